What follows belongs to an exercise in optimizing a design on an open flow for small area; a production flow would make more cautious choices.
At most, simulation tests tie the RTL to the original design; equivalence was not proved.
Runs are listed by start time; runs that overlapped did not see each other's results, and the first one shown may already differ from the original design.
Some runs may be left out. An edit can pass the tests and still lose a function that they never use.
The RTL of runs 2 to 6 was laid out without a check of its function.

<file path="flow/constraint.sdc">
create_clock -name core_clock -period 25.0 [get_ports {clk}]
set_input_delay 5.0000 -clock core_clock [delete_from_list [all_inputs] [get_ports {clk}]]
set_output_delay 5.0000 -clock core_clock [all_outputs]
set_load 0.01 [all_outputs]
</file>
<file path="flow/config.mk">
export PLATFORM = sky130hd
export DESIGN_NAME = dlf_core
export DESIGN_NICKNAME = dlf_core
export VERILOG_FILES = /design/flow/design.v
export SDC_FILE = /design/flow/constraint.sdc
export NUM_CORES = 4
export LEC_CHECK = 0
export CAP_MARGIN = 20
export CORE_MARGIN = 2
export CORE_UTILIZATION = 40
export SLEW_MARGIN = 20
</file>
<file path="flow/run.sh">
#!/bin/bash
# synth_recipe.tcl (not shown) runs the flow's synth.tcl, then flattens the netlist and writes it again
# the make line also repeats each setting of config.mk as NAME=value (left out here)
make -C /OpenROAD-flow-scripts/flow DESIGN_CONFIG=/design/flow/config.mk WORK_HOME=/design/flow/orfs CLKGATE_MAP_FILE= SYNTH_SCRIPT=/design/flow/synth_recipe.tcl finish
</file>
<file path="flow/design.v">
module decimator
               (
                clk,
                enable,
                rstn,
                filter_in,
                filter_out,
                ce_out
                );
  input   clk; 
  input   enable; 
  input   rstn; 
  input   [5:0] filter_in;  
  output  [20:0] filter_out;  
  output  ce_out; 
  reg  [3:0] cur_count;  
  wire phase_1;  
  reg  ce_out_reg;  
  reg  signed [5:0] input_register;  
  wire signed [5:0] section_in1;  
  wire signed [20:0] section_cast1;  
  wire signed [20:0] sum1;  
  reg  signed [20:0] section_out1;  
  wire signed [20:0] add_cast;  
  wire signed [20:0] add_cast_1;  
  wire signed [21:0] add_temp;  
  wire signed [20:0] section_in2;  
  wire signed [20:0] sum2;  
  reg  signed [20:0] section_out2;  
  wire signed [20:0] add_cast_2;  
  wire signed [20:0] add_cast_3;  
  wire signed [21:0] add_temp_1;  
  wire signed [20:0] section_in3;  
  wire signed [20:0] sum3;  
  reg  signed [20:0] section_out3;  
  wire signed [20:0] add_cast_4;  
  wire signed [20:0] add_cast_5;  
  wire signed [21:0] add_temp_2;  
  wire signed [20:0] section_in4;  
  wire signed [20:0] diff1;  
  wire signed [20:0] section_out4;  
  wire signed [20:0] sub_cast;  
  wire signed [20:0] sub_cast_1;  
  wire signed [21:0] sub_temp;  
  reg  signed [20:0] int_delay_pipe [0:1] ;  
  wire signed [20:0] section_in5;  
  wire signed [20:0] diff2;  
  wire signed [20:0] section_out5;  
  wire signed [20:0] sub_cast_2;  
  wire signed [20:0] sub_cast_3;  
  wire signed [21:0] sub_temp_1;  
  reg  signed [20:0] int_delay_pipe_1 [0:1] ;  
  wire signed [20:0] section_in6;  
  wire signed [20:0] diff3;  
  wire signed [20:0] section_out6;  
  wire signed [20:0] sub_cast_4;  
  wire signed [20:0] sub_cast_5;  
  wire signed [21:0] sub_temp_2;  
  reg  signed [20:0] int_delay_pipe_2 [0:1] ;  
  reg  signed [20:0] output_register;  
  always @ (posedge clk or negedge rstn)
    begin: ce_output
      if (rstn == 1'b0) begin
        cur_count <= 4'b0000;
      end
      else begin
        if (enable == 1'b1) begin
          if (cur_count == 4'b1111) begin
            cur_count <= 4'b0000;
          end
          else begin
            cur_count <= cur_count + 1'b1;
          end
        end
      end
    end  
  assign  phase_1 = (cur_count == 4'b0001 && enable == 1'b1)? 1'b1 : 1'b0;
  always @ (posedge clk or negedge rstn)
    begin: ce_output_register
      if (rstn == 1'b0) begin
        ce_out_reg <= 1'b0;
      end
      else begin
          ce_out_reg <= phase_1;
      end
    end  
  always @ (posedge clk or negedge rstn)
    begin: input_reg_process
      if (rstn == 1'b0) begin
        input_register <= 0;
      end
      else begin
        if (enable == 1'b1) begin
          input_register <= filter_in;
        end
      end
    end  
  assign section_in1 = input_register;
  assign section_cast1 = $signed({{15{section_in1[5]}}, section_in1});
  assign add_cast = section_cast1;
  assign add_cast_1 = section_out1;
  assign add_temp = add_cast + add_cast_1;
  assign sum1 = add_temp[20:0];
  always @ (posedge clk or negedge rstn)
    begin: integrator_delay_section1
      if (rstn == 1'b0) begin
        section_out1 <= 0;
      end
      else begin
        if (enable == 1'b1) begin
          section_out1 <= sum1;
        end
      end
    end  
  assign section_in2 = section_out1;
  assign add_cast_2 = section_in2;
  assign add_cast_3 = section_out2;
  assign add_temp_1 = add_cast_2 + add_cast_3;
  assign sum2 = add_temp_1[20:0];
  always @ (posedge clk or negedge rstn)
    begin: integrator_delay_section2
      if (rstn == 1'b0) begin
        section_out2 <= 0;
      end
      else begin
        if (enable == 1'b1) begin
          section_out2 <= sum2;
        end
      end
    end  
  assign section_in3 = section_out2;
  assign add_cast_4 = section_in3;
  assign add_cast_5 = section_out3;
  assign add_temp_2 = add_cast_4 + add_cast_5;
  assign sum3 = add_temp_2[20:0];
  always @ (posedge clk or negedge rstn)
    begin: integrator_delay_section3
      if (rstn == 1'b0) begin
        section_out3 <= 0;
      end
      else begin
        if (enable == 1'b1) begin
          section_out3 <= sum3;
        end
      end
    end  
  assign section_in4 = section_out3;
  assign sub_cast = section_in4;
  assign sub_cast_1 = diff1;
  assign sub_temp = sub_cast - sub_cast_1;
  assign section_out4 = sub_temp[20:0];
  always @ (posedge clk or negedge rstn)
    begin: comb_delay_section4
      if (rstn == 1'b0) begin
        int_delay_pipe[0] <= 21'b000000000000000000000;
        int_delay_pipe[1] <= 21'b000000000000000000000;
      end
      else begin
        if (phase_1 == 1'b1) begin
          int_delay_pipe[1] <= int_delay_pipe[0];
          int_delay_pipe[0] <= section_in4;
        end
      end
    end  
  assign diff1 = int_delay_pipe[1];
  assign section_in5 = section_out4;
  assign sub_cast_2 = section_in5;
  assign sub_cast_3 = diff2;
  assign sub_temp_1 = sub_cast_2 - sub_cast_3;
  assign section_out5 = sub_temp_1[20:0];
  always @ (posedge clk or negedge rstn)
    begin: comb_delay_section5
      if (rstn == 1'b0) begin
        int_delay_pipe_1[0] <= 21'b000000000000000000000;
        int_delay_pipe_1[1] <= 21'b000000000000000000000;
      end
      else begin
        if (phase_1 == 1'b1) begin
          int_delay_pipe_1[1] <= int_delay_pipe_1[0];
          int_delay_pipe_1[0] <= section_in5;
        end
      end
    end  
  assign diff2 = int_delay_pipe_1[1];
  assign section_in6 = section_out5;
  assign sub_cast_4 = section_in6;
  assign sub_cast_5 = diff3;
  assign sub_temp_2 = sub_cast_4 - sub_cast_5;
  assign section_out6 = sub_temp_2[20:0];
  always @ (posedge clk or negedge rstn)
    begin: comb_delay_section6
      if (rstn == 1'b0) begin
        int_delay_pipe_2[0] <= 21'b000000000000000000000;
        int_delay_pipe_2[1] <= 21'b000000000000000000000;
      end
      else begin
        if (phase_1 == 1'b1) begin
          int_delay_pipe_2[1] <= int_delay_pipe_2[0];
          int_delay_pipe_2[0] <= section_in6;
        end
      end
    end  
  assign diff3 = int_delay_pipe_2[1];
  always @ (posedge clk or negedge rstn)
    begin: output_reg_process
      if (rstn == 1'b0) begin
        output_register <= 0;
      end
      else begin
        if (phase_1 == 1'b1) begin
          output_register <= section_out6;
        end
      end
    end  
  assign ce_out = ce_out_reg;
  assign filter_out = output_register;
endmodule   
`timescale 1 ns / 1 ns
module loop_filter
          (
           clk,
           rstn,
           enable,
           filter_in,
           ceout,
           filter_out,
           a2,a3,b1,b2
          );
  input   clk;
  input   rstn;
  input   enable;
  input   signed [15:0] filter_in;   
  output  ceout;
  output  signed [15:0] filter_out;   
  input signed [17:0] a2,a3,b1,b2;
  wire enb_1_16_0;
  wire signed [33:0] b_1_out1;   
  wire signed [33:0] b_2_out1;   
  wire signed [15:0] CastCAS_out1;   
  wire signed [33:0] a_2_out1;   
  wire signed [33:0] a_3_out1;   
  wire signed [15:0] CastStates3_out1;   
  reg signed [15:0] BodyDelay3_out1;   
  wire signed [36:0] BodyLSum2_sub_cast;   
  wire signed [37:0] BodyLSum2_sub_cast_1;   
  wire signed [36:0] BodyLSum2_sub_cast_2;   
  wire signed [37:0] BodyLSum2_sub_cast_3;   
  wire signed [37:0] BodyLSum2_sub_temp;   
  wire signed [36:0] BodyLSum2_out1;   
  wire signed [37:0] BodyRSum2_sub_cast;   
  wire signed [36:0] BodyRSum2_sub_cast_1;   
  wire signed [37:0] BodyRSum2_sub_cast_2;   
  wire signed [37:0] BodyRSum2_sub_temp;   
  wire signed [36:0] BodyRSum2_out1;   
  wire signed [15:0] CastStates2_out1;   
  reg signed [15:0] BodyDelay2_out1;   
  wire signed [36:0] HeadSum1_add_cast;   
  wire signed [37:0] HeadSum1_add_cast_1;   
  wire signed [36:0] HeadSum1_add_cast_2;   
  wire signed [37:0] HeadSum1_add_cast_3;   
  wire signed [37:0] HeadSum1_add_temp;   
  wire signed [36:0] HeadSum1_out1;   
  assign b_1_out1 = b1 * filter_in;
  assign b_2_out1 = b2 * filter_in;
  assign enb_1_16_0 = enable;
  assign a_2_out1 = a2 * CastCAS_out1;
  assign a_3_out1 = a3 * CastCAS_out1;
  assign CastStates3_out1 = {{3{a_3_out1[33]}}, a_3_out1[33:21]};
  always @(posedge clk or negedge rstn)
    begin : BodyDelay3_process
      if (rstn == 1'b0) begin
        BodyDelay3_out1 <= 16'sb0000000000000000;
      end
      else begin
        if (enb_1_16_0) begin
          BodyDelay3_out1 <= CastStates3_out1;
        end
      end
    end
  assign BodyLSum2_sub_cast = {{2{b_2_out1[33]}}, {b_2_out1, 1'b0}};
  assign BodyLSum2_sub_cast_1 = BodyLSum2_sub_cast;
  assign BodyLSum2_sub_cast_2 = {BodyDelay3_out1, 21'b000000000000000000000};
  assign BodyLSum2_sub_cast_3 = BodyLSum2_sub_cast_2;
  assign BodyLSum2_sub_temp = BodyLSum2_sub_cast_1 - BodyLSum2_sub_cast_3;
  assign BodyLSum2_out1 = ((BodyLSum2_sub_temp[37] == 1'b0) && (BodyLSum2_sub_temp[36] != 1'b0) ? 37'sh0FFFFFFFFF :
              ((BodyLSum2_sub_temp[37] == 1'b1) && (BodyLSum2_sub_temp[36] != 1'b1) ? 37'sh1000000000 :
              $signed(BodyLSum2_sub_temp[36:0])));
  assign BodyRSum2_sub_cast = BodyLSum2_out1;
  assign BodyRSum2_sub_cast_1 = a_2_out1;
  assign BodyRSum2_sub_cast_2 = BodyRSum2_sub_cast_1;
  assign BodyRSum2_sub_temp = BodyRSum2_sub_cast - BodyRSum2_sub_cast_2;
  assign BodyRSum2_out1 = ((BodyRSum2_sub_temp[37] == 1'b0) && (BodyRSum2_sub_temp[36] != 1'b0) ? 37'sh0FFFFFFFFF :
              ((BodyRSum2_sub_temp[37] == 1'b1) && (BodyRSum2_sub_temp[36] != 1'b1) ? 37'sh1000000000 :
              $signed(BodyRSum2_sub_temp[36:0])));
  assign CastStates2_out1 = ((BodyRSum2_out1[36] == 1'b0) && (BodyRSum2_out1[35:21] == 15'b111111111111111) ? 16'sb0111111111111111 :
              $signed(BodyRSum2_out1[36:21]));
  always @(posedge clk or negedge rstn)
    begin : BodyDelay2_process
      if (rstn == 1'b0) begin
        BodyDelay2_out1 <= 16'sb0000000000000000;
      end
      else begin
        if (enb_1_16_0) begin
          BodyDelay2_out1 <= CastStates2_out1;
        end
      end
    end
  assign HeadSum1_add_cast = {{2{b_1_out1[33]}}, {b_1_out1, 1'b0}};
  assign HeadSum1_add_cast_1 = HeadSum1_add_cast;
  assign HeadSum1_add_cast_2 = {BodyDelay2_out1, 21'b000000000000000000000};
  assign HeadSum1_add_cast_3 = HeadSum1_add_cast_2;
  assign HeadSum1_add_temp = HeadSum1_add_cast_1 + HeadSum1_add_cast_3;
  assign HeadSum1_out1 = ((HeadSum1_add_temp[37] == 1'b0) && (HeadSum1_add_temp[36] != 1'b0) ? 37'sh0FFFFFFFFF :
              ((HeadSum1_add_temp[37] == 1'b1) && (HeadSum1_add_temp[36] != 1'b1) ? 37'sh1000000000 :
              $signed(HeadSum1_add_temp[36:0])));
  assign CastCAS_out1 = ((HeadSum1_out1[36] == 1'b0) && (HeadSum1_out1[35:31] != 5'b00000) ? 16'sb0111111111111111 :
              ((HeadSum1_out1[36] == 1'b1) && (HeadSum1_out1[35:31] != 5'b11111) ? 16'sb1000000000000000 :
              $signed(HeadSum1_out1[31:16])));
  assign filter_out = CastCAS_out1;
  assign ceout = enable;
endmodule   
module dlf_core (
   input             clk,
   input             rstn,
   input             dlf_en,
   input  [4:0]      tdc_dout,
   input  [17:0]     dlf_a2,
   input  [17:0]     dlf_a3,
   input  [17:0]     dlf_b1,
   input  [17:0]     dlf_b2,
   input  [14:0]     dlf_sdm_nc_in,
   output [15:0]     dlf_out,
   output            dlf_valid
   );
   wire signed [5:0]  dec_in;
   wire signed [20:0] dec_out;
   wire signed [15:0] dec_out_slc;
   wire signed [15:0] dlf_sdm_nc_in_ext;
   wire signed [15:0] dlf_in;
   wire signed [15:0] lf_out;
   wire               dec_ce;
   reg  [15:0]        dlf_out_r;
   reg                dlf_valid_r;
   assign dec_in = tdc_dout - 6'sd16;
   assign dlf_sdm_nc_in_ext = {1'b0,dlf_sdm_nc_in};
   assign dec_out_slc = dec_out[20:5];
   assign dlf_in = dec_out_slc - dlf_sdm_nc_in_ext;
   decimator decimator_1(
			 .clk(clk),
			 .enable(dlf_en),
			 .rstn(rstn),
			 .filter_in(dec_in),
			 .filter_out(dec_out),
			 .ce_out(dec_ce)
			 );
   loop_filter loop_filter_1(
			     .clk(clk),
			     .rstn(rstn),
			     .enable(dec_ce),
			     .filter_in(dlf_in),
			     .ceout(),
			     .filter_out(lf_out),
			     .a2(dlf_a2),
			     .a3(dlf_a3),
			     .b1(dlf_b1),
			     .b2(dlf_b2)
			     );
   always @(posedge clk or negedge rstn) begin
      if (rstn == 1'b0) begin
	 dlf_out_r <= 16'd0;
	 dlf_valid_r <= 1'b0;
      end
      else begin
	 dlf_valid_r <= dec_ce;
	 if (dec_ce)
	   dlf_out_r <= lf_out;
      end
   end
   assign dlf_out = dlf_out_r;
   assign dlf_valid = dlf_valid_r;
endmodule
</file>
==> results of run 1 <==
metrics by stage:
stage               cells  utilization [%]
floorplan            6756                -
global placement     8715             42.4
detailed placement   8716             42.4
CTS                  8776             43.1
global route         8782             43.2
finish               8782             43.2
layout make-up:
cell class / instances / area share [%]
multi-input combinational: 4768 / 73.4
sequential: 261 / 9.96
inverter: 1479 / 8.47
tap: 2030 / 3.87
timing repair buffer: 179 / 2.50
clock buffer: 50 / 1.50
clock inverter: 10 / 0.233
antenna: 5 / 0.0191
cells by family (layout without fill, tap and decap cells):
logic type | Yosys count | after routing
muxes | 77 | 77
adders and majority gates | 1747 | 1747
xor gates and xnor gates | 204 | 204
AOI/OAI and AO/OA | 723 | 723
DFF | 261 | 261
other | 0 | 5
and+or+nand+nor | 2017 | 2017
buffers and inverters | 1727 | 1718
how the worst max path moves through the flow:
| stage | start | endpoint | slack [ps] | depth (start not counted) |
|---|---|---|---|---|
| final | dlf_sdm_nc_in[0] | loop_filter_1.BodyDelay2_out1[10] | 1330 | 72 |
| after global routing | dlf_sdm_nc_in[0] | loop_filter_1.BodyDelay2_out1[14] | 70 | 72 |
| after CTS | dlf_sdm_nc_in[0] | loop_filter_1.BodyDelay2_out1[14] | 1070 | 72 |
| after detailed placement | dlf_sdm_nc_in[0] | loop_filter_1.BodyDelay2_out1[14] | 520 | 72 |
| after global placement | dlf_sdm_nc_in[0] | loop_filter_1.BodyDelay3_out1[10] | 800 | 72 |
| after floorplan | dlf_sdm_nc_in[0] | loop_filter_1.BodyDelay2_out1[14] | 3570 | 78 |
synth_stat cells, drive strengths merged (40+ instances only):
master,count,area [um2]
inv,1479,5550
xnor2,144,1290
nor2b,82,513
xor2,59,517
o21ai,222,1120
ha,518,6480
nand2,972,3650
nand2b,97,614
nor3,50,250
fa,1228,24600
a21oi,162,822
mux2,58,653
clkbuf,239,897
and2,372,2330
nor2,238,893
a21boi,40,300
dfrtp,261,6530
nand3,69,345
a21o,96,721
and3,62,388
cell usage in the layout (no fill, tap or decap), types with 9 or more instances in the layout:
master and instances:
a21boi_0 34, o41ai_1 10, o21bai_1 17, a21oi_1 159
nand4_1 10, a21o_1 95, nor2_1 230, clkbuf_16 34
nand2b_1 94, ha_1 518, clkdlybuf4s50_1 109, dfrtp_1 260
nor3_1 50, nor2b_1 82, o21a_1 23, and3_1 62
xor2_1 56, and2_1 372, o211ai_1 12, xnor2_1 141
or2_2 10, mux2_2 58, a31oi_1 9, inv_1 1477
o2bb2ai_2 10, o31ai_1 15, buf_4 66, mux2i_1 19
nand2_1 972, o21ai_0 215, fa_1 1228, or3_1 20
a211oi_1 21, nand3_1 69, clkbuf_1 9
metal layers:
layer,global-route usage (%),wire length [um]
met5,0,9
met4,4.65,3590
met3,1.96,7050
met2,34.0,72800
met1,27.2,65400
worst register-to-register path: cells and delay by family (launching register included):
kind / cells / cell delay, ps
simple gates: 10 / 2890
compound gates: 28 / 6450
buf+inv: 13 / 1350
fa+ha+maj: 17 / 7070
xor+xnor: 4 / 1110
flops: 1 / 430
==> impl_metrics.json, run 1 <==
{
  "ctsHoldBuffers": 0,
  "root_buffer": "clkbuf_16",
  "vias": 44100,
  "multi_input_area_mm2": 0.0482,
  "postRouteAntennaNets": 0,
  "remaining_drc_errors": 0,
  "dr.pass1.iters": 5,
  "worst_hold_slack_ps": 462,
  "placed_cell_area_mm2": 0.0644,
  "core_area_mm2": 0.152,
  "run_status": "finished clean",
  "grt_max_degree": 119,
  "regArea_mm2": 0.00653,
  "syn_avg_cell_area_um2": 9.05,
  "synthAdderAreaFrac_pct": 50.8,
  "grt-ovfl-total": 0,
  "crit_type": "input pin to flip-flop",
  "syn_area_mm2": 0.0611,
  "yosysWarnings": 6,
  "period_minus_slack_ps": 23670,
  "fillCellCount": 15000,
  "fin_skew_ps": 22.6,
  "drt_wl_total_um": 149000,
  "synth_cells": 6756,
  "grt_pass1_wl_um": 251000,
  "fmax_ghz": 0.0422,
  "r2r_start": "decimator_1.output_register[5]",
  "clk_path_buf_depth": 3,
  "first_iter_violations": 2360,
  "drv_slew": 0,
  "path_buf_inv": 13,
  "async_flop_share_pct": 100,
  "finalSetupViolations": 0,
  "ys_seq_area_share_pct": 10.7,
  "maxSlewHeadroom_pct": 24.3,
  "place_ws_ps": 517,
  "hp-start": "decimator_1.int_delay_pipe_1[0][0]",
  "initial_utilization_pct": 40.3,
  "rows": 143,
  "synth-edff-count": 0,
  "slowest_delay_ps": 820,
  "synth_xor_area_share_pct": 2.99,
  "ys_ff_latch": 261,
  "worstRegToRegCells": 72,
  "synth_compound_area_share_pct": 7.93,
  "synth.area.mux_share_pct": 1.38,
  "vias_per_cell": 5.02,
  "gp_congestion": 0.911,
  "critPathMaxFanout": 16,
  "critPathMostFrequentCell": "fa_1",
  "clock_latency_ps": 570,
  "ctsResizeCount": 0,
  "slowest_stage": "a21o_1",
  "arrival_ps": 24170,
  "design_area_mm2": 0.0656,
  "timing.final.crit_share_pct": 94.7,
  "largestRegisters": "decimator_1.int_delay_pipe (42), decimator_1.int_delay_pipe_1 (42), decimator_1.int_delay_pipe_2 (42)",
  "worstMarginPinSlew_ps": 1130,
  "path_delay_family": "adder cells",
  "hold_class": "flip-flop to flip-flop",
  "cts_inserted_buffers": 34,
  "min_to": "decimator_1.int_delay_pipe_1[1][0]",
  "grt_pass1_vias": 47100,
  "synth-simple-area-share_pct": 15.6,
  "num-nets-final": 8564,
  "fin_ws_ps": 1330,
  "area_growth_syn_to_layout_pct": 7.27,
  "die_w_um": 395,
  "fin_tns_setup_ps": 0,
  "hold_viol_final": 0,
  "boundaryPins": 112,
  "cts_tree": "built",
  "path_clk_slew_ps": 60,
  "postCtsSetupBuffers": 0,
  "cp_data_required_time_ps": 25500,
  "design.die.area_mm2": 0.156,
  "synth_cell_types": 100,
  "rsz0062_at_grt": "no",
  "io_buffers": 111,
  "synth_top_family_by_area": "adder cells",
  "r2r_setup_slack_ps": 5640,
  "synth_flop_cell": "dfrtp_1",
  "cp-end-kind": "flip-flop",
  "cp-start-kind": "input pin",
  "r2r_end": "loop_filter_1.BodyDelay2_out1[10]",
  "h-tree-depth": 2,
  "hold-path-cell-count": 2,
  "final_layout_size_suffix_gt1_share_pct": 3.84,
  "syn_nets": 8597,
  "grt_use_total_pct": 19.9,
  "drt-wirelength-per-cell_um": 16.9,
  "cts_num_sinks": 261,
  "dp_hpwl_um": 119000,
  "maxCapViolations": 0,
  "die-height_um": 395,
  "antenna_found_initial": 10
}
Power of run 1 is left out: the tool's default activity adds up to more than one toggle a clock period on the data nets, which glitch-free logic cannot reach.
==> run 2, diff against run 1 <==
==> flow/design.v (replaced) <==
module decimator (
   input             clk,
   input             rstn,
   input             enable,
   input      [4:0]  tdc,         
   output reg        sflag,       
   output     [15:0] dec_hi       
   );
   reg [3:0]  cnt;
   reg [4:0]  in1, in2;
   reg [19:0] i1, i2, i3;
   reg [19:0] d11, d12, d21, d22, d31, d32;
   wire [19:0] e1 = i3 - d12;
   wire [19:0] e2 = e1 - d22;
   wire [19:0] e3 = e2 - d32;
   wire [19:0] a1 = enable ? {{15{in2[4]}}, in2} : 20'd0;
   wire [19:0] a2 = enable ? i1 : 20'd0;
   wire [19:0] a3 = enable ? i2 : 20'd0;
   always @(posedge clk or negedge rstn) begin
      if (!rstn) begin
         cnt <= 4'd0;
         sflag <= 1'b0;
         in1 <= 5'd0;
         in2 <= 5'd0;
         i1 <= 20'd0;
         i2 <= 20'd0;
         i3 <= 20'd0;
         d11 <= 20'd0;
         d12 <= 20'd0;
         d21 <= 20'd0;
         d22 <= 20'd0;
         d31 <= 20'd0;
         d32 <= 20'd0;
      end
      else begin
         sflag <= enable & (cnt == 4'd1);
         if (enable) begin
            cnt <= cnt + 4'd1;
            in1 <= tdc ^ 5'h10;
            in2 <= in1;
         end
         i1 <= i1 + a1;
         i2 <= i2 + a2;
         i3 <= i3 + a3;
         if (sflag) begin
            d11 <= i3;
            d12 <= d11;
            d21 <= e1;
            d22 <= d21;
            d31 <= e2;
            d32 <= d31;
         end
      end
   end
   assign dec_hi = {e3[19], e3[19:5]};
endmodule
module loop_filter (
   input                    clk,
   input                    rstn,
   input                    start,
   input             [15:0] x_in,
   input  signed     [17:0] a2,
   input  signed     [17:0] a3,
   input  signed     [17:0] b1,
   input  signed     [17:0] b2,
   output reg        [15:0] y,
   output reg               valid
   );
   reg               run;
   reg        [3:0]  t;
   reg        [15:0] x;
   reg signed [18:0] acc;
   reg signed [13:0] s2;
   reg signed [12:0] s3;
   wire p1 = (t[3:2] == 2'b00);
   wire p3 = (t[3:2] == 2'b11);
   wire p2 = ~p1 & ~p3;
   wire first = (t == 4'd0) | (t == 4'd4) | (t == 4'd12);
   wire [2:0]  j  = t[2:0] - 3'd4;
   wire [2:0]  mA = p2 ? j : {t[1:0], 1'b0};
   wire [2:0]  mB = p2 ? j : {t[1:0], 1'b1};
   wire [16:0] xe = {x, 1'b0};
   wire [16:0] ye = {y, 1'b0};
   wire [16:0] srcA = p3 ? ye : xe;
   wire [16:0] srcB = p1 ? xe : ye;
   wire [2:0]  trA = srcA[{mA, 1'b0} +: 3];
   wire [2:0]  trB = srcB[{mB, 1'b0} +: 3];
   wire signed [18:0] mulA = p1 ? {b1, 1'b0} : p2 ? {b2, 1'b0} : {a3[17], a3};
   wire signed [20:0] mulB = p1 ? {b1, 3'b000} : p2 ? {{3{a2[17]}}, a2} : {a3[17], a3, 2'b00};
   wire negA = trA[2];
   wire oneA = trA[1] ^ trA[0];
   wire twoA = trA[2] ? ~(trA[1] | trA[0]) : (trA[1] & trA[0]);
   wire negB = trB[2] ^ p2;
   wire oneB = trB[1] ^ trB[0];
   wire twoB = trB[2] ? ~(trB[1] | trB[0]) : (trB[1] & trB[0]);
   wire [22:0] mA23 = {{4{mulA[18]}}, mulA};
   wire [22:0] mB23 = {{2{mulB[20]}}, mulB};
   wire [22:0] ppA = oneA ? mA23 : twoA ? {mA23[21:0], 1'b0} : 23'd0;
   wire [22:0] ppB = oneB ? mB23 : twoB ? {mB23[21:0], 1'b0} : 23'd0;
   wire [22:0] rowA = ppA ^ {23{negA}};
   wire [22:0] rowB = ppB ^ {23{negB}};
   wire [22:0] acc_in = first ? 23'd0 : {{4{acc[18]}}, acc};
   wire [22:0] sum = acc_in + rowA + rowB + {22'd0, negA} + {22'd0, negB};
   wire signed [19:0] z = $signed(sum[22:4]) + $signed({s2, 5'b00000});
   wire [15:0] ynew = (z[19:15] == 5'b00000 || z[19:15] == 5'b11111) ? z[15:0] :
                      (z[19] ? 16'h8000 : 16'h7fff);
   wire [13:0] s2new = sum[20:7] - {s3[12], s3};
   wire [12:0] s3new = sum[21:9];
   always @(posedge clk)
      if (run)
         acc <= p2 ? sum[20:2] : sum[22:4];
   always @(posedge clk)
      if (start)
         x <= x_in;
   always @(posedge clk or negedge rstn) begin
      if (!rstn) begin
         run <= 1'b0;
         t <= 4'd0;
         y <= 16'd0;
         valid <= 1'b0;
         s2 <= 14'sd0;
         s3 <= 13'sd0;
      end
      else begin
         valid <= run & (t == 4'd3);
         if (start) begin
            run <= 1'b1;
            t <= 4'd0;
         end
         else if (run) begin
            t <= t + 4'd1;
            if (t == 4'd15)
               run <= 1'b0;
         end
         if (run & (t == 4'd3))
            y <= ynew;
         if (run & (t == 4'd11))
            s2 <= s2new;
         if (run & (t == 4'd15))
            s3 <= s3new;
      end
   end
endmodule
module dlf_core (
   input             clk,
   input             rstn,
   input             dlf_en,
   input  [4:0]      tdc_dout,
   input  [17:0]     dlf_a2,
   input  [17:0]     dlf_a3,
   input  [17:0]     dlf_b1,
   input  [17:0]     dlf_b2,
   input  [14:0]     dlf_sdm_nc_in,
   output [15:0]     dlf_out,
   output            dlf_valid
   );
   wire        sflag;
   wire [15:0] dec_hi;
   wire [15:0] dlf_in = dec_hi - {1'b0, dlf_sdm_nc_in};
   decimator decimator_1 (
      .clk(clk),
      .rstn(rstn),
      .enable(dlf_en),
      .tdc(tdc_dout),
      .sflag(sflag),
      .dec_hi(dec_hi)
      );
   loop_filter loop_filter_1 (
      .clk(clk),
      .rstn(rstn),
      .start(sflag),
      .x_in(dlf_in),
      .a2(dlf_a2),
      .a3(dlf_a3),
      .b1(dlf_b1),
      .b2(dlf_b2),
      .y(dlf_out),
      .valid(dlf_valid)
      );
endmodule
--- a/flow/config.mk
+++ b/flow/config.mk
@@ -7,2 +7,3 @@
 export LEC_CHECK = 0
+export ABC_AREA = 1
 export CAP_MARGIN = 20
==> impl_metrics.json, run 2 <==
{
  "cts_num_sinks": 279,
  "cp-end-kind": "flip-flop",
  "area_growth_syn_to_layout_pct": 13.4,
  "drv_slew": 0,
  "ctsResizeCount": 0,
  "worst_hold_slack_ps": 471,
  "die-height_um": 236,
  "yosysTopAreaCellShare_pct": 28.3,
  "clk_path_buf_depth": 3,
  "ys_top_cells_by_count": "795 x nand2_1, 343 x inv_1, 244 x dfrtp_1",
  "r2r_end": "loop_filter_1.y[12]",
  "design.die.area_mm2": 0.0559,
  "synth-edff-count": 35,
  "num-nets-final": 3283,
  "critPathMaxFanout": 15,
  "grt_pass1_wl_um": 92800,
  "ys_ff_latch": 279,
  "cts_inserted_buffers": 34,
  "crit_type": "input pin to flip-flop",
  "fin_tns_setup_ps": 0,
  "design_area_mm2": 0.0245,
  "ys_seq_area_share_pct": 33.1,
  "synth_cells": 2888,
  "remaining_drc_errors": 0,
  "ctsHoldBuffers": 0,
  "maxCapViolations": 0,
  "cp-start-kind": "input pin",
  "vias_per_cell": 5.10,
  "antenna_found_initial": 0,
  "timing.final.crit_share_pct": 43.1,
  "die_w_um": 236,
  "gp_congestion": 0.900,
  "hold-path-cell-count": 2,
  "dp_hpwl_um": 43800,
  "regArea_mm2": 0.00716,
  "r2r_setup_slack_ps": 14860,
  "final_layout_size_suffix_gt1_share_pct": 4.07,
  "clock_latency_ps": 550,
  "initial_utilization_pct": 40.3,
  "core_area_mm2": 0.0536,
  "run_status": "finished clean",
  "layout_common_cells": "795 x nand2_1, 342 x inv_1, 243 x dfrtp_1",
  "grt-ovfl-total": 0,
  "synthTopCellsByArea": "dfrtp_1 28%, nand2_1 14%, ha_1 11%, inv_1 6.0%, xor2_1 5.5%",
  "slowest_stage": "a21oi_1",
  "maxSlewHeadroom_pct": 31.0,
  "drt_wl_total_um": 55900,
  "hold_viol_final": 0,
  "multi_input_area_mm2": 0.0128,
  "rows": 85,
  "arrival_ps": 11140,
  "io_buffers": 111,
  "hp-start": "decimator_1.d11[3]",
  "grt_max_degree": 91,
  "postCtsSetupBuffers": 0,
  "grt_pass1_vias": 18500,
  "path_clk_slew_ps": 50,
  "diodes": 0,
  "mostFrequentLayoutCell": "nand2_1",
  "grt_use_total_pct": 20.0,
  "synth_cell_types": 60,
  "h-tree-depth": 2,
  "worstMarginPinSlew_ps": 1040,
  "postRouteAntennaNets": 0,
  "syn_area_mm2": 0.0216,
  "fin_skew_ps": 20.0,
  "yosysTopAreaCell": "dfrtp_1",
  "first_iter_violations": 1009,
  "root_buffer": "clkbuf_16",
  "finalSetupViolations": 0,
  "drt-wirelength-per-cell_um": 15.2,
  "yosysWarnings": 2,
  "fillCellCount": 5401,
  "yosysMostFrequentCell": "nand2_1",
  "slowest_delay_ps": 810,
  "hold_class": "flip-flop to flip-flop",
  "fmax_ghz": 0.0927,
  "dr.pass1.iters": 5,
  "vias": 18800,
  "syn_avg_cell_area_um2": 7.48,
  "cts_tree": "built",
  "min_to": "decimator_1.d11[3]",
  "cp_data_required_time_ps": 25360,
  "period_minus_slack_ps": 10780,
  "syn_nets": 3201,
  "worstRegToRegCells": 33,
  "r2r_start": "loop_filter_1.t[2]",
  "async_flop_share_pct": 87.5,
  "synth_flop_cell": "dfrtp_1",
  "boundaryPins": 112,
  "rsz0062_at_grt": "no",
  "placed_cell_area_mm2": 0.0233
}
run 2: through the flow:
stage | util [%] | setup slack, ps | cells
final | 45.7 | 14220 | 3690
after global routing | 45.7 | 13680 | 3690
after CTS | 45.7 | 14220 | 3690
after detailed placement | 43.5 | 13680 | 3630
after global placement | 43.5 | 13800 | 3630
after floorplan | - | 15440 | 2888
run 2: area by class of cell:
class,count,area share [%]
clock inverter,8,0.281
clock buffer,52,4.47
inverter,352,5.42
sequential,279,29.2
timing repair buffer,121,4.84
multi-input combinational,2182,52.2
tap,696,3.56
run 2: worst max-delay path: cells and delay by family:
kind	cells	cell delay, ps
compound gates	8	2380
xor+xnor	3	780
fa+ha+maj	4	1590
buf+inv	3	570
simple gates	7	820
run 2: how the worst max path moves through the flow:
stage | start | end | slack, ps | cells past startpoint
after floorplan | dlf_a3[1] | loop_filter_1.y[10] | 15440 | 25
after global placement | dlf_a3[8] | loop_filter_1.y[12] | 13800 | 28
after detailed placement | dlf_a3[1] | loop_filter_1.y[1] | 13680 | 25
after CTS | dlf_a3[1] | loop_filter_1.y[1] | 14220 | 25
after global routing | dlf_b1[5] | loop_filter_1.y[8] | 13680 | 28
final | dlf_a3[1] | loop_filter_1.y[12] | 14220 | 25
run 2: kinds of logic (layout without fill, tap and decap cells):
kind of cell    count (synthesis)  after routing  synth area share [%]
compound gates                568            568                  14.5
xor+xnor                      198            198                  8.29
fa+ha+maj                     218            218                  13.6
buf+inv                       427            533                  7.70
flops                         279            279                  33.1
mux                             1              1                0.0463
simple gates                 1197           1197                  22.7
run 2: per-layer routing:
| metal | track usage, % | wire (um) | share of wire, % |
|---|---|---|---|
| met1 | 27.2 | 26600 | 48 |
| met2 | 33.7 | 25700 | 46 |
| met3 | 2.87 | 2480 | 4.4 |
| met4 | 4.64 | 1140 | 2.0 |
| met5 | 0 | 0 | 0 |
Power of run 2 is left out for the same reason.
==> run 3, diff against run 2 <==
--- a/flow/design.v
+++ b/flow/design.v
@@ -12,5 +12,6 @@
    reg [19:0] d11, d12, d21, d22, d31, d32;
-   wire [19:0] e1 = i3 - d12;
-   wire [19:0] e2 = e1 - d22;
-   wire [19:0] e3 = e2 - d32;
+   wire [19:0] e1, e2, e3, n1, n2, n3;
+   rca #(20) u_c1 (.a(i3), .b(~d12), .ci(1'b1), .s(e1));
+   rca #(20) u_c2 (.a(e1), .b(~d22), .ci(1'b1), .s(e2));
+   rca #(20) u_c3 (.a(e2), .b(~d32), .ci(1'b1), .s(e3));
    wire [19:0] a1 = enable ? {{15{in2[4]}}, in2} : 20'd0;
@@ -18,2 +19,5 @@
    wire [19:0] a3 = enable ? i2 : 20'd0;
+   rca #(20) u_i1 (.a(i1), .b(a1), .ci(1'b0), .s(n1));
+   rca #(20) u_i2 (.a(i2), .b(a2), .ci(1'b0), .s(n2));
+   rca #(20) u_i3 (.a(i3), .b(a3), .ci(1'b0), .s(n3));
    always @(posedge clk or negedge rstn) begin
@@ -41,5 +45,5 @@
          end
-         i1 <= i1 + a1;
-         i2 <= i2 + a2;
-         i3 <= i3 + a3;
+         i1 <= n1;
+         i2 <= n2;
+         i3 <= n3;
          if (sflag) begin
@@ -102,7 +106,13 @@
    wire [22:0] acc_in = first ? 23'd0 : {{4{acc[18]}}, acc};
-   wire [22:0] sum = acc_in + rowA + rowB + {22'd0, negA} + {22'd0, negB};
-   wire signed [19:0] z = $signed(sum[22:4]) + $signed({s2, 5'b00000});
+   wire [22:0] cs_s = acc_in ^ rowA ^ rowB;
+   wire [22:0] cs_c = (acc_in & rowA) | (acc_in & rowB) | (rowA & rowB);
+   wire [22:0] sum;
+   rca #(23) u_sum (.a(cs_s), .b({cs_c[21:0], negA}), .ci(negB), .s(sum));
+   wire [14:0] zh;
+   rca #(15) u_z (.a({sum[22], sum[22:9]}), .b({s2[13], s2}), .ci(1'b0), .s(zh));
+   wire [19:0] z = {zh, sum[8:4]};
    wire [15:0] ynew = (z[19:15] == 5'b00000 || z[19:15] == 5'b11111) ? z[15:0] :
                       (z[19] ? 16'h8000 : 16'h7fff);
-   wire [13:0] s2new = sum[20:7] - {s3[12], s3};
+   wire [13:0] s2new;
+   rca #(14) u_s2 (.a(sum[20:7]), .b(~{s3[12], s3}), .ci(1'b1), .s(s2new));
    wire [12:0] s3new = sum[21:9];
@@ -158,3 +168,4 @@
    wire [15:0] dec_hi;
-   wire [15:0] dlf_in = dec_hi - {1'b0, dlf_sdm_nc_in};
+   wire [15:0] dlf_in;
+   rca #(16) u_x (.a(dec_hi), .b(~{1'b0, dlf_sdm_nc_in}), .ci(1'b1), .s(dlf_in));
    decimator decimator_1 (
@@ -180 +191,17 @@
 endmodule
+module rca #(parameter W = 8) (
+   input  [W-1:0] a,
+   input  [W-1:0] b,
+   input          ci,
+   output [W-1:0] s
+   );
+   wire [W:0] c;
+   assign c[0] = ci;
+   genvar i;
+   generate
+      for (i = 0; i < W; i = i + 1) begin : bit_
+         assign s[i] = a[i] ^ b[i] ^ c[i];
+         assign c[i+1] = (a[i] & b[i]) | (c[i] & (a[i] ^ b[i]));
+      end
+   endgenerate
+endmodule
--- a/flow/config.mk
+++ b/flow/config.mk
@@ -7,3 +7,2 @@
 export LEC_CHECK = 0
-export ABC_AREA = 1
 export CAP_MARGIN = 20
==> impl_metrics.json, run 3 <==
{
  "r2r_start": "loop_filter_1.t[2]",
  "cp_data_required_time_ps": 25420,
  "fin_cells": 2211,
  "worstRegToRegCells": 50,
  "dp_hpwl_um": 27800,
  "postRouteAntennaNets": 0,
  "syn_area_mm2": 0.0179,
  "yosysTopAreaCellShare_pct": 34.2,
  "period_minus_slack_ps": 17000,
  "timing.final.crit_share_pct": 68.0,
  "initial_utilization_pct": 40.5,
  "cp-start-kind": "input pin",
  "dpl.cell_count": 2155,
  "async_flop_share_pct": 87.5,
  "arrival_ps": 17430,
  "yosysMostFrequentCell": "dfrtp_1",
  "placed_cell_area_mm2": 0.0195,
  "cts_num_sinks": 279,
  "diodes": 0,
  "die-height_um": 215,
  "ctsHoldBuffers": 0,
  "grt_pass1_vias": 11800,
  "syn_avg_cell_area_um2": 11.8,
  "clock_latency_ps": 590,
  "maxSlewHeadroom_pct": 31.1,
  "root_buffer": "clkbuf_16",
  "yosysWarnings": 2,
  "gp_congestion": 0.900,
  "hold_class": "flip-flop to flip-flop",
  "place_ws_ps": 7340,
  "fmax_ghz": 0.0588,
  "fillCellCount": 4048,
  "fin_tns_setup_ps": 0,
  "area_growth_syn_to_layout_pct": 15.2,
  "num-nets-final": 1901,
  "synthTopCellsByArea": "dfrtp_1 34%, fa_1 21%, mux2_2 7.1%, edfxtp_1 5.9%, inv_1 4.2%",
  "clk_path_buf_depth": 3,
  "grt_use_total_pct": 17.0,
  "dr.pass1.iters": 5,
  "ctsResizeCount": 0,
  "synth_cells": 1520,
  "synth_cell_types": 55,
  "worstMarginPinSlew_ps": 1030,
  "boundaryPins": 112,
  "vias_per_cell": 5.04,
  "fin_skew_ps": 33.9,
  "crit_type": "input pin to flip-flop",
  "critPathMostFrequentCell": "fa_1",
  "design_area_mm2": 0.0206,
  "cts_inserted_buffers": 30,
  "slowest_delay_ps": 740,
  "cts_tree": "built",
  "h-tree-depth": 1,
  "core_area_mm2": 0.0441,
  "ys_ff_latch": 279,
  "maxCapViolations": 0,
  "drt-wirelength-per-cell_um": 17.1,
  "slowest_stage": "o21ai_0",
  "synth_flop_cell": "dfrtp_1",
  "hp-start": "decimator_1.cnt[3]",
  "ys_top_cells_by_count": "244 x dfrtp_1, 198 x inv_1, 185 x fa_1",
  "drv_slew": 0,
  "min_to": "decimator_1.sflag",
  "hold_viol_final": 0,
  "vias": 11100,
  "rsz0062_at_grt": "no",
  "timing.critical_path.from": "dlf_a3[1]",
  "path_clk_slew_ps": 60,
  "ys_seq_area_share_pct": 40.0,
  "hold-path-cell-count": 1,
  "grt-ovfl-total": 0,
  "layout_common_cells": "243 x dfrtp_1, 198 x inv_1, 185 x fa_1",
  "rows": 77,
  "r2r_setup_slack_ps": 9450,
  "yosysTopAreaCell": "dfrtp_1",
  "remaining_drc_errors": 0,
  "syn_nets": 1826,
  "grt_pass1_wl_um": 63700,
  "postCtsSetupBuffers": 0,
  "synth-edff-count": 35,
  "io_buffers": 111,
  "cp-end-kind": "flip-flop",
  "drt_wl_total_um": 37800,
  "grt_max_degree": 103,
  "final_layout_size_suffix_gt1_share_pct": 13.1,
  "r2r_end": "loop_filter_1.y[6]",
  "critPathMaxFanout": 11,
  "antenna_found_initial": 0,
  "first_iter_violations": 758,
  "fin_ws_ps": 8000,
  "regArea_mm2": 0.00716,
  "mostFrequentLayoutCell": "dfrtp_1",
  "multi_input_area_mm2": 0.00963,
  "run_status": "finished clean",
  "design.die.area_mm2": 0.0464,
  "finalSetupViolations": 0,
  "die_w_um": 215
}
run 3: changes by cell type in the layout (fill, tap and decap cells not counted), moves of 144 or more:
cell	change
a21oi_1	-144
ha_1	-165
inv_1	-144
fa_1	+156
o21ai_0	-166
nand2_1	-687
run 3: routing by layer:
layer  vias to the layer above  track usage (%)  wire length [um]
met5                         -                0                 0
met4                         0             5.22               898
met3                        58             2.89              2080
met2                       262             27.1             17600
met1                      5618             23.9             17200
li1                       5200                -                 -
run 3: area by class of cell:
| cell class | instances | area share [%] |
|---|---|---|
| timing repair buffer | 129 | 6.05 |
| clock buffer | 42 | 4.51 |
| clock inverter | 14 | 0.614 |
| multi-input combinational | 954 | 46.8 |
| tap | 592 | 3.60 |
| sequential | 279 | 34.8 |
| inverter | 201 | 3.66 |
run 3: cells by family after synthesis:
group | after synthesis | synth area share, %
AO/OA/AOI/OAI | 247 | 8.80
multiplexers | 185 | 12.3
XOR/XNOR | 62 | 3.04
AND/OR/NAND/NOR | 249 | 6.96
adder cells (fa/ha/maj) | 211 | 22.5
buffers and inverters | 287 | 6.29
flip-flops | 279 | 40.0
run 3: critical path: cells and delay by family:
family	cells	cell delay, ps
fa+ha+maj	24	8950
compound gates	6	2010
simple gates	2	300
buf+inv	8	950
mux	1	90
xor+xnor	1	110
run 3: worst max path at each step:
stage               slack, ps             endpoint
global route             7370   loop_filter_1.y[6]
global placement         7620   loop_filter_1.y[9]
finish                   8000   loop_filter_1.y[6]
CTS                      8010   loop_filter_1.y[6]
detailed placement       7340   loop_filter_1.y[6]
floorplan                8900  loop_filter_1.y[10]
run 3: per-stage QoR:
step | utilization (%) | hold slack [ps]
5_1_grt | 46.7 | 473
4_1_cts | 46.7 | 460
6_report | 46.7 | 455
3_5_place_dp | 44.3 | 452
3_3_place_gp | 44.3 | 440
2_1_floorplan | - | 426
Power of run 3 is left out for the same reason.
==> run 4, diff against run 3 <==
--- a/flow/design.v
+++ b/flow/design.v
@@ -10,14 +10,23 @@
    reg [4:0]  in1, in2;
-   reg [19:0] i1, i2, i3;
-   reg [19:0] d11, d12, d21, d22, d31, d32;
-   wire [19:0] e1, e2, e3, n1, n2, n3;
-   rca #(20) u_c1 (.a(i3), .b(~d12), .ci(1'b1), .s(e1));
-   rca #(20) u_c2 (.a(e1), .b(~d22), .ci(1'b1), .s(e2));
-   rca #(20) u_c3 (.a(e2), .b(~d32), .ci(1'b1), .s(e3));
-   wire [19:0] a1 = enable ? {{15{in2[4]}}, in2} : 20'd0;
-   wire [19:0] a2 = enable ? i1 : 20'd0;
-   wire [19:0] a3 = enable ? i2 : 20'd0;
-   rca #(20) u_i1 (.a(i1), .b(a1), .ci(1'b0), .s(n1));
-   rca #(20) u_i2 (.a(i2), .b(a2), .ci(1'b0), .s(n2));
-   rca #(20) u_i3 (.a(i3), .b(a3), .ci(1'b0), .s(n3));
+   reg [16:0] i1, i2, j3;
+   reg [16:0] r1, r2, c1;
+   reg [17:0] c2;
+   reg [18:0] c3;
+   wire [16:0] g1 = enable ? {{12{in2[4]}}, in2} : 17'd0;
+   wire [16:0] g2 = enable ? i1 : 17'd0;
+   wire [16:0] g3 = enable ? i2 : 17'd0;
+   wire [16:0] j3f = sflag ? 17'd0 : j3;
+   wire [16:0] n1, n2, n3;
+   rca #(17) u_i1 (.a(i1), .b(g1), .ci(1'b0), .s(n1));
+   rca #(17) u_i2 (.a(i2), .b(g2), .ci(1'b0), .s(n2));
+   rca #(17) u_i3 (.a(j3f), .b(g3), .ci(1'b0), .s(n3));
+   wire [16:0] f1, f2;
+   wire [17:0] v1;
+   wire [18:0] v2;
+   wire [19:0] dec;
+   rca #(17) u_f1 (.a(j3), .b(~r1), .ci(1'b1), .s(f1));
+   rca #(17) u_f2 (.a(f1), .b(~r2), .ci(1'b1), .s(f2));
+   rca #(18) u_v1 (.a({f2[16], f2}), .b({c1[16], c1}), .ci(1'b0), .s(v1));
+   rca #(19) u_v2 (.a({v1[17], v1}), .b({c2[17], c2}), .ci(1'b0), .s(v2));
+   rca #(20) u_v3 (.a({v2[18], v2}), .b({c3[18], c3}), .ci(1'b0), .s(dec));
    always @(posedge clk or negedge rstn) begin
@@ -28,11 +37,10 @@
          in2 <= 5'd0;
-         i1 <= 20'd0;
-         i2 <= 20'd0;
-         i3 <= 20'd0;
-         d11 <= 20'd0;
-         d12 <= 20'd0;
-         d21 <= 20'd0;
-         d22 <= 20'd0;
-         d31 <= 20'd0;
-         d32 <= 20'd0;
+         i1 <= 17'd0;
+         i2 <= 17'd0;
+         j3 <= 17'd0;
+         r1 <= 17'd0;
+         r2 <= 17'd0;
+         c1 <= 17'd0;
+         c2 <= 18'd0;
+         c3 <= 19'd0;
       end
@@ -47,10 +55,9 @@
          i2 <= n2;
-         i3 <= n3;
+         j3 <= n3;
          if (sflag) begin
-            d11 <= i3;
-            d12 <= d11;
-            d21 <= e1;
-            d22 <= d21;
-            d31 <= e2;
-            d32 <= d31;
+            r1 <= j3;
+            r2 <= f1;
+            c1 <= f2;
+            c2 <= v1;
+            c3 <= v2;
          end
@@ -58,3 +65,3 @@
    end
-   assign dec_hi = {e3[19], e3[19:5]};
+   assign dec_hi = {dec[19], dec[19:5]};
 endmodule
@@ -119,4 +126,3 @@
    always @(posedge clk)
-      if (run)
-         acc <= p2 ? sum[20:2] : sum[22:4];
+      acc <= p2 ? sum[20:2] : sum[22:4];
    always @(posedge clk)
--- a/flow/config.mk
+++ b/flow/config.mk
@@ -9,3 +9,6 @@
 export CORE_MARGIN = 2
-export CORE_UTILIZATION = 40
+export CORE_UTILIZATION = 60
+export CTS_BUF_LIST = sky130_fd_sc_hd__clkbuf_8
+export CTS_CLUSTER_DIAMETER = 50
+export CTS_CLUSTER_SIZE = 20
 export SLEW_MARGIN = 20
==> impl_metrics.json, run 4 <==
{
  "period_minus_slack_ps": 16470,
  "ys_seq_area_share_pct": 35.3,
  "critPathMostFrequentCell": "fa_1",
  "timing.critical_path.from": "dlf_a3[1]",
  "ctsHoldBuffers": 0,
  "boundaryPins": 112,
  "crit_type": "input pin to flip-flop",
  "rsz0062_at_grt": "no",
  "ctsResizeCount": 0,
  "grt_pass1_wl_um": 60000,
  "design_area_mm2": 0.0188,
  "synth_cell_types": 65,
  "r2r_setup_slack_ps": 9630,
  "rows": 61,
  "dp_hpwl_um": 27600,
  "drt_wl_total_um": 36500,
  "cts_tree": "built",
  "synth.area.mux_share_pct": 10.7,
  "grt-ovfl-total": 0,
  "synthTopCellsByArea": "dfrtp_1 30%, fa_1 24%, mux2_2 7.1%, inv_1 4.3%, edfxtp_1 2.9%",
  "cp-start-kind": "input pin",
  "clock_latency_ps": 560,
  "placed_cell_area_mm2": 0.0182,
  "root_buffer": "clkbuf_8",
  "syn_avg_cell_area_um2": 11.2,
  "synth-edff-count": 16,
  "syn_nets": 1822,
  "area_growth_syn_to_layout_pct": 11.8,
  "vias": 11000,
  "die-height_um": 171,
  "synth_compound_area_share_pct": 10.0,
  "r2r_end": "loop_filter_1.y[13]",
  "remaining_drc_errors": 0,
  "fillCellCount": 2196,
  "grt_pass1_vias": 11500,
  "worstRegToRegCells": 49,
  "worstMarginPinSlew_ps": 1050,
  "yosysTopAreaCellShare_pct": 30.2,
  "run_status": "finished clean",
  "synth_top_family_by_area": "adder cells",
  "first_iter_violations": 889,
  "grt_use_total_pct": 26.1,
  "cts_num_sinks": 238,
  "h-tree-depth": 1,
  "yosysWarnings": 2,
  "postCtsSetupBuffers": 0,
  "cp-end-kind": "flip-flop",
  "async_flop_share_pct": 85.3,
  "arrival_ps": 16910,
  "timing.final.crit_share_pct": 65.9,
  "dr.pass1.iters": 9,
  "largestRegisters": "decimator_1.c3 (19), loop_filter_1.acc (19), decimator_1.c2 (18)",
  "synth_cells": 1496,
  "endpoint": "loop_filter_1.y[13]",
  "finalSetupViolations": 0,
  "antenna_found_initial": 1,
  "ys_ff_latch": 238,
  "syn_area_mm2": 0.0168,
  "fin_skew_ps": 19.0,
  "worst_hold_slack_ps": 461,
  "yosysTopAreaCell": "dfrtp_1",
  "fin_tns_setup_ps": 0,
  "synth_flop_cell": "dfrtp_1",
  "clk_path_buf_depth": 3,
  "core_area_mm2": 0.0277,
  "gp_congestion": 0.917,
  "final_layout_size_suffix_gt1_share_pct": 11.9,
  "die_w_um": 171,
  "synthAdderAreaFrac_pct": 26.3,
  "cts_inserted_buffers": 28,
  "vias_per_cell": 5.61,
  "ys_top_cells_by_count": "203 x dfrtp_1, 203 x fa_1, 193 x inv_1",
  "hold_viol_final": 0,
  "critPathMaxFanout": 10,
  "fmax_ghz": 0.0607,
  "synth-simple-area-share_pct": 7.94,
  "initial_utilization_pct": 60.7,
  "layout_common_cells": "203 x fa_1, 202 x dfrtp_1, 197 x inv_1",
  "maxCapViolations": 0,
  "postRouteAntennaNets": 0,
  "io_buffers": 111,
  "mostFrequentLayoutCell": "fa_1",
  "slowest_delay_ps": 730,
  "drt-wirelength-per-cell_um": 18.5,
  "path_clk_slew_ps": 80,
  "drv_slew": 0,
  "r2r_start": "loop_filter_1.t[2]",
  "cp_data_required_time_ps": 25440,
  "hold_class": "flip-flop to flip-flop",
  "slowest_stage": "a41oi_1",
  "design.die.area_mm2": 0.0294,
  "maxSlewHeadroom_pct": 30.0,
  "num-nets-final": 1894,
  "grt_max_degree": 96,
  "synth_xor_area_share_pct": 3.07
}
-- run 4: area by class of cell --
cell class	instances	area (um2)	area share, %
Antenna cell	1	2.50	0.0133
Clock buffer	31	427	2.27
Clock inverter	21	193	1.03
Inverter	195	732	3.90
Multi-Input combinational cell	978	9790	52.1
Sequential cell	238	5940	31.6
Tap cell	378	473	2.52
Timing Repair Buffer	127	1230	6.55
-- run 4: cell families after synthesis --
logic type	after synthesis
mux	152
fa+ha+maj	231
buf+inv	280
compound gates	258
xor+xnor	59
flops	238
simple gates	278
-- run 4: critical path, delay by kind of cell --
family / cells / cell delay (ps)
compound gates: 6 / 1690
mux: 1 / 200
simple gates: 1 / 90
fa+ha+maj: 24 / 8850
xor+xnor: 1 / 100
buf+inv: 8 / 940
-- run 4: how the worst min path moves through the flow --
stage	from	endpoint	cells past startpoint
after floorplan	decimator_1.cnt[3]	decimator_1.sflag	1
after global placement	decimator_1.cnt[3]	decimator_1.sflag	1
after detailed placement	decimator_1.cnt[3]	decimator_1.sflag	1
after CTS	decimator_1.cnt[3]	decimator_1.sflag	1
after global routing	decimator_1.cnt[3]	decimator_1.sflag	1
final	decimator_1.cnt[3]	decimator_1.sflag	1
-- run 4: through the flow --
step           util (%)  worst slack, ps  cells
4_1_cts            67.8             8550   1968
3_5_place_dp       65.6             7910   1916
3_3_place_gp       65.6             8170   1916
6_report           67.8             8530   1969
5_1_grt            67.8             7940   1969
2_1_floorplan         -             9090   1496
-- run 4: per-layer routing --
layer | vias up | routed length, um | share of wire [%] | global-route usage, %
li1 | 5094 | - | - | -
met1 | 5631 | 15900 | 44 | 35.9
met2 | 257 | 17800 | 49 | 43.6
met3 | 65 | 1620 | 4.4 | 3.27
met4 | 0 | 1180 | 3.2 | 8.81
met5 | - | 0 | 0 | 0
Power of run 4 is left out for the same reason.
==> run 5, diff against run 4 <==
--- a/flow/config.mk
+++ b/flow/config.mk
@@ -10,5 +10,5 @@
 export CORE_UTILIZATION = 60
-export CTS_BUF_LIST = sky130_fd_sc_hd__clkbuf_8
-export CTS_CLUSTER_DIAMETER = 50
-export CTS_CLUSTER_SIZE = 20
+export CTS_BUF_LIST = sky130_fd_sc_hd__clkbuf_4
+export CTS_CLUSTER_DIAMETER = 40
+export CTS_CLUSTER_SIZE = 12
 export SLEW_MARGIN = 20
==> impl_metrics.json, run 5 <==
{
  "critPathMaxFanout": 10,
  "rsz0062_at_grt": "no",
  "ys_top_cells_by_count": "203 x dfrtp_1, 203 x fa_1, 193 x inv_1",
  "worstMarginPinSlew_ps": 1050,
  "design_area_mm2": 0.0188,
  "gp_congestion": 0.917,
  "period_minus_slack_ps": 16440,
  "synth.area.mux_share_pct": 10.7,
  "syn_nets": 1822,
  "cp-start-kind": "input pin",
  "utilization_pct": 67.8,
  "remaining_drc_errors": 0,
  "run_status": "finished clean",
  "dr.pass1.iters": 8,
  "worstRegToRegCells": 49,
  "placed_cell_area_mm2": 0.0182,
  "maxSlewHeadroom_pct": 30.3,
  "yosysTopAreaCellShare_pct": 30.2,
  "cp_data_required_time_ps": 25470,
  "hold_class": "flip-flop to flip-flop",
  "async_flop_share_pct": 85.3,
  "die_w_um": 171,
  "multi_input_area_mm2": 0.00979,
  "path_delay_family": "adder cells",
  "synth_flop_cell": "dfrtp_1",
  "arrival_ps": 16910,
  "synth_cells": 1496,
  "h-tree-depth": 2,
  "met2_usage_pct": 43.4,
  "top_usage_layer": "met2",
  "area_growth_syn_to_layout_pct": 11.8,
  "layout_common_cells": "203 x fa_1, 202 x dfrtp_1, 193 x inv_1",
  "drt-wirelength-per-cell_um": 18.4,
  "grtUsageMet3_pct": 3.96,
  "grt_pass1_wl_um": 60100,
  "fillCellCount": 2206,
  "cp-end-kind": "flip-flop",
  "path_buf_inv": 8,
  "postCtsSetupBuffers": 0,
  "synth-simple-area-share_pct": 7.94,
  "boundaryPins": 112,
  "first_iter_violations": 907,
  "ctsHoldBuffers": 0,
  "vias_per_cell": 5.60,
  "initial_utilization_pct": 60.7,
  "synth_cell_types": 65,
  "fmax_ghz": 0.0608,
  "largestRegisters": "decimator_1.c3 (19), loop_filter_1.acc (19), decimator_1.c2 (18)",
  "slowest_delay_ps": 740,
  "mostFrequentLayoutCell": "fa_1",
  "final_layout_size_suffix_gt1_share_pct": 12.9,
  "vias": 11100,
  "cts_inserted_buffers": 38,
  "rows": 61,
  "die-height_um": 171,
  "syn_avg_cell_area_um2": 11.2,
  "design.die.area_mm2": 0.0294,
  "timing.final.crit_share_pct": 65.8,
  "grt_use_total_pct": 26.3,
  "crit_type": "input pin to flip-flop",
  "grt_max_degree": 96,
  "finalSetupViolations": 0,
  "fin_tns_setup_ps": 0,
  "synth-edff-count": 16,
  "slowest_stage": "a41oi_1",
  "yosysTopAreaCell": "dfrtp_1",
  "grt-ovfl-total": 0,
  "clock_latency_ps": 660,
  "hold_viol_final": 0,
  "cp.depth": 41,
  "synth_compound_area_share_pct": 10.0,
  "yosysWarnings": 2,
  "synth_top_family_by_area": "adder cells",
  "num-nets-final": 1904,
  "postRouteAntennaNets": 0,
  "drv_slew": 0,
  "critPathMostFrequentCell": "fa_1",
  "root_buffer": "clkbuf_4",
  "drt_wl_total_um": 36600,
  "ctsResizeCount": 0,
  "synth_xor_area_share_pct": 3.07,
  "ys_ff_latch": 238,
  "met1_usage_pct": 35.8,
  "grt_pass1_vias": 11600,
  "clk_path_buf_depth": 3,
  "hold-path-cell-count": 1,
  "synthTopCellsByArea": "dfrtp_1 30%, fa_1 24%, mux2_2 7.1%, inv_1 4.3%, edfxtp_1 2.9%",
  "ys_seq_area_share_pct": 35.3,
  "path_clk_slew_ps": 110,
  "fin_skew_ps": 74.3,
  "io_buffers": 111,
  "cts_tree": "built",
  "antenna_found_initial": 2,
  "synthAdderAreaFrac_pct": 26.3,
  "cts_num_sinks": 238,
  "regArea_mm2": 0.00594,
  "dp_hpwl_um": 27600,
  "core_area_mm2": 0.0277,
  "syn_area_mm2": 0.0168,
  "maxCapViolations": 0
}
[run 5: cell count changes in the layout (fill, tap and decap cells not counted), sizes merged]
| cell | previous run | this run |
|---|---|---|
| clkinv | 8 | 14 |
| clkbuf | 31 | 46 |
| bufinv | 2 | 6 |
| inv | 204 | 196 |
| diode | 1 | 2 |
[run 5: cells by family after synthesis]
| family | count (synthesis) |
|---|---|
| xor+xnor | 59 |
| compound gates | 258 |
| buf+inv | 280 |
| flops | 238 |
| simple gates | 278 |
| fa+ha+maj | 231 |
| mux | 152 |
[run 5: path summary, 6_finish.rpt]
path	startpoint	slack, ps	endpoint
max	dlf_a3[1]	8560	loop_filter_1.y[14]
min	decimator_1.cnt[3]	460	decimator_1.sflag
max reg2reg	loop_filter_1.t[2]	9530	loop_filter_1.y[14]
min reg2reg	decimator_1.cnt[3]	460	decimator_1.sflag
max in group asynchronous	rstn	19300	decimator_1.c2[1]
min in group asynchronous	rstn	4380	loop_filter_1.t[1]
[run 5: metal layers]
metal | vias up | wire [um]
li1 | 5135 | -
met3 | 78 | 1900
met1 | 5616 | 15600
met4 | 0 | 1270
met5 | - | 0
met2 | 304 | 17800
[run 5: worst reg2reg max path, delay by kind of cell, from the launching register on]
kind / cells / cell delay, ps
adders and majority gates: 26 / 9840
AOI/OAI and AO/OA: 7 / 1910
buffers and inverters: 10 / 1290
and+or+nand+nor: 3 / 900
muxes: 3 / 870
DFF: 1 / 500
[run 5: layout make-up]
type | instances | share of cell area, %
clock buffers | 46 | 1.84
multi-input cells | 978 | 52.1
well taps | 378 | 2.52
repair buffers | 127 | 6.55
flip-flops and latches | 238 | 31.6
inverters | 195 | 3.89
diodes | 2 | 0.0266
clock inverters | 23 | 1.50
[run 5: through the flow]
stage / instances / hold slack [ps] / setup slack [ps]
floorplan: 1496 / 426 / 9090
global placement: 1916 / 439 / 8170
detailed placement: 1916 / 452 / 7910
CTS: 1985 / 468 / 8580
global route: 1987 / 503 / 7990
finish: 1987 / 462 / 8560
Power of run 5 is left out for the same reason.
==> run 6, diff against run 5 <==
==> flow/flow/run.sh (new file) <==
#!/bin/bash
# Own flow: the standard layout (standard.sh), with the buffers that the
# placement step puts on the input and output ports made of
# sky130_fd_sc_hd__buf_1 instead of the placer's default buffer cell.
set -euo pipefail
export BUFFER_PORTS_ARGS="-buffer_cell sky130_fd_sc_hd__buf_1"
bash standard.sh > standard.log 2>&1
==> flow/standard.sh (new file) <==
#!/bin/bash
# synth_recipe.tcl (not shown) runs the flow's synth.tcl, then flattens the netlist and writes it again
# the make line also repeats each setting of config.mk as NAME=value (left out here)
make -C /OpenROAD-flow-scripts/flow DESIGN_CONFIG=/design/flow/config.mk WORK_HOME=/design/flow/orfs CLKGATE_MAP_FILE= SYNTH_SCRIPT=/design/flow/synth_recipe.tcl "${@:-finish}"
--- a/flow/config.mk
+++ b/flow/config.mk
@@ -10,5 +10,5 @@
 export CORE_UTILIZATION = 60
-export CTS_BUF_LIST = sky130_fd_sc_hd__clkbuf_4
-export CTS_CLUSTER_DIAMETER = 40
-export CTS_CLUSTER_SIZE = 12
+export CTS_BUF_LIST = sky130_fd_sc_hd__clkbuf_16
+export CTS_CLUSTER_DIAMETER = 100
+export CTS_CLUSTER_SIZE = 25
 export SLEW_MARGIN = 20
removed: flow/run.sh
==> impl_metrics.json, run 6 <==
{
  "postCtsSetupBuffers": 0,
  "largestRegisters": "decimator_1.c3 (19), loop_filter_1.acc (19), decimator_1.c2 (18)",
  "synth_cells": 1496,
  "crit_type": "input pin to flip-flop",
  "period_minus_slack_ps": 16160,
  "gp_congestion": 0.895,
  "cts_tree": "built",
  "timing.final.crit_share_pct": 64.6,
  "cp-start-kind": "input pin",
  "slowest_stage": "a41oi_1",
  "postRouteAntennaNets": 0,
  "first_iter_violations": 786,
  "cts_num_sinks": 238,
  "syn_area_mm2": 0.0168,
  "final_layout_size_suffix_gt1_share_pct": 10.3,
  "num-nets-final": 1883,
  "root_buffer": "clkbuf_16",
  "die_w_um": 171,
  "syn_avg_cell_area_um2": 11.2,
  "area_growth_syn_to_layout_pct": 6.44,
  "drv_slew": 0,
  "synth-edff-count": 16,
  "dr.pass1.iters": 8,
  "design.die.area_mm2": 0.0294,
  "antenna_found_initial": 0,
  "path_clk_slew_ps": 110,
  "ctsHoldBuffers": 0,
  "maxSlewHeadroom_pct": 33.2,
  "maxCapViolations": 0,
  "grt_pass1_wl_um": 57700,
  "grt_pass1_vias": 11100,
  "rows": 61,
  "ctsResizeCount": 0,
  "boundaryPins": 112,
  "drt-wirelength-per-cell_um": 18.3,
  "clk_path_buf_depth": 3,
  "worstMarginPinSlew_ps": 992,
  "die-height_um": 171,
  "ys_seq_area_share_pct": 35.3,
  "diodes": 0,
  "design_area_mm2": 0.0179,
  "mostFrequentLayoutCell": "fa_1",
  "fin_tns_setup_ps": 0,
  "yosysTopAreaCellShare_pct": 30.2,
  "place_ws_ps": 8320,
  "yosysTopAreaCell": "dfrtp_1",
  "finalSetupViolations": 0,
  "placed_cell_area_mm2": 0.0175,
  "initial_utilization_pct": 60.7,
  "dp_hpwl_um": 26900,
  "path_buf_inv": 8,
  "vias_per_cell": 5.63,
  "core_area_mm2": 0.0277,
  "ys_ff_latch": 238,
  "cp_data_required_time_ps": 25370,
  "run_status": "finished clean",
  "arrival_ps": 16530,
  "io_buffers": 111,
  "remaining_drc_errors": 0,
  "grt_max_degree": 79,
  "synth_cell_types": 65,
  "cp-end-kind": "flip-flop",
  "worst_hold_slack_ps": 459,
  "h-tree-depth": 1,
  "ys_top_cells_by_count": "203 x dfrtp_1, 203 x fa_1, 193 x inv_1",
  "critPathMaxFanout": 10,
  "hold_viol_final": 0,
  "layout_common_cells": "203 x fa_1, 202 x dfrtp_1, 199 x inv_1",
  "fin_ws_ps": 8840,
  "rsz0062_at_grt": "no",
  "path_delay_family": "adder cells",
  "cts_inserted_buffers": 13,
  "vias": 10900,
  "grt-ovfl-total": 0,
  "synth_flop_cell": "dfrtp_1",
  "fin_skew_ps": 21.9,
  "hold_class": "flip-flop to flip-flop",
  "critPathMostFrequentCell": "fa_1",
  "fmax_ghz": 0.0619,
  "drt_wl_total_um": 35500,
  "synthTopCellsByArea": "dfrtp_1 30%, fa_1 24%, mux2_2 7.1%, inv_1 4.3%, edfxtp_1 2.9%",
  "async_flop_share_pct": 85.3,
  "yosysWarnings": 2,
  "syn_nets": 1822,
  "grt_use_total_pct": 25.3,
  "slowest_delay_ps": 780,
  "clock_latency_ps": 480
}
run 6: cell counts after synthesis:
Identical to the previous run, type by type.
run 6: worst paths after layout:
| check | from | cells past startpoint | end | slack (ps) |
|---|---|---|---|---|
| setup / recovery | dlf_a3[1] | 41 | loop_filter_1.y[13] | 8840 |
| hold / removal | decimator_1.cnt[3] | 1 | decimator_1.sflag | 460 |
| setup reg to reg | loop_filter_1.t[2] | 49 | loop_filter_1.y[13] | 9570 |
| hold reg to reg | decimator_1.cnt[3] | 1 | decimator_1.sflag | 460 |
| max in group asynchronous | rstn | 4 | decimator_1.i1[16] | 18580 |
| min in group asynchronous | rstn | 2 | loop_filter_1.valid | 4710 |
run 6: cell families (layout without fill, tap and decap cells):
logic type | after synthesis | count (layout) | synth area share, %
adders and majority gates | 231 | 231 | 26.3
xor gates and xnor gates | 59 | 59 | 3.07
DFF | 238 | 238 | 35.3
muxes | 152 | 152 | 10.7
AOI/OAI and AO/OA | 258 | 258 | 10.0
and+or+nand+nor | 278 | 278 | 7.94
buffers and inverters | 280 | 347 | 6.59
run 6: cell type report:
type	instances	area, um2
clock buffers	13	325
clock inverters	8	37.5
fillers	2271	9820
inverters	195	732
multi-input cells	978	9790
flip-flops and latches	238	5940
well taps	378	473
repair buffers	131	592
run 6: metrics by stage:
step	instances	util, %
5_1_grt	1941	64.6
6_report	1941	64.6
3_5_place_dp	1919	63.2
2_1_floorplan	1496	-
3_3_place_gp	1919	63.2
4_1_cts	1940	64.5
run 6: per-layer routing:
layer,vias to the layer above,track usage [%],routed length [um],part of all wire [%]
li1,5047,-,-,-
met3,56,3.36,1860,5.2
met4,0,7.74,1140,3.2
met1,5522,34.9,15300,43
met2,294,42.1,17300,49
met5,-,0,0,0
Power of run 6 is left out for the same reason.
==> run 7, diff against run 6 <==
--- a/flow/design.v
+++ b/flow/design.v
@@ -77,3 +77,3 @@
    output reg        [15:0] y,
-   output reg               valid
+   output                   valid
    );
@@ -90,12 +90,13 @@
    wire [2:0]  j  = t[2:0] - 3'd4;
-   wire [2:0]  mA = p2 ? j : {t[1:0], 1'b0};
    wire [2:0]  mB = p2 ? j : {t[1:0], 1'b1};
-   wire [16:0] xe = {x, 1'b0};
    wire [16:0] ye = {y, 1'b0};
-   wire [16:0] srcA = p3 ? ye : xe;
-   wire [16:0] srcB = p1 ? xe : ye;
-   wire [2:0]  trA = srcA[{mA, 1'b0} +: 3];
-   wire [2:0]  trB = srcB[{mB, 1'b0} +: 3];
+   wire        xprev = ~first & x[15];
+   wire [2:0]  trX0 = {x[1:0], xprev};
+   wire [2:0]  trX1 = x[3:1];
+   wire [2:0]  trY0 = ye[{t[1:0], 2'b00} +: 3];
+   wire [2:0]  trYB = ye[{mB, 1'b0} +: 3];
+   wire [2:0]  trA = p3 ? trY0 : trX0;
+   wire [2:0]  trB = p1 ? trX1 : trYB;
    wire signed [18:0] mulA = p1 ? {b1, 1'b0} : p2 ? {b2, 1'b0} : {a3[17], a3};
-   wire signed [20:0] mulB = p1 ? {b1, 3'b000} : p2 ? {{3{a2[17]}}, a2} : {a3[17], a3, 2'b00};
+   wire signed [20:0] mulB = p2 ? {{3{a2[17]}}, a2} : {mulA, 2'b00};
    wire negA = trA[2];
@@ -128,4 +129,4 @@
    always @(posedge clk)
-      if (start)
-         x <= x_in;
+      x <= start ? x_in : p1 ? {x[3:0], x[15:4]} : {x[1:0], x[15:2]};
+   assign valid = run & (t == 4'd4);
    always @(posedge clk or negedge rstn) begin
@@ -135,3 +136,2 @@
          y <= 16'd0;
-         valid <= 1'b0;
          s2 <= 14'sd0;
@@ -140,3 +140,2 @@
       else begin
-         valid <= run & (t == 4'd3);
          if (start) begin
==> flow/flow/run.sh (replaced) <==
#!/bin/bash
# Own flow: the standard layout (standard.sh) with two changes:
#  - the buffers that the placement step puts on the input and output ports
#    are sky130_fd_sc_hd__buf_1 instead of the placer's default buffer cell;
#  - clock tree synthesis uses clkbuf_8 buffers in clusters of up to 14
#    sinks and inserts no dummy load cells.
set -euo pipefail
export BUFFER_PORTS_ARGS="-buffer_cell sky130_fd_sc_hd__buf_1"
export CTS_ARGS="-sink_clustering_enable -repair_clock_nets -dont_use_dummy_load -buf_list sky130_fd_sc_hd__clkbuf_8 -sink_clustering_size 14 -sink_clustering_max_diameter 60"
bash standard.sh > standard.log 2>&1
==> flow/config.mk (replaced) <==
export PLATFORM = sky130hd
export DESIGN_NAME = dlf_core
export DESIGN_NICKNAME = dlf_core
export VERILOG_FILES = /design/flow/design.v
export SDC_FILE = /design/flow/constraint.sdc
export NUM_CORES = 4
export LEC_CHECK = 0
export CAP_MARGIN = 5
export CORE_MARGIN = 2
export CORE_UTILIZATION = 60
export GPL_TIMING_DRIVEN = 0
export SLEW_MARGIN = 5
==> impl_metrics.json, run 7 <==
{
  "path_buf_inv": 9,
  "slowest_stage": "fa_1",
  "yosysWarnings": 2,
  "initial_utilization_pct": 60.5,
  "cts_num_sinks": 237,
  "grt_max_degree": 37,
  "first_iter_violations": 671,
  "fin_tns_setup_ps": 0,
  "critPathMostFrequentCell": "fa_1",
  "placed_cell_area_mm2": 0.0171,
  "io_buffers": 110,
  "ys_ff_latch": 237,
  "root_buffer": "clkbuf_8",
  "drt-wirelength-per-cell_um": 18.1,
  "fmax_ghz": 0.0605,
  "cts_tree": "built",
  "async_flop_share_pct": 85.2,
  "dp_hpwl_um": 27800,
  "maxCapViolations": 0,
  "h-tree-depth": 1,
  "synth_cell_types": 65,
  "yosysTopAreaCellShare_pct": 31.3,
  "path_clk_slew_ps": 80,
  "dpl.cell_count": 1896,
  "synth_flop_cell": "dfrtp_1",
  "largestRegisters": "decimator_1.c3 (19), loop_filter_1.acc (19), decimator_1.c2 (18)",
  "fillCellCount": 2154,
  "antenna_found_initial": 0,
  "postCtsSetupBuffers": 0,
  "grtUsageMet3_pct": 3.88,
  "worstMarginPinSlew_ps": 910,
  "design_area_mm2": 0.0175,
  "layout_common_cells": "204 x fa_1, 202 x dfrtp_1, 195 x inv_1",
  "ctsResizeCount": 0,
  "syn_nets": 1767,
  "cp-end-kind": "flip-flop",
  "synthTopCellsByArea": "dfrtp_1 31%, fa_1 25%, mux2_2 6.9%, inv_1 4.5%, dfxtp_1 4.3%",
  "yosysMostFrequentCell": "fa_1",
  "grt_pass1_vias": 11200,
  "cp-start-kind": "input pin",
  "syn_avg_cell_area_um2": 11.2,
  "run_status": "finished clean",
  "area_growth_syn_to_layout_pct": 8.16,
  "grt-ovfl-total": 0,
  "synth_cells": 1439,
  "fin_skew_ps": 56.6,
  "slowest_delay_ps": 600,
  "vias": 10400,
  "path_delay_family": "adder cells",
  "maxSlewHeadroom_pct": 39.3,
  "num-nets-final": 1911,
  "syn_area_mm2": 0.0162,
  "hold_viol_final": 0,
  "clk_path_buf_depth": 3,
  "vias_per_cell": 5.41,
  "mostFrequentLayoutCell": "fa_1",
  "utilization_pct": 65.4,
  "critPathMaxFanout": 10,
  "synth-edff-count": 0,
  "dr.pass1.iters": 7,
  "drv_slew": 0,
  "final_layout_size_suffix_gt1_share_pct": 10.9,
  "core_area_mm2": 0.0267,
  "rsz0062_at_grt": "no",
  "drt_wl_total_um": 34800,
  "clock_latency_ps": 580,
  "boundaryPins": 112,
  "met2_usage_pct": 42.0,
  "hold_class": "flip-flop to flip-flop",
  "gp_congestion": 0.869,
  "design.die.area_mm2": 0.0283,
  "period_minus_slack_ps": 16530,
  "die_w_um": 168,
  "ys_seq_area_share_pct": 35.6,
  "cp_data_required_time_ps": 25410,
  "postRouteAntennaNets": 0,
  "regArea_mm2": 0.00576,
  "fin_cells": 1922,
  "yosysTopAreaCell": "dfrtp_1",
  "cts_inserted_buffers": 26,
  "arrival_ps": 16950,
  "top_usage_layer": "met2",
  "grt_use_total_pct": 26.4,
  "met1_usage_pct": 39.4,
  "crit_type": "input pin to flip-flop",
  "diodes": 0,
  "remaining_drc_errors": 0,
  "ys_top_cells_by_count": "204 x fa_1, 202 x dfrtp_1, 195 x inv_1",
  "multi_input_area_mm2": 0.00934,
  "finalSetupViolations": 0,
  "grt_pass1_wl_um": 58500,
  "rows": 60,
  "ctsHoldBuffers": 0,
  "timing.final.crit_share_pct": 66.1,
  "die-height_um": 168
}
==> run 7: cell type report <==
cell class                 instances  share of cell area [%]
buffer                            71                    1.87
clock buffer                      26                    2.05
inverter                         197                    4.23
multi-input combinational        934                    53.4
sequential                       237                    32.9
tap                              341                    2.44
timing repair buffer             116                    3.06
==> run 7: routing by layer <==
metal / up-vias / routed length [um]
met5: - / 0
li1: 4875 / -
met1: 5224 / 16500
met3: 48 / 2000
met2: 255 / 15700
met4: 0 / 570
==> run 7: final timing paths <==
kind | slack, ps | cells after the start | from | to
setup reg to reg | 9190 | 54 | loop_filter_1.t[2] | loop_filter_1.y[5]
setup / recovery | 8470 | 45 | dlf_a3[1] | loop_filter_1.y[5]
hold reg to reg | 450 | 1 | decimator_1.cnt[3] | decimator_1.sflag
hold / removal | 450 | 1 | decimator_1.cnt[3] | decimator_1.sflag
max in group asynchronous | 19680 | 4 | rstn | decimator_1.i2[13]
min in group asynchronous | 4340 | 1 | rstn | decimator_1.i1[2]
==> run 7: stage by stage <==
step | hold slack [ps] | setup slack [ps]
after detailed placement | 448 | 7860
final | 449 | 8470
after global routing | 478 | 7780
after CTS | 452 | 8410
after global placement | 444 | 7880
after floorplan | 426 | 8950
==> run 7: cells by family (layout without fill, tap and decap cells) <==
kind of cell    count (synthesis)  count (layout)  share of synthesized area, %
compound gates                211             211                          8.32
xor+xnor                       63              63                          3.62
fa+ha+maj                     233             233                          27.5
buf+inv                       268             410                          6.60
flops                         237             237                          35.6
mux                           150             150                          10.5
simple gates                  277             277                          7.79
Power of run 7 is left out for the same reason.
==> run 8, diff against run 7 <==
--- a/flow/config.mk
+++ b/flow/config.mk
@@ -7,6 +7,5 @@
 export LEC_CHECK = 0
-export CAP_MARGIN = 5
+export CAP_MARGIN = 20
 export CORE_MARGIN = 2
 export CORE_UTILIZATION = 60
-export GPL_TIMING_DRIVEN = 0
-export SLEW_MARGIN = 5
+export SLEW_MARGIN = 20
==> impl_metrics.json, run 8 <==
{
  "grt_pass1_vias": 10500,
  "worstMarginPinSlew_ps": 1000,
  "finalSetupViolations": 0,
  "root_buffer": "clkbuf_8",
  "mostFrequentLayoutCell": "fa_1",
  "postRouteAntennaNets": 0,
  "maxCapViolations": 0,
  "area_growth_syn_to_layout_pct": 6.12,
  "io_buffers": 111,
  "crit_type": "input pin to flip-flop",
  "vias": 9955,
  "slowest_stage": "fa_1",
  "hold_viol_final": 0,
  "placed_cell_area_mm2": 0.0168,
  "dr.pass1.iters": 5,
  "final_layout_size_suffix_gt1_share_pct": 10.9,
  "syn_area_mm2": 0.0162,
  "initial_utilization_pct": 60.5,
  "diodes": 0,
  "fin_cells": 1855,
  "clock_latency_ps": 570,
  "grt_use_total_pct": 23.0,
  "design_area_mm2": 0.0171,
  "synth_flop_cell": "dfrtp_1",
  "cp-start-kind": "input pin",
  "antenna_found_initial": 0,
  "synthTopCellsByArea": "dfrtp_1 31%, fa_1 25%, mux2_2 6.9%, inv_1 4.5%, dfxtp_1 4.3%",
  "period_minus_slack_ps": 16140,
  "boundaryPins": 112,
  "core_area_mm2": 0.0267,
  "timing.final.crit_share_pct": 64.6,
  "grt-ovfl-total": 0,
  "die_w_um": 168,
  "worst_hold_slack_ps": 456,
  "postCtsSetupBuffers": 0,
  "die-height_um": 168,
  "first_iter_violations": 708,
  "rows": 60,
  "cp_data_required_time_ps": 25440,
  "grt_pass1_wl_um": 52500,
  "gp_congestion": 0.860,
  "syn_avg_cell_area_um2": 11.2,
  "ys_ff_latch": 237,
  "critPathMostFrequentCell": "fa_1",
  "grt_max_degree": 163,
  "arrival_ps": 16580,
  "critPathMaxFanout": 15,
  "largestRegisters": "decimator_1.c3 (19), loop_filter_1.acc (19), decimator_1.c2 (18)",
  "cp-end-kind": "flip-flop",
  "vias_per_cell": 5.37,
  "ctsHoldBuffers": 0,
  "ys_seq_area_share_pct": 35.6,
  "remaining_drc_errors": 0,
  "drv_slew": 0,
  "ctsResizeCount": 0,
  "fillCellCount": 2205,
  "h-tree-depth": 1,
  "path_clk_slew_ps": 90,
  "cts_num_sinks": 237,
  "yosysTopAreaCellShare_pct": 31.3,
  "maxSlewHeadroom_pct": 33.2,
  "fin_tns_setup_ps": 0,
  "yosysTopAreaCell": "dfrtp_1",
  "yosysMostFrequentCell": "fa_1",
  "cts_tree": "built",
  "num-nets-final": 1844,
  "hold_class": "flip-flop to flip-flop",
  "synth-edff-count": 0,
  "async_flop_share_pct": 85.2,
  "drt_wl_total_um": 30900,
  "yosysWarnings": 2,
  "fmax_ghz": 0.0620,
  "layout_common_cells": "204 x fa_1, 201 x dfrtp_1, 195 x inv_1",
  "synth_cell_types": 65,
  "dp_hpwl_um": 23200,
  "ys_top_cells_by_count": "204 x fa_1, 202 x dfrtp_1, 195 x inv_1",
  "design.die.area_mm2": 0.0283,
  "cts_inserted_buffers": 28,
  "dpl.cell_count": 1827,
  "drt-wirelength-per-cell_um": 16.6,
  "r2r_setup_slack_ps": 10080,
  "rsz0062_at_grt": "no",
  "fin_skew_ps": 53.7,
  "clk_path_buf_depth": 3,
  "slowest_delay_ps": 570,
  "syn_nets": 1767,
  "synth_cells": 1439,
  "run_status": "finished clean"
}
==> run 8: cell counts after synthesis <==
Identical to the previous run, type by type.
==> run 8: through the flow <==
stage | worst slack, ps | util (%)
after floorplan | 8950 | -
after global placement | 8370 | 62.7
after detailed placement | 8230 | 62.7
after CTS | 8820 | 64.1
after global routing | 8130 | 64.2
final | 8860 | 64.2
==> run 8: cell families after synthesis <==
kind of cell    synth area share, %
xor+xnor                       3.62
simple gates                   7.79
compound gates                 8.32
buf+inv                        6.60
fa+ha+maj                      27.5
mux                            10.5
flops                          35.6
==> run 8: cell type report <==
class                   instances  area [um2]  area share (%)
repair buffers                118         487            2.84
well taps                     341         427            2.49
flip-flops and latches        237        5760            33.6
inverters                     197         739            4.31
multi-input cells             934        9350            54.5
clock buffers                  28         385            2.25
==> run 8: path summary, 6_finish.rpt <==
check	startpoint	endpoint	cells past startpoint
max	dlf_b2[0]	loop_filter_1.y[5]	44
min	decimator_1.cnt[3]	decimator_1.sflag	1
max reg2reg	loop_filter_1.t[2]	loop_filter_1.y[5]	52
min reg2reg	decimator_1.cnt[3]	decimator_1.sflag	1
max in group asynchronous	rstn	decimator_1.c1[15]	2
min in group asynchronous	rstn	decimator_1.r2[0]	1
==> run 8: worst max-delay path, delay by kind of cell <==
family	cells	cell delay [ps]
AOI/OAI and AO/OA	6	1440
buffers and inverters	8	540
muxes	1	120
and+or+nand+nor	4	510
adders and majority gates	24	8810
xor gates and xnor gates	1	110
==> run 8: per-layer routing <==
metal | vias up | routed length [um] | global-route usage [%]
li1 | 4746 | - | -
met1 | 4933 | 14800 | 34.8
met2 | 233 | 13900 | 36.1
met3 | 43 | 1600 | 3.29
met4 | 0 | 606 | 5.28
met5 | - | 0 | 0
Power of run 8 is left out for the same reason.
==> run 9, diff against run 8 <==
==> flow/flow/run.sh (replaced) <==
#!/bin/bash
# Own flow: the standard layout (standard.sh) with two changes:
#  - the buffers that the placement step puts on the input and output ports
#    are sky130_fd_sc_hd__buf_1 instead of the placer's default buffer cell;
#  - clock tree synthesis uses clkbuf_16 buffers in clusters of up to 30
#    sinks and inserts no dummy load cells.
set -euo pipefail
export BUFFER_PORTS_ARGS="-buffer_cell sky130_fd_sc_hd__buf_1"
export CTS_ARGS="-sink_clustering_enable -repair_clock_nets -dont_use_dummy_load -buf_list sky130_fd_sc_hd__clkbuf_16 -sink_clustering_size 30 -sink_clustering_max_diameter 100"
bash standard.sh > standard.log 2>&1
==> impl_metrics.json, run 9 <==
{
  "run_status": "finished clean",
  "finalSetupViolations": 0,
  "vias_per_cell": 5.38,
  "met3_wirelength_um": 1560,
  "path_delay_family": "adder cells",
  "synth_cell_types": 65,
  "slowest_stage": "fa_1",
  "drt-wirelength-per-cell_um": 16.6,
  "rsz0062_at_grt": "no",
  "cts_inserted_buffers": 12,
  "grt_pass1_wl_um": 52000,
  "timing.final.crit_share_pct": 65.0,
  "clock_latency_ps": 490,
  "die-height_um": 168,
  "largestRegisters": "decimator_1.c3 (19), loop_filter_1.acc (19), decimator_1.c2 (18)",
  "worstMarginPinSlew_ps": 1000,
  "first_iter_violations": 655,
  "path_clk_slew_ps": 110,
  "fin_tns_setup_ps": 0,
  "arrival_ps": 16590,
  "async_flop_share_pct": 85.2,
  "cts_num_sinks": 237,
  "slowest_delay_ps": 570,
  "endpoint": "loop_filter_1.y[5]",
  "final_layout_size_suffix_gt1_share_pct": 9.95,
  "highest_layer": "met4",
  "remaining_drc_errors": 0,
  "r2r_setup_slack_ps": 9990,
  "crit_type": "input pin to flip-flop",
  "hold_class": "flip-flop to flip-flop",
  "synthTopCellsByArea": "dfrtp_1 31%, fa_1 25%, mux2_2 6.9%, inv_1 4.5%, dfxtp_1 4.3%",
  "grt-ovfl-total": 0,
  "diodes": 0,
  "ys_top_cells_by_count": "204 x fa_1, 202 x dfrtp_1, 195 x inv_1",
  "syn_area_mm2": 0.0162,
  "cts_tree": "built",
  "core_area_mm2": 0.0267,
  "critPathMaxFanout": 15,
  "worstRegToRegCells": 52,
  "num-nets-final": 1828,
  "postRouteAntennaNets": 0,
  "initial_utilization_pct": 60.5,
  "yosysTopAreaCell": "dfrtp_1",
  "yosysWarnings": 2,
  "period_minus_slack_ps": 16250,
  "fmax_ghz": 0.0615,
  "gp_congestion": 0.860,
  "synth-edff-count": 0,
  "dr.pass1.iters": 5,
  "wl_met2_um": 14100,
  "timing.critical_path.from": "dlf_b2[0]",
  "maxCapViolations": 0,
  "ys_seq_area_share_pct": 35.6,
  "yosysTopAreaCellShare_pct": 31.3,
  "h-tree-depth": 1,
  "dp_hpwl_um": 23200,
  "ys_ff_latch": 237,
  "cp-end-kind": "flip-flop",
  "path_buf_inv": 8,
  "maxSlewHeadroom_pct": 33.2,
  "synth_flop_cell": "dfrtp_1",
  "mostFrequentLayoutCell": "fa_1",
  "grt_max_degree": 163,
  "yosysMostFrequentCell": "fa_1",
  "ctsResizeCount": 0,
  "rows": 60,
  "drv_slew": 0,
  "die_w_um": 168,
  "grt_use_total_pct": 22.9,
  "layout_common_cells": "204 x fa_1, 201 x dfrtp_1, 195 x inv_1",
  "drt_wl_total_um": 30500,
  "cp-start-kind": "input pin",
  "antenna_found_initial": 0,
  "boundaryPins": 112,
  "io_buffers": 111,
  "syn_avg_cell_area_um2": 11.2,
  "critPathMostFrequentCell": "fa_1",
  "grt_pass1_vias": 10400,
  "cp.depth": 44,
  "design.die.area_mm2": 0.0283,
  "root_buffer": "clkbuf_16",
  "vias": 9888,
  "synth_cells": 1439,
  "met1_length_um": 14700,
  "r2r_start": "loop_filter_1.t[2]",
  "postCtsSetupBuffers": 0,
  "fin_skew_ps": 35.3,
  "hold_viol_final": 0,
  "r2r_end": "loop_filter_1.y[5]",
  "cp_data_required_time_ps": 25340,
  "ctsHoldBuffers": 0,
  "area_growth_syn_to_layout_pct": 5.59,
  "clk_path_buf_depth": 3,
  "syn_nets": 1767
}
## run 9: cell counts after synthesis
No cell type changed its count.
## run 9: cells by family (layout without fill, tap and decap cells)
| family | after synthesis | count (layout) | synth area share, % |
|---|---|---|---|
| buffers and inverters | 268 | 327 | 6.60 |
| and+or+nand+nor | 277 | 277 | 7.79 |
| xor gates and xnor gates | 63 | 63 | 3.62 |
| adders and majority gates | 233 | 233 | 27.5 |
| muxes | 150 | 150 | 10.5 |
| AOI/OAI and AO/OA | 211 | 211 | 8.32 |
| DFF | 237 | 237 | 35.6 |
## run 9: final cells by class
| class | count | area [um2] |
|---|---|---|
| sequential | 237 | 5760 |
| inverter | 197 | 739 |
| tap | 341 | 427 |
| fill | 2211 | 9670 |
| multi-input combinational | 934 | 9350 |
| timing repair buffer | 118 | 487 |
| clock buffer | 12 | 300 |
## run 9: routing by layer
layer  vias to the layer above  global-route usage, %
met2                       205                   36.7
met5                         -                      0
met1                      4938                   34.3
met4                         0                   3.56
li1                       4723                      -
met3                        22                   3.43
## run 9: how the worst min path moves through the flow
| stage | slack, ps | start | depth (start not counted) | to |
|---|---|---|---|---|
| detailed placement | 440 | decimator_1.cnt[3] | 1 | decimator_1.sflag |
| global placement | 440 | decimator_1.cnt[3] | 1 | decimator_1.sflag |
| finish | 460 | decimator_1.cnt[3] | 1 | decimator_1.sflag |
| global route | 490 | decimator_1.cnt[3] | 1 | decimator_1.sflag |
| floorplan | 430 | decimator_1.cnt[3] | 1 | decimator_1.sflag |
| CTS | 460 | decimator_1.cnt[3] | 1 | decimator_1.sflag |
## run 9: metrics by stage
step,std cells,worst slack (ps),utilization [%],area (um2),hold WS [ps]
3_5_place_dp,1827,8230,62.7,16800,445
2_1_floorplan,1439,8950,-,16200,426
5_1_grt,1839,8020,63.8,17100,487
3_3_place_gp,1827,8370,62.7,16800,441
6_report,1839,8750,63.8,17100,465
4_1_cts,1839,8700,63.8,17100,462
Power of run 9 is left out for the same reason.
==> run 10, diff against run 9 <==
--- a/flow/design.v
+++ b/flow/design.v
@@ -99,3 +99,3 @@
    wire [2:0]  trB = p1 ? trX1 : trYB;
-   wire signed [18:0] mulA = p1 ? {b1, 1'b0} : p2 ? {b2, 1'b0} : {a3[17], a3};
+   wire signed [18:0] mulA = p1 ? {b1[17], b1} : p2 ? {b2, 1'b0} : {a3[17], a3};
    wire signed [20:0] mulB = p2 ? {{3{a2[17]}}, a2} : {mulA, 2'b00};
@@ -107,16 +107,16 @@
    wire twoB = trB[2] ? ~(trB[1] | trB[0]) : (trB[1] & trB[0]);
-   wire [22:0] mA23 = {{4{mulA[18]}}, mulA};
-   wire [22:0] mB23 = {{2{mulB[20]}}, mulB};
-   wire [22:0] ppA = oneA ? mA23 : twoA ? {mA23[21:0], 1'b0} : 23'd0;
-   wire [22:0] ppB = oneB ? mB23 : twoB ? {mB23[21:0], 1'b0} : 23'd0;
-   wire [22:0] rowA = ppA ^ {23{negA}};
-   wire [22:0] rowB = ppB ^ {23{negB}};
-   wire [22:0] acc_in = first ? 23'd0 : {{4{acc[18]}}, acc};
-   wire [22:0] cs_s = acc_in ^ rowA ^ rowB;
-   wire [22:0] cs_c = (acc_in & rowA) | (acc_in & rowB) | (rowA & rowB);
-   wire [22:0] sum;
-   rca #(23) u_sum (.a(cs_s), .b({cs_c[21:0], negA}), .ci(negB), .s(sum));
+   wire [21:0] mA22 = {{3{mulA[18]}}, mulA};
+   wire [21:0] mB22 = {mulB[20], mulB};
+   wire [21:0] ppA = oneA ? mA22 : twoA ? {mA22[20:0], 1'b0} : 22'd0;
+   wire [21:0] ppB = oneB ? mB22 : twoB ? {mB22[20:0], 1'b0} : 22'd0;
+   wire [21:0] rowA = ppA ^ {22{negA}};
+   wire [21:0] rowB = ppB ^ {22{negB}};
+   wire [21:0] acc_in = first ? 22'd0 : {{3{acc[18]}}, acc};
+   wire [21:0] cs_s = acc_in ^ rowA ^ rowB;
+   wire [21:0] cs_c = (acc_in & rowA) | (acc_in & rowB) | (rowA & rowB);
+   wire [21:0] sum;
+   rca #(22) u_sum (.a(cs_s), .b({cs_c[20:0], negA}), .ci(negB), .s(sum));
    wire [14:0] zh;
-   rca #(15) u_z (.a({sum[22], sum[22:9]}), .b({s2[13], s2}), .ci(1'b0), .s(zh));
-   wire [19:0] z = {zh, sum[8:4]};
+   rca #(15) u_z (.a({sum[21], sum[21:8]}), .b({s2[13], s2}), .ci(1'b0), .s(zh));
+   wire [19:0] z = {zh, sum[7:3]};
    wire [15:0] ynew = (z[19:15] == 5'b00000 || z[19:15] == 5'b11111) ? z[15:0] :
@@ -127,3 +127,3 @@
    always @(posedge clk)
-      acc <= p2 ? sum[20:2] : sum[22:4];
+      acc <= p2 ? sum[20:2] : {sum[21], sum[21:4]};
    always @(posedge clk)
--- a/flow/config.mk
+++ b/flow/config.mk
@@ -7,5 +7,6 @@
 export LEC_CHECK = 0
+export ABC_AREA = 1
 export CAP_MARGIN = 20
 export CORE_MARGIN = 2
-export CORE_UTILIZATION = 60
+export CORE_UTILIZATION = 75
 export SLEW_MARGIN = 20
==> impl_metrics.json, run 10 <==
{
  "arrival_ps": 15960,
  "root_buffer": "clkbuf_16",
  "yosysMostFrequentCell": "nand2_1",
  "boundaryPins": 112,
  "period_minus_slack_ps": 15630,
  "r2r_start": "loop_filter_1.t[2]",
  "crit_type": "input pin to flip-flop",
  "cts_tree": "built",
  "core_area_mm2": 0.0210,
  "synth.area.mux_share_pct": 0.141,
  "clock_latency_ps": 480,
  "synth_xor_area_share_pct": 3.29,
  "rsz0062_at_grt": "no",
  "vias_per_cell": 5.46,
  "largestRegisters": "decimator_1.c3 (19), loop_filter_1.acc (19), decimator_1.c2 (18)",
  "drv_slew": 0,
  "run_status": "finished clean",
  "slowest_stage": "a21oi_2",
  "initial_utilization_pct": 76.2,
  "synthAdderAreaFrac_pct": 27.7,
  "fmax_ghz": 0.0640,
  "async_flop_share_pct": 85.2,
  "final_layout_size_suffix_gt1_share_pct": 3.54,
  "place_ws_ps": 8510,
  "synth_flop_cell": "dfrtp_1",
  "gp_congestion": 0.923,
  "remaining_drc_errors": 0,
  "grt_max_degree": 152,
  "synth-simple-area-share_pct": 14.5,
  "hold_class": "flip-flop to flip-flop",
  "path_delay_family": "adder cells",
  "ys_ff_latch": 237,
  "cp-start-kind": "input pin",
  "syn_avg_cell_area_um2": 9.12,
  "fin_ws_ps": 9370,
  "path_clk_slew_ps": 110,
  "first_iter_violations": 799,
  "drt_wl_total_um": 34000,
  "postRouteAntennaNets": 0,
  "timing.critical_path.from": "dlf_b2[0]",
  "yosysTopAreaCellShare_pct": 31.6,
  "critPathMaxFanout": 15,
  "slowest_delay_ps": 580,
  "rows": 53,
  "grt_pass1_wl_um": 56300,
  "yosysWarnings": 2,
  "diodes": 0,
  "hold_viol_final": 0,
  "syn_nets": 2079,
  "synth_top_family_by_area": "adder cells",
  "multi_input_area_mm2": 0.00875,
  "ctsHoldBuffers": 0,
  "h-tree-depth": 1,
  "dp_hpwl_um": 25900,
  "clk_path_buf_depth": 3,
  "area_growth_syn_to_layout_pct": 4.82,
  "grt-ovfl-total": 0,
  "synth_cells": 1752,
  "die-height_um": 150,
  "ys_seq_area_share_pct": 36.0,
  "path_buf_inv": 8,
  "maxCapViolations": 0,
  "cts_inserted_buffers": 11,
  "synth_compound_area_share_pct": 9.08,
  "cp_data_required_time_ps": 25340,
  "antenna_found_initial": 0,
  "maxSlewHeadroom_pct": 35.9,
  "vias": 11400,
  "layout_common_cells": "438 x nand2_1, 292 x inv_1, 202 x fa_1",
  "num-nets-final": 2135,
  "ys_top_cells_by_count": "438 x nand2_1, 292 x inv_1, 202 x dfrtp_1, 202 x fa_1, 178 x o21ai_0",
  "synth_cell_types": 42,
  "design.die.area_mm2": 0.0225,
  "syn_area_mm2": 0.0160,
  "fillCellCount": 1389,
  "critPathMostFrequentCell": "fa_1",
  "ctsResizeCount": 0,
  "grt_use_total_pct": 32.0,
  "synth-edff-count": 0,
  "hp-start": "decimator_1.cnt[3]",
  "fin_skew_ps": 21.1,
  "synthTopCellsByArea": "dfrtp_1 32%, fa_1 25%, nand2_1 10%, inv_1 6.9%, o21ai_0 5.6%",
  "drt-wirelength-per-cell_um": 16.3,
  "die_w_um": 150,
  "fin_tns_setup_ps": 0,
  "cts_num_sinks": 237,
  "mostFrequentLayoutCell": "nand2_1",
  "finalSetupViolations": 0,
  "timing.final.crit_share_pct": 62.5,
  "worstMarginPinSlew_ps": 961,
  "postCtsSetupBuffers": 0,
  "yosysTopAreaCell": "dfrtp_1",
  "grt_pass1_vias": 11500,
  "regArea_mm2": 0.00576,
  "io_buffers": 111,
  "dr.pass1.iters": 5,
  "cp-end-kind": "flip-flop"
}
## run 10: cell types whose count changed after synthesis, moves of 17 or more
cell,before,now
xnor2_1,38,7
inv_1,195,292
nor2_1,49,72
and2_1,41,0
a22oi_1,0,17
mux2i_1,45,0
o21ai_0,91,178
nand2_2,0,19
nand2_1,146,438
nand3_1,4,35
nor2b_1,18,0
xor2_1,22,53
mux2_2,99,2
## run 10: path summary, 6_finish.rpt
| check | slack, ps | to | cells after the start |
|---|---|---|---|
| worst max-delay path | 9370 | loop_filter_1.y[5] | 46 |
| worst min-delay path | 460 | decimator_1.sflag | 1 |
| worst max register to register | 10650 | loop_filter_1.y[5] | 52 |
| worst min register to register | 460 | decimator_1.sflag | 1 |
| max in group asynchronous | 19050 | decimator_1.i1[11] | 2 |
| min in group asynchronous | 4590 | decimator_1.c2[11] | 1 |
## run 10: through the flow
stage | cells | util (%) | hold slack [ps] | area (um2)
6_report | 2081 | 79.9 | 464 | 16700
5_1_grt | 2081 | 79.9 | 487 | 16700
2_1_floorplan | 1752 | - | 426 | 16000
3_3_place_gp | 2070 | 78.6 | 439 | 16500
3_5_place_dp | 2070 | 78.6 | 437 | 16500
4_1_cts | 2081 | 79.9 | 465 | 16700
## run 10: area by class of cell
| cell class | count | area share, % |
|---|---|---|
| Multi-Input combinational cell | 1140 | 52.2 |
| Tap cell | 275 | 2.05 |
| Timing Repair Buffer | 119 | 2.95 |
| Sequential cell | 237 | 34.4 |
| Clock buffer | 11 | 1.64 |
| Inverter | 299 | 6.74 |
## run 10: cells by family (layout without fill, tap and decap cells)
logic type | Yosys count | count (layout)
DFF | 237 | 237
AOI/OAI and AO/OA | 270 | 270
and+or+nand+nor | 576 | 576
adders and majority gates | 232 | 232
xor gates and xnor gates | 60 | 60
muxes | 2 | 2
buffers and inverters | 375 | 429
## run 10: layer usage
metal  GRT usage, %  vias to the layer above  part of all wire (%)
met5              0                        -                     0
met4           5.71                        0                   1.3
met3           7.93                       40                   9.2
met2           51.2                      412                    47
met1           46.3                     5518                    42
li1               -                     5392                     -
Power of run 10 is left out for the same reason.
==> run 11, diff against run 10 <==
==> flow/flow/run.sh (replaced) <==
#!/bin/bash
# Own flow: the standard layout (standard.sh) with two changes:
#  - the buffers that the placement step puts on the input and output ports
#    are sky130_fd_sc_hd__buf_1 instead of the placer's default buffer cell;
#  - clock tree synthesis uses clkbuf_8 buffers in clusters of up to 18
#    sinks and inserts no dummy load cells.
set -euo pipefail
export BUFFER_PORTS_ARGS="-buffer_cell sky130_fd_sc_hd__buf_1"
export CTS_ARGS="-sink_clustering_enable -repair_clock_nets -dont_use_dummy_load -buf_list sky130_fd_sc_hd__clkbuf_8 -sink_clustering_size 18 -sink_clustering_max_diameter 80"
bash standard.sh > standard.log 2>&1
==> impl_metrics.json, run 11 <==
{
  "syn_area_mm2": 0.0160,
  "slowest_delay_ps": 580,
  "cts_tree": "built",
  "worstMarginPinSlew_ps": 915,
  "dp_hpwl_um": 25900,
  "mostFrequentLayoutCell": "nand2_1",
  "syn_avg_cell_area_um2": 9.12,
  "worst_hold_slack_ps": 465,
  "fillCellCount": 1414,
  "layout_common_cells": "438 x nand2_1, 292 x inv_1, 202 x fa_1",
  "root_buffer": "clkbuf_8",
  "grt_use_total_pct": 32.1,
  "gp_congestion": 0.923,
  "area_growth_syn_to_layout_pct": 4.56,
  "ys_seq_area_share_pct": 36.0,
  "die_w_um": 150,
  "yosysWarnings": 2,
  "final_layout_size_suffix_gt1_share_pct": 3.86,
  "largestRegisters": "decimator_1.c3 (19), loop_filter_1.acc (19), decimator_1.c2 (18)",
  "grt-ovfl-total": 0,
  "async_flop_share_pct": 85.2,
  "antenna_found_initial": 0,
  "maxCapViolations": 0,
  "vias_per_cell": 5.46,
  "h-tree-depth": 1,
  "cp_data_required_time_ps": 25370,
  "design.die.area_mm2": 0.0225,
  "synth_flop_cell": "dfrtp_1",
  "clock_latency_ps": 540,
  "ys_top_cells_by_count": "438 x nand2_1, 292 x inv_1, 202 x dfrtp_1, 202 x fa_1, 178 x o21ai_0",
  "die-height_um": 150,
  "core_area_mm2": 0.0210,
  "remaining_drc_errors": 0,
  "maxSlewHeadroom_pct": 38.9,
  "period_minus_slack_ps": 15580,
  "boundaryPins": 112,
  "drv_slew": 0,
  "arrival_ps": 15940,
  "postRouteAntennaNets": 0,
  "hold_class": "flip-flop to flip-flop",
  "fmax_ghz": 0.0642,
  "yosysTopAreaCellShare_pct": 31.6,
  "path_clk_slew_ps": 120,
  "critPathMostFrequentCell": "fa_1",
  "dpl.cell_count": 2070,
  "drt-wirelength-per-cell_um": 16.3,
  "fin_tns_setup_ps": 0,
  "diodes": 0,
  "ys_ff_latch": 237,
  "vias": 11400,
  "crit_type": "input pin to flip-flop",
  "io_buffers": 111,
  "ctsHoldBuffers": 0,
  "rsz0062_at_grt": "no",
  "fin_skew_ps": 64.9,
  "cts_num_sinks": 237,
  "finalSetupViolations": 0,
  "synthTopCellsByArea": "dfrtp_1 32%, fa_1 25%, nand2_1 10%, inv_1 6.9%, o21ai_0 5.6%",
  "cp-start-kind": "input pin",
  "rows": 53,
  "yosysMostFrequentCell": "nand2_1",
  "hold_viol_final": 0,
  "first_iter_violations": 779,
  "utilization_pct": 79.7,
  "fin_cells": 2087,
  "run_status": "finished clean",
  "grt_pass1_vias": 11600,
  "grt_pass1_wl_um": 56200,
  "ctsResizeCount": 0,
  "postCtsSetupBuffers": 0,
  "cp-end-kind": "flip-flop",
  "dr.pass1.iters": 6,
  "drt_wl_total_um": 33900,
  "clk_path_buf_depth": 3,
  "critPathMaxFanout": 15,
  "grt_max_degree": 152,
  "num-nets-final": 2141,
  "yosysTopAreaCell": "dfrtp_1",
  "initial_utilization_pct": 76.2,
  "timing.final.crit_share_pct": 62.3,
  "synth_cells": 1752,
  "syn_nets": 2079,
  "synth_cell_types": 42,
  "synth-edff-count": 0,
  "slowest_stage": "a21oi_2",
  "r2r_setup_slack_ps": 10610,
  "cts_inserted_buffers": 17
}
run 11: kinds of logic (layout without fill, tap and decap cells):
kind of cell,count (synthesis),in the layout,synth area share [%]
DFF,237,237,36.0
and+or+nand+nor,576,576,14.5
muxes,2,2,0.141
adders and majority gates,232,232,27.7
AOI/OAI and AO/OA,270,270,9.08
buffers and inverters,375,435,9.30
xor gates and xnor gates,60,60,3.29
run 11: layout make-up:
| class | count | area (um2) | area share, % |
|---|---|---|---|
| Tap cell | 275 | 344 | 2.06 |
| Multi-Input combinational cell | 1140 | 8750 | 52.4 |
| Inverter | 299 | 1130 | 6.76 |
| Sequential cell | 237 | 5760 | 34.5 |
| Timing Repair Buffer | 119 | 494 | 2.96 |
| Clock buffer | 17 | 234 | 1.40 |
run 11: final timing paths:
path                                    startpoint            endpoint  depth (start not counted)
worst min register to register  decimator_1.cnt[3]   decimator_1.sflag                          1
worst max-delay path                     dlf_b2[0]  loop_filter_1.y[7]                         46
worst min-delay path            decimator_1.cnt[3]   decimator_1.sflag                          1
max in group asynchronous                     rstn   decimator_1.sflag                          2
worst max register to register  loop_filter_1.t[2]  loop_filter_1.y[7]                         52
min in group asynchronous                     rstn  decimator_1.c3[14]                          1
run 11: critical path: cells and delay by family:
kind / cells / cell delay [ps]
adder cells (fa/ha/maj): 22 / 8030
AO/OA/AOI/OAI: 5 / 1170
AND/OR/NAND/NOR: 8 / 640
XOR/XNOR: 3 / 580
buffers and inverters: 8 / 540
run 11: through the flow:
stage	worst slack, ps	cell area, um2
after floorplan	9620	16000
after global placement	8840	16500
after detailed placement	8510	16500
after CTS	9110	16700
after global routing	8770	16700
final	9420	16700
run 11: per-layer routing:
| metal | up-vias | routed length, um | track usage, % |
|---|---|---|---|
| li1 | 5404 | - | - |
| met1 | 5575 | 14500 | 45.1 |
| met2 | 369 | 15900 | 51.6 |
| met3 | 43 | 3050 | 8.54 |
| met4 | 0 | 483 | 6.42 |
| met5 | - | 0 | 0 |
Power of run 11 is left out for the same reason.
==> run 12, diff against run 11 <==
==> flow/flow/run.sh (replaced) <==
#!/bin/bash
# Own flow: the standard layout (standard.sh) with two changes:
#  - the buffers that the placement step puts on the input and output ports
#    are sky130_fd_sc_hd__buf_1 instead of the placer's default buffer cell;
#  - clock tree synthesis uses clkbuf_16 buffers in clusters of up to 30
#    sinks and inserts no dummy load cells.
set -euo pipefail
export BUFFER_PORTS_ARGS="-buffer_cell sky130_fd_sc_hd__buf_1"
export CTS_ARGS="-sink_clustering_enable -repair_clock_nets -dont_use_dummy_load -buf_list sky130_fd_sc_hd__clkbuf_16 -sink_clustering_size 30 -sink_clustering_max_diameter 100"
bash standard.sh > standard.log 2>&1
--- a/flow/config.mk
+++ b/flow/config.mk
@@ -10,3 +10,3 @@
 export CORE_MARGIN = 2
-export CORE_UTILIZATION = 75
+export CORE_UTILIZATION = 85
 export SLEW_MARGIN = 20
==> impl_metrics.json, run 12 <==
{
  "ys_seq_area_share_pct": 36.0,
  "synth_flop_cell": "dfrtp_1",
  "drt-wirelength-per-cell_um": 18.9,
  "multi_input_area_mm2": 0.00875,
  "fillCellCount": 794,
  "rsz0062_at_grt": "no",
  "grt-ovfl-total": 0,
  "drv_slew": 0,
  "boundaryPins": 112,
  "ctsResizeCount": 0,
  "min_to": "loop_filter_1.x[12]",
  "antenna_found_initial": 0,
  "path_clk_slew_ps": 120,
  "cts_tree": "built",
  "core_area_mm2": 0.0186,
  "slowest_delay_ps": 600,
  "diodes": 0,
  "root_buffer": "clkbuf_16",
  "layout_common_cells": "438 x nand2_1, 292 x inv_1, 202 x fa_1",
  "hp-start": "loop_filter_1.x[14]",
  "cp_data_required_time_ps": 25340,
  "initial_utilization_pct": 86.0,
  "finalSetupViolations": 0,
  "die-height_um": 141,
  "async_flop_share_pct": 85.2,
  "vias": 12200,
  "postCtsSetupBuffers": 0,
  "r2r_start": "loop_filter_1.t[2]",
  "critPathMaxFanout": 15,
  "postRouteAntennaNets": 0,
  "yosysTopAreaCellShare_pct": 31.6,
  "syn_nets": 2079,
  "io_buffers": 111,
  "fin_tns_setup_ps": 0,
  "ys_ff_latch": 237,
  "run_status": "finished clean",
  "final_layout_size_suffix_gt1_share_pct": 3.60,
  "syn_area_mm2": 0.0160,
  "synthTopCellsByArea": "dfrtp_1 32%, fa_1 25%, nand2_1 10%, inv_1 6.9%, o21ai_0 5.6%",
  "dp_hpwl_um": 28500,
  "design.die.area_mm2": 0.0199,
  "die_w_um": 141,
  "gp_congestion": 0.965,
  "regArea_mm2": 0.00576,
  "maxCapViolations": 0,
  "mostFrequentLayoutCell": "nand2_1",
  "fmax_ghz": 0.0632,
  "cts_num_sinks": 237,
  "synth_cells": 1752,
  "hold-path-cell-count": 2,
  "r2r_end": "loop_filter_1.y[5]",
  "crit_type": "input pin to flip-flop",
  "worstRegToRegCells": 52,
  "largestRegisters": "decimator_1.c3 (19), loop_filter_1.acc (19), decimator_1.c2 (18)",
  "cts_inserted_buffers": 11,
  "timing.final.crit_share_pct": 63.3,
  "hold_class": "flip-flop to flip-flop",
  "first_iter_violations": 1019,
  "dr.pass1.iters": 5,
  "cp-start-kind": "input pin",
  "num-nets-final": 2136,
  "area_growth_syn_to_layout_pct": 4.49,
  "vias_per_cell": 5.97,
  "rows": 50,
  "syn_avg_cell_area_um2": 9.12,
  "h-tree-depth": 1,
  "grt_use_total_pct": 40.6,
  "ys_top_cells_by_count": "438 x nand2_1, 292 x inv_1, 202 x dfrtp_1, 202 x fa_1, 178 x o21ai_0",
  "hold_viol_final": 0,
  "critPathMostFrequentCell": "fa_1",
  "grt_pass1_vias": 12600,
  "r2r_setup_slack_ps": 10390,
  "synth_cell_types": 42,
  "grt_pass1_wl_um": 62600,
  "synth-edff-count": 0,
  "maxSlewHeadroom_pct": 31.3,
  "yosysTopAreaCell": "dfrtp_1",
  "yosysWarnings": 2,
  "drt_wl_total_um": 38600,
  "grt_max_degree": 127,
  "clk_path_buf_depth": 3,
  "clock_latency_ps": 490,
  "remaining_drc_errors": 0,
  "period_minus_slack_ps": 15830,
  "worstMarginPinSlew_ps": 1030,
  "fin_skew_ps": 29.9,
  "cp-end-kind": "flip-flop",
  "arrival_ps": 16180,
  "yosysMostFrequentCell": "nand2_1",
  "slowest_stage": "a21oi_2",
  "ctsHoldBuffers": 0
}
## run 12: cell counts after synthesis
No cell type changed its count.
## run 12: worst max-delay path by stage
stage                         start                  end
after floorplan           dlf_b1[0]  loop_filter_1.y[10]
after global placement    dlf_b2[0]  loop_filter_1.y[11]
after detailed placement  dlf_b2[0]   loop_filter_1.y[5]
after CTS                 dlf_b2[0]   loop_filter_1.y[5]
after global routing      dlf_b2[0]   loop_filter_1.y[0]
final                     dlf_b2[0]   loop_filter_1.y[5]
## run 12: per-layer routing
metal  part of all wire (%)  vias up  global-route usage [%]
met1                     38     6034                    54.6
met4                    3.6        0                    14.4
met2                     50      641                    67.5
met3                    8.9      120                    8.56
met5                      0        -                       0
li1                       -     5384                       -
## run 12: kinds of logic (layout without fill, tap and decap cells)
group	after synthesis	in the layout	synth area share (%)
xor gates and xnor gates	60	60	3.29
AOI/OAI and AO/OA	270	270	9.08
adders and majority gates	232	232	27.7
buffers and inverters	375	430	9.30
and+or+nand+nor	576	576	14.5
DFF	237	237	36.0
muxes	2	2	0.141
## run 12: critical path: cells and delay by family
kind / cells / cell delay (ps)
AND/OR/NAND/NOR: 8 / 690
buffers and inverters: 8 / 550
adder cells (fa/ha/maj): 22 / 8110
XOR/XNOR: 3 / 630
AO/OA/AOI/OAI: 5 / 1200
## run 12: layout make-up
cell class	count	area share [%]
clock buffer	11	1.65
multi-input combinational	1140	52.4
sequential	237	34.5
timing repair buffer	120	2.95
tap	234	1.75
inverter	299	6.76
## run 12: stage by stage
step / hold WS (ps) / setup slack (ps) / util (%) / instance area (um2) / std cells
global placement: 441 / 8870 / 88.3 / 16400 / 2030
detailed placement: 457 / 8420 / 88.3 / 16400 / 2030
finish: 473 / 9170 / 89.9 / 16700 / 2041
CTS: 474 / 8920 / 89.8 / 16700 / 2041
floorplan: 426 / 9620 / - / 16000 / 1752
global route: 492 / 8600 / 89.9 / 16700 / 2041
Power of run 12 is left out for the same reason.
==> run 13, diff against run 12 <==
--- a/flow/config.mk
+++ b/flow/config.mk
@@ -10,3 +10,4 @@
 export CORE_MARGIN = 2
-export CORE_UTILIZATION = 85
+export CORE_UTILIZATION = 75
+export GPL_TIMING_DRIVEN = 0
 export SLEW_MARGIN = 20
==> impl_metrics.json, run 13 <==
{
  "dpl.cell_count": 2144,
  "hold_viol_final": 0,
  "clk_path_buf_depth": 3,
  "postRouteAntennaNets": 0,
  "top_usage_layer": "met2",
  "timing.final.crit_share_pct": 64.2,
  "fin_tns_setup_ps": 0,
  "fin_skew_ps": 80.0,
  "met2_usage_pct": 57.3,
  "clock_latency_ps": 500,
  "dp_hpwl_um": 29700,
  "ys_ff_latch": 237,
  "worst_hold_slack_ps": 447,
  "core_area_mm2": 0.0210,
  "largestRegisters": "decimator_1.c3 (19), loop_filter_1.acc (19), decimator_1.c2 (18)",
  "cp-end-kind": "flip-flop",
  "remaining_drc_errors": 0,
  "met1_usage_pct": 49.6,
  "crit_type": "input pin to flip-flop",
  "run_status": "finished clean",
  "grt_max_degree": 34,
  "yosysWarnings": 2,
  "grt_use_total_pct": 34.8,
  "syn_area_mm2": 0.0160,
  "boundaryPins": 112,
  "num-nets-final": 2210,
  "yosysMostFrequentCell": "nand2_1",
  "area_growth_syn_to_layout_pct": 7.55,
  "dr.pass1.iters": 6,
  "rsz0062_at_grt": "no",
  "h-tree-depth": 1,
  "drt-wirelength-per-cell_um": 17.3,
  "fin_cells": 2156,
  "cts_num_sinks": 237,
  "path_clk_slew_ps": 120,
  "grt-ovfl-total": 0,
  "ctsResizeCount": 0,
  "grt_pass1_vias": 12300,
  "first_iter_violations": 787,
  "drv_slew": 0,
  "diodes": 0,
  "root_buffer": "clkbuf_16",
  "die-height_um": 150,
  "cts_inserted_buffers": 12,
  "layout_common_cells": "438 x nand2_1, 292 x inv_1, 202 x fa_1, 202 x dfrtp_1, 178 x o21ai_0",
  "slowest_delay_ps": 500,
  "syn_avg_cell_area_um2": 9.12,
  "critPathMaxFanout": 10,
  "synthTopCellsByArea": "dfrtp_1 32%, fa_1 25%, nand2_1 10%, inv_1 6.9%, o21ai_0 5.6%",
  "synth-edff-count": 0,
  "worstMarginPinSlew_ps": 1000,
  "final_layout_size_suffix_gt1_share_pct": 4.25,
  "critPathMostFrequentCell": "fa_1",
  "die_w_um": 150,
  "syn_nets": 2079,
  "cp_data_required_time_ps": 25360,
  "synth_cells": 1752,
  "grtUsageMet3_pct": 5.49,
  "period_minus_slack_ps": 16050,
  "yosysTopAreaCell": "dfrtp_1",
  "postCtsSetupBuffers": 0,
  "async_flop_share_pct": 85.2,
  "hold_class": "flip-flop to flip-flop",
  "utilization_pct": 82.0,
  "vias_per_cell": 5.52,
  "arrival_ps": 16410,
  "ys_top_cells_by_count": "438 x nand2_1, 292 x inv_1, 202 x dfrtp_1, 202 x fa_1, 178 x o21ai_0",
  "vias": 11900,
  "antenna_found_initial": 0,
  "path_delay_family": "adder cells",
  "rows": 53,
  "synth_cell_types": 42,
  "cts_tree": "built",
  "mostFrequentLayoutCell": "nand2_1",
  "ys_seq_area_share_pct": 36.0,
  "cp-start-kind": "input pin",
  "io_buffers": 110,
  "drt_wl_total_um": 37200,
  "maxCapViolations": 0,
  "maxSlewHeadroom_pct": 32.8,
  "synth_flop_cell": "dfrtp_1",
  "slowest_stage": "fa_1",
  "finalSetupViolations": 0,
  "initial_utilization_pct": 76.2,
  "ctsHoldBuffers": 0,
  "path_buf_inv": 9,
  "fmax_ghz": 0.0623,
  "grt_pass1_wl_um": 60400,
  "design.die.area_mm2": 0.0225,
  "gp_congestion": 0.925,
  "yosysTopAreaCellShare_pct": 31.6
}
## run 13: worst min-delay path: cells and delay by family, from the launching register on
family / cells / cell delay [ps]
simple gates: 1 / 70
compound gates: 1 / 60
flops: 1 / 340
## run 13: cells by family (layout without fill, tap and decap cells)
group                      count (synthesis)  count (layout)  synth area share [%]
buffers and inverters                    375             504                  9.30
DFF                                      237             237                  36.0
adders and majority gates                232             232                  27.7
muxes                                      2               2                 0.141
xor gates and xnor gates                  60              60                  3.29
AOI/OAI and AO/OA                        270             270                  9.08
and+or+nand+nor                          576             576                  14.5
## run 13: layout make-up
type	count	area, um2
repair buffers	117	562
plain buffers	76	358
inverters	299	1130
multi-input cells	1140	8740
clock buffers	12	300
well taps	275	344
flip-flops and latches	237	5760
fillers	1305	3770
## run 13: final timing paths
check                                            to  slack [ps]                 from  cells after the start
worst max-delay path            loop_filter_1.y[13]        8950            dlf_b1[1]                     45
worst min-delay path            loop_filter_1.x[13]         450  loop_filter_1.x[15]                      2
worst max register to register  loop_filter_1.y[13]       10840   loop_filter_1.t[2]                     50
worst min register to register  loop_filter_1.x[13]         450  loop_filter_1.x[15]                      2
max in group asynchronous       loop_filter_1.s3[5]       19540                 rstn                      5
min in group asynchronous         decimator_1.c3[8]        4330                 rstn                      1
## run 13: per-stage QoR
step / setup slack [ps] / area (um2)
6_report: 8950 / 17200
4_1_cts: 9020 / 17200
5_1_grt: 8340 / 17200
3_3_place_gp: 8750 / 16700
2_1_floorplan: 9620 / 16000
3_5_place_dp: 8500 / 16900
## run 13: metal layers
| metal | up-vias | part of all wire [%] |
|---|---|---|
| li1 | 5546 | - |
| met1 | 5839 | 42 |
| met2 | 454 | 48 |
| met3 | 64 | 7.8 |
| met4 | 0 | 2.1 |
| met5 | - | 0 |
Power of run 13 is left out for the same reason.
==> run 14, diff against run 13 <==
--- a/flow/design.v
+++ b/flow/design.v
@@ -80,6 +80,6 @@
    reg               run;
-   reg        [3:0]  t;
+   reg        [3:0]  t;           
    reg        [15:0] x;
-   reg signed [18:0] acc;
-   reg signed [13:0] s2;
+   reg signed [19:0] acc;
+   reg signed [14:0] s2m;         
    reg signed [12:0] s3;
@@ -88,3 +88,6 @@
    wire p2 = ~p1 & ~p3;
-   wire first = (t == 4'd0) | (t == 4'd4) | (t == 4'd12);
+   wire t0 = (t == 4'd0);
+   wire first = t0 | (t == 4'd4) | (t == 4'd12);
+   wire t3 = (t == 4'd3);
+   wire t11 = (t == 4'd11);
    wire [2:0]  j  = t[2:0] - 3'd4;
@@ -99,4 +102,4 @@
    wire [2:0]  trB = p1 ? trX1 : trYB;
-   wire signed [18:0] mulA = p1 ? {b1[17], b1} : p2 ? {b2, 1'b0} : {a3[17], a3};
-   wire signed [20:0] mulB = p2 ? {{3{a2[17]}}, a2} : {mulA, 2'b00};
+   wire signed [19:0] mulA = p1 ? {{2{b1[17]}}, b1} : p2 ? {b2, 2'b00} : {{2{a3[17]}}, a3};
+   wire signed [21:0] mulB = p2 ? {{3{a2[17]}}, a2, 1'b0} : {mulA, 2'b00};
    wire negA = trA[2];
@@ -107,25 +110,29 @@
    wire twoB = trB[2] ? ~(trB[1] | trB[0]) : (trB[1] & trB[0]);
-   wire [21:0] mA22 = {{3{mulA[18]}}, mulA};
-   wire [21:0] mB22 = {mulB[20], mulB};
-   wire [21:0] ppA = oneA ? mA22 : twoA ? {mA22[20:0], 1'b0} : 22'd0;
-   wire [21:0] ppB = oneB ? mB22 : twoB ? {mB22[20:0], 1'b0} : 22'd0;
-   wire [21:0] rowA = ppA ^ {22{negA}};
-   wire [21:0] rowB = ppB ^ {22{negB}};
-   wire [21:0] acc_in = first ? 22'd0 : {{3{acc[18]}}, acc};
-   wire [21:0] cs_s = acc_in ^ rowA ^ rowB;
-   wire [21:0] cs_c = (acc_in & rowA) | (acc_in & rowB) | (rowA & rowB);
-   wire [21:0] sum;
-   rca #(22) u_sum (.a(cs_s), .b({cs_c[20:0], negA}), .ci(negB), .s(sum));
-   wire [14:0] zh;
-   rca #(15) u_z (.a({sum[21], sum[21:8]}), .b({s2[13], s2}), .ci(1'b0), .s(zh));
-   wire [19:0] z = {zh, sum[7:3]};
+   wire [22:0] mA23 = {{3{mulA[19]}}, mulA};
+   wire [22:0] mB23 = {mulB[21], mulB};
+   wire [22:0] ppA = oneA ? mA23 : twoA ? {mA23[21:0], 1'b0} : 23'd0;
+   wire [22:0] ppB = oneB ? mB23 : twoB ? {mB23[21:0], 1'b0} : 23'd0;
+   wire [22:0] rowA = ppA ^ {23{negA}};
+   wire [22:0] rowB = ppB ^ {23{negB}};
+   wire [22:0] acc_in = first ? {2'b00, t0, 20'd0} : {{3{acc[19]}}, acc};
+   wire [14:0] kv = t3 ? s2m : t11 ? ~{{2{s3[12]}}, s3} : 15'd0;
+   wire [22:0] k = {kv, 8'd0};
+   wire [22:0] c1s = acc_in ^ rowA ^ rowB;
+   wire [22:0] c1c = (acc_in & rowA) | (acc_in & rowB) | (rowA & rowB);
+   wire [22:0] c1cs = {c1c[21:0], negA};
+   wire [22:8] l2s = c1s[22:8] ^ c1cs[22:8] ^ k[22:8];
+   wire [21:8] l2c = (c1s[21:8] & c1cs[21:8]) | (c1s[21:8] & k[21:8]) | (c1cs[21:8] & k[21:8]);
+   wire [22:0] sum;
+   rca #(23) u_sum (.a({l2s, c1s[7:0]}), .b({l2c, 1'b0, c1cs[7:0]}), .ci(negB), .s(sum));
+   wire [19:0] z = sum[22:3];
    wire [15:0] ynew = (z[19:15] == 5'b00000 || z[19:15] == 5'b11111) ? z[15:0] :
                       (z[19] ? 16'h8000 : 16'h7fff);
-   wire [13:0] s2new;
-   rca #(14) u_s2 (.a(sum[20:7]), .b(~{s3[12], s3}), .ci(1'b1), .s(s2new));
+   wire [14:0] s2new = sum[22:8];
    wire [12:0] s3new = sum[21:9];
    always @(posedge clk)
-      acc <= p2 ? sum[20:2] : {sum[21], sum[21:4]};
+      acc <= p2 ? sum[21:2] : {sum[22], sum[22:4]};
    always @(posedge clk)
       x <= start ? x_in : p1 ? {x[3:0], x[15:4]} : {x[1:0], x[15:2]};
+   always @(posedge clk)
+      t <= start ? 4'd0 : t + 4'd1;
    assign valid = run & (t == 4'd4);
@@ -134,5 +141,4 @@
          run <= 1'b0;
-         t <= 4'd0;
          y <= 16'd0;
-         s2 <= 14'sd0;
+         s2m <= 15'h7fff;
          s3 <= 13'sd0;
@@ -140,15 +146,10 @@
       else begin
-         if (start) begin
+         if (start)
             run <= 1'b1;
-            t <= 4'd0;
-         end
-         else if (run) begin
-            t <= t + 4'd1;
-            if (t == 4'd15)
-               run <= 1'b0;
-         end
-         if (run & (t == 4'd3))
+         else if (t == 4'd15)
+            run <= 1'b0;
+         if (run & t3)
             y <= ynew;
-         if (run & (t == 4'd11))
-            s2 <= s2new;
+         if (run & t11)
+            s2m <= s2new;
          if (run & (t == 4'd15))
--- a/flow/config.mk
+++ b/flow/config.mk
@@ -11,3 +11,2 @@
 export CORE_UTILIZATION = 75
-export GPL_TIMING_DRIVEN = 0
 export SLEW_MARGIN = 20
==> impl_metrics.json, run 14 <==
{
  "dr.pass1.iters": 5,
  "ys_ff_latch": 239,
  "grt_use_total_pct": 33.1,
  "cts_inserted_buffers": 12,
  "ys_seq_area_share_pct": 36.6,
  "fin_skew_ps": 71.6,
  "remaining_drc_errors": 0,
  "cp-end-kind": "flip-flop",
  "async_flop_share_pct": 83.3,
  "arrival_ps": 14130,
  "slowest_delay_ps": 440,
  "layout_common_cells": "462 x nand2_1, 262 x inv_1, 217 x o21ai_0",
  "rows": 53,
  "dpl.cell_count": 2068,
  "diodes": 0,
  "clock_latency_ps": 510,
  "clk_path_buf_depth": 3,
  "fillCellCount": 1385,
  "syn_area_mm2": 0.0158,
  "drv_slew": 0,
  "synthTopCellsByArea": "dfrtp_1 29%, fa_1 24%, nand2_1 11%, o21ai_0 6.9%, inv_1 6.2%",
  "syn_avg_cell_area_um2": 9.02,
  "top_register": "loop_filter_1.acc",
  "hold_class": "flip-flop to flip-flop",
  "yosysTopAreaCell": "dfrtp_1",
  "worstMarginPinSlew_ps": 1120,
  "timing.final.crit_share_pct": 55.1,
  "cts_num_sinks": 239,
  "maxSlewHeadroom_pct": 24.7,
  "postCtsSetupBuffers": 0,
  "antenna_found_initial": 0,
  "die_w_um": 149,
  "path_clk_slew_ps": 110,
  "hp-start": "decimator_1.cnt[3]",
  "mostFrequentLayoutCell": "nand2_1",
  "yosysMostFrequentCell": "nand2_1",
  "critPathMaxFanout": 15,
  "hold-path-cell-count": 1,
  "critPathMostFrequentCell": "fa_1",
  "syn_nets": 2069,
  "grt-ovfl-total": 0,
  "ys_top_cells_by_count": "462 x nand2_1, 262 x inv_1, 217 x o21ai_0",
  "synth_cells": 1755,
  "dp_hpwl_um": 26300,
  "grt_pass1_wl_um": 57700,
  "synth_xor_area_share_pct": 3.26,
  "synth.area.mux_share_pct": 0.0711,
  "finalSetupViolations": 0,
  "final_layout_size_suffix_gt1_share_pct": 4.71,
  "synth_compound_area_share_pct": 9.91,
  "r2r_start": "loop_filter_1.t[2]",
  "met2_usage_pct": 53.9,
  "num-nets-final": 2121,
  "initial_utilization_pct": 75.8,
  "ctsResizeCount": 0,
  "top_usage_layer": "met2",
  "boundaryPins": 112,
  "grt_pass1_vias": 11600,
  "synth_flop_cell": "dfrtp_1",
  "vias_per_cell": 5.52,
  "grtUsageMet3_pct": 5.38,
  "run_status": "finished clean",
  "cts_tree": "built",
  "design.die.area_mm2": 0.0223,
  "vias": 11500,
  "hold_viol_final": 0,
  "yosysTopAreaCellShare_pct": 29.1,
  "synth_cell_types": 46,
  "fmax_ghz": 0.0726,
  "synthAdderAreaFrac_pct": 26.4,
  "gp_congestion": 0.919,
  "synth-simple-area-share_pct": 15.1,
  "postRouteAntennaNets": 0,
  "met1_usage_pct": 47.9,
  "crit_type": "input pin to flip-flop",
  "first_iter_violations": 884,
  "root_buffer": "clkbuf_16",
  "grt_max_degree": 89,
  "die-height_um": 149,
  "cp_data_required_time_ps": 25350,
  "area_growth_syn_to_layout_pct": 4.95,
  "timing.critical_path.from": "dlf_a3[1]",
  "maxCapViolations": 0,
  "period_minus_slack_ps": 13780,
  "drt_wl_total_um": 34700,
  "utilization_pct": 79.5,
  "yosysWarnings": 2,
  "rsz0062_at_grt": "no",
  "synth-edff-count": 0,
  "slowest_stage": "fa_1",
  "synth_top_family_by_area": "adder cells",
  "drt-wirelength-per-cell_um": 16.7,
  "h-tree-depth": 1,
  "largest_register_ffs": 20,
  "cp-start-kind": "input pin",
  "worstRegToRegCells": 50,
  "ctsHoldBuffers": 0,
  "largestRegisters": "loop_filter_1.acc (20), decimator_1.c3 (19), decimator_1.c2 (18)",
  "io_buffers": 111,
  "fin_tns_setup_ps": 0,
  "core_area_mm2": 0.0209,
  "fin_cells": 2080
}
==> run 14: cell count changes in the layout (fill, tap and decap cells not counted), sizes merged, moves of 11 or more <==
| cell | change |
|---|---|
| dfrtp | -18 |
| dfstp | +15 |
| clkbuf | -49 |
| a22oi | -15 |
| nand2 | +15 |
| inv | -29 |
| o21ai | +41 |
| fa | -11 |
| buf | -24 |
==> run 14: logic make-up after synthesis <==
group | Yosys count
compound gates | 293
xor+xnor | 59
fa+ha+maj | 219
buf+inv | 352
flops | 239
mux | 1
simple gates | 592
==> run 14: layout make-up <==
class	count	area, um2	area share (%)
flip-flops and latches	239	5800	34.9
repair buffers	120	489	2.94
inverters	270	1020	6.12
multi-input cells	1164	8660	52.1
clock buffers	12	300	1.81
well taps	275	344	2.07
==> run 14: through the flow <==
step	setup slack, ps	instance area (um2)	hold WS [ps]
floorplan	11460	15800	426
global placement	10900	16300	449
detailed placement	10690	16300	446
CTS	11200	16600	472
global route	10660	16600	501
finish	11220	16600	470
==> run 14: layer usage <==
layer / vias up / part of all wire (%)
li1: 5431 / -
met1: 5596 / 42
met2: 400 / 48
met3: 56 / 8.2
met4: 0 / 2.4
met5: - / 0
==> run 14: worst max-delay path, delay by kind of cell <==
kind | cells | cell delay [ps]
compound gates | 4 | 500
xor+xnor | 3 | 540
fa+ha+maj | 22 | 6600
buf+inv | 7 | 470
simple gates | 10 | 980
==> run 14: final timing paths <==
path                                      endpoint  slack, ps
worst max-delay path            loop_filter_1.y[1]      11220
worst min-delay path             decimator_1.sflag        470
worst max register to register  loop_filter_1.y[1]      12090
worst min register to register   decimator_1.sflag        470
max in group asynchronous       decimator_1.in1[4]      18110
min in group asynchronous       decimator_1.c2[13]       4700
Power of run 14 is left out for the same reason.
==> run 15, diff against run 14 <==
--- a/flow/design.v
+++ b/flow/design.v
@@ -5,2 +5,3 @@
    input      [4:0]  tdc,         
+   output            samp,        
    output reg        sflag,       
@@ -9,3 +10,3 @@
    reg [3:0]  cnt;
-   reg [4:0]  in1, in2;
+   reg [4:0]  in1;
    reg [16:0] i1, i2, j3;
@@ -14,6 +15,7 @@
    reg [18:0] c3;
-   wire [16:0] g1 = enable ? {{12{in2[4]}}, in2} : 17'd0;
+   wire [16:0] g1 = enable ? {{12{in1[4]}}, in1} : 17'd0;
    wire [16:0] g2 = enable ? i1 : 17'd0;
    wire [16:0] g3 = enable ? i2 : 17'd0;
-   wire [16:0] j3f = sflag ? 17'd0 : j3;
+   assign samp = enable & (cnt == 4'd1);
+   wire [16:0] j3f = samp ? 17'd0 : j3;
    wire [16:0] n1, n2, n3;
@@ -36,3 +38,2 @@
          in1 <= 5'd0;
-         in2 <= 5'd0;
          i1 <= 17'd0;
@@ -47,3 +48,3 @@
       else begin
-         sflag <= enable & (cnt == 4'd1);
+         sflag <= samp;
          if (enable) begin
@@ -51,3 +52,2 @@
             in1 <= tdc ^ 5'h10;
-            in2 <= in1;
          end
@@ -56,3 +56,3 @@
          j3 <= n3;
-         if (sflag) begin
+         if (samp) begin
             r1 <= j3;
@@ -70,4 +70,6 @@
    input                    rstn,
-   input                    start,
-   input             [15:0] x_in,
+   input                    samp,       
+   input                    start,      
+   input             [15:0] dec_in,     
+   input             [14:0] nc,
    input  signed     [17:0] a2,
@@ -133,4 +135,6 @@
       acc <= p2 ? sum[21:2] : {sum[22], sum[22:4]};
+   wire [15:0] xnc;
+   rca #(16) u_x (.a(x), .b(~{1'b0, nc}), .ci(1'b1), .s(xnc));
    always @(posedge clk)
-      x <= start ? x_in : p1 ? {x[3:0], x[15:4]} : {x[1:0], x[15:2]};
+      x <= samp ? dec_in : start ? xnc : p1 ? {x[3:0], x[15:4]} : {x[1:0], x[15:2]};
    always @(posedge clk)
@@ -172,6 +176,5 @@
    );
+   wire        samp;
    wire        sflag;
    wire [15:0] dec_hi;
-   wire [15:0] dlf_in;
-   rca #(16) u_x (.a(dec_hi), .b(~{1'b0, dlf_sdm_nc_in}), .ci(1'b1), .s(dlf_in));
    decimator decimator_1 (
@@ -181,2 +184,3 @@
       .tdc(tdc_dout),
+      .samp(samp),
       .sflag(sflag),
@@ -187,4 +191,6 @@
       .rstn(rstn),
+      .samp(samp),
       .start(sflag),
-      .x_in(dlf_in),
+      .dec_in(dec_hi),
+      .nc(dlf_sdm_nc_in),
       .a2(dlf_a2),
==> impl_metrics.json, run 15 <==
{
  "run_status": "finished clean",
  "slowest_delay_ps": 440,
  "die_w_um": 149,
  "ctsResizeCount": 0,
  "num-nets-final": 2144,
  "slowest_stage": "fa_1",
  "first_iter_violations": 702,
  "hp-start": "loop_filter_1.s2m[14]",
  "yosysMostFrequentCell": "nand2_1",
  "root_buffer": "clkbuf_16",
  "grt_max_degree": 119,
  "yosysTopAreaCell": "dfrtp_1",
  "synth_cells": 1777,
  "fmax_ghz": 0.0708,
  "cts_tree": "built",
  "cts_inserted_buffers": 12,
  "critPathMostFrequentCell": "fa_1",
  "synthTopCellsByArea": "dfrtp_1 28%, fa_1 24%, nand2_1 11%, o21ai_0 8.1%, inv_1 6.5%",
  "syn_area_mm2": 0.0158,
  "area_growth_syn_to_layout_pct": 5.10,
  "period_minus_slack_ps": 14110,
  "clock_latency_ps": 480,
  "core_area_mm2": 0.0208,
  "worstRegToRegCells": 52,
  "drt_wl_total_um": 33200,
  "crit_type": "input pin to flip-flop",
  "postCtsSetupBuffers": 0,
  "async_flop_share_pct": 82.9,
  "vias_per_cell": 5.50,
  "syn_avg_cell_area_um2": 8.88,
  "final_layout_size_suffix_gt1_share_pct": 4.43,
  "yosysWarnings": 2,
  "grt_pass1_vias": 11700,
  "path_buf_inv": 6,
  "largest_register_ffs": 20,
  "layout_common_cells": "450 x nand2_1, 271 x inv_1, 255 x o21ai_0",
  "postRouteAntennaNets": 0,
  "yosysTopAreaCellShare_pct": 28.4,
  "grt_pass1_wl_um": 55400,
  "dr.pass1.iters": 6,
  "cp-start-kind": "input pin",
  "io_buffers": 111,
  "mostFrequentLayoutCell": "nand2_1",
  "h-tree-depth": 1,
  "synth_cell_types": 40,
  "initial_utilization_pct": 75.7,
  "ys_ff_latch": 234,
  "fin_tns_setup_ps": 0,
  "synth-edff-count": 0,
  "timing.final.crit_share_pct": 56.5,
  "design_area_mm2": 0.0166,
  "gp_congestion": 0.951,
  "remaining_drc_errors": 0,
  "synth_flop_cell": "dfrtp_1",
  "worstMarginPinSlew_ps": 1030,
  "design.die.area_mm2": 0.0222,
  "hold_class": "flip-flop to flip-flop",
  "largestRegisters": "loop_filter_1.acc (20), decimator_1.c3 (19), decimator_1.c2 (18)",
  "rsz0062_at_grt": "no",
  "maxSlewHeadroom_pct": 31.1,
  "diodes": 0,
  "vias": 11600,
  "r2r_start": "loop_filter_1.t[2]",
  "drt-wirelength-per-cell_um": 15.8,
  "ctsHoldBuffers": 0,
  "cp-end-kind": "flip-flop",
  "r2r_end": "loop_filter_1.y[2]",
  "min_to": "loop_filter_1.s2m[14]",
  "r2r_setup_slack_ps": 12270,
  "fin_skew_ps": 38.4,
  "rows": 53,
  "ys_top_cells_by_count": "450 x nand2_1, 272 x inv_1, 255 x o21ai_0",
  "maxCapViolations": 0,
  "arrival_ps": 14440,
  "grt-ovfl-total": 0,
  "die-height_um": 149,
  "grt_use_total_pct": 31.5,
  "cts_num_sinks": 234,
  "dp_hpwl_um": 25400,
  "clk_path_buf_depth": 3,
  "hold_viol_final": 0,
  "placed_cell_area_mm2": 0.0163,
  "cp_data_required_time_ps": 25330,
  "ys_seq_area_share_pct": 36.0,
  "finalSetupViolations": 0,
  "antenna_found_initial": 0,
  "top_register": "loop_filter_1.acc",
  "path_delay_family": "adder cells",
  "drv_slew": 0,
  "hold-path-cell-count": 2,
  "path_clk_slew_ps": 80,
  "critPathMaxFanout": 15,
  "syn_nets": 2090,
  "boundaryPins": 112
}
## run 15: cell types whose count changed after synthesis, sizes merged, moves of 2 or more
| cell | before | now |
|---|---|---|
| buf | 14 | 21 |
| xor2 | 51 | 49 |
| o21ai | 224 | 258 |
| nand3 | 42 | 50 |
| nand2 | 473 | 458 |
| a21oi | 53 | 59 |
| nor2 | 67 | 60 |
| inv | 269 | 279 |
| dfrtp | 184 | 179 |
| clkbuf | 68 | 61 |
## run 15: how the worst max path moves through the flow
stage | from | endpoint | cells after the start
finish | dlf_b1[1] | loop_filter_1.y[2] | 43
global route | dlf_b1[1] | loop_filter_1.y[2] | 45
CTS | dlf_b1[1] | loop_filter_1.y[2] | 43
detailed placement | dlf_b1[1] | loop_filter_1.y[2] | 43
global placement | dlf_b1[0] | loop_filter_1.y[2] | 43
floorplan | dlf_a3[1] | loop_filter_1.y[10] | 45
## run 15: area by class of cell
cell class / instances / area [um2]
multi-input combinational: 1180 / 8700
clock buffer: 12 / 300
fill: 1411 / 4250
inverter: 281 / 1050
timing repair buffer: 122 / 504
sequential: 234 / 5670
tap: 275 / 344
## run 15: cells by family after synthesis
logic type | Yosys count | share of synthesized area (%)
AO/OA/AOI/OAI | 329 | 10.9
XOR/XNOR | 57 | 3.17
adder cells (fa/ha/maj) | 218 | 26.3
buffers and inverters | 363 | 8.96
flip-flops | 234 | 36.0
AND/OR/NAND/NOR | 576 | 14.7
## run 15: routing by layer
| metal | up-vias | routed length, um | track usage [%] |
|---|---|---|---|
| met3 | 70 | 2210 | 3.82 |
| met4 | 0 | 981 | 9.38 |
| met5 | - | 0 | 0 |
| met2 | 404 | 16100 | 53.2 |
| met1 | 5573 | 13900 | 43.7 |
| li1 | 5525 | - | - |
## run 15: through the flow
step	hold slack (ps)	utilization (%)	setup slack (ps)	instances
after detailed placement	463	78.2	10470	2092
after CTS	476	79.6	10910	2104
after global routing	513	79.6	10330	2104
after global placement	455	78.2	10760	2092
final	479	79.6	10890	2104
after floorplan	442	-	11320	1777
## run 15: worst min-delay path, cell delays in order, from the launching register on
cell     delay (ps)
dfstp_2         380
nand2_1          60
nand2_1          50
Power of run 15 is left out for the same reason.

## static timing again, ports no longer ideal
No port has a modelled driver above. Below, the same layouts with a new extraction and two added sets of constraints.
Step 1 assumes that a clkbuf_16 drives the clock port and a buf_2 every other input.
Step 2 adds t to the input delays and takes it off the output delays; t is the mean of the earliest and latest rising clock arrival at the registers after step 1. Input paths then give back, and output paths get back, about the clock's delay inside the block.
Three values: ideal, step 1, step 2; two values: the first two.
run	shift t [ns]	setup WS [ns]	hold WS [ns]
run 1	0.617	1.328 / 1.365 / 0.747	0.462 / 0.462 / 0.462
run 2	0.594	14.217 / 14.245 / 13.651	0.471 / 0.471 / 0.471
run 3	0.627	7.995 / 8.016 / 7.389	0.455 / 0.455 / 0.455
run 4	0.605	8.535 / 8.559 / 7.954	0.461 / 0.461 / 0.461
run 5	0.666	8.560 / 8.581 / 7.915	0.462 / 0.462 / 0.462
run 6	0.523	8.844 / 8.873 / 8.350	0.459 / 0.459 / 0.459
run 7	0.599	8.465 / 8.493 / 7.894	0.449 / 0.449 / 0.449
run 8	0.589	8.859 / 8.881 / 8.292	0.456 / 0.456 / 0.456
run 9	0.518	8.745 / 8.772 / 8.254	0.465 / 0.465 / 0.465
run 10	0.518	9.373 / 9.397 / 8.880	0.464 / 0.464 / 0.464
run 11	0.550	9.424 / 9.444 / 8.894	0.465 / 0.465 / 0.465
run 12	0.522	9.166 / 9.193 / 8.672	0.473 / 0.473 / 0.473
run 13	0.507	8.946 / 8.972 / 8.465	0.447 / 0.447 / 0.447
run 14	0.518	11.218 / 11.242 / 10.725	0.470 / 0.470 / 0.470
run 15	0.510	10.885 / 10.909 / 10.398	0.479 / 0.479 / 0.479
After both steps every run listed still meets setup and hold. The setup slack of run 5, which loses most, moves by +0.021 ns with the drivers and by -0.645 ns with both steps.
